This design comes from an exercise in tuning for small area on the open sky130 flow, not from production work. Function was checked by simulation only, so behaviour that the tests miss may differ from the original. Order is by start time. A run may have started before the one above it ended, and the first run may already hold edits. The series may have gaps, and a smaller design here may also do less where the tests do not look. Power and IR drop assume default switching activity.

$ cat design/flow/config.mk
export PLATFORM = sky130hd
export DESIGN_NAME = top
export DESIGN_NICKNAME = top
export VERILOG_FILES = /design/flow/design.v
export SDC_FILE = /design/flow/constraint.sdc
export NUM_CORES = 4
export LEC_CHECK = 0
export CAP_MARGIN = 20
export CORE_MARGIN = 2
export CORE_UTILIZATION = 40
export SLEW_MARGIN = 20
$ cat design/flow/constraint.sdc
create_clock -name core_clock -period 10.0 [get_ports {clk}]
set_input_delay 2.0000 -clock core_clock [delete_from_list [all_inputs] [get_ports {clk}]]
set_output_delay 2.0000 -clock core_clock [all_outputs]
set_load 0.01 [all_outputs]
$ cat design/flow/design.v
module values (
    input logic       clk,
    input logic       rst_n,       
    input logic       newframe,   
    input logic [5:0] pixel,       
    input logic [63:0] seed,       
    output logic [7:0] read_data,
    output logic [63:0] debug_grid  
);
    logic [63:0] current_state;
    logic [63:0] next_state;
    logic [31:0] frame_counter;    
    logic update_frame;            
    always_ff @(posedge clk) begin
        if (!rst_n) begin
            current_state <= seed;   
        end else if (newframe) begin
            current_state <= next_state;
        end
    end
    assign debug_grid = current_state;
always_comb begin 
    integer x_offset, y_offset;
    logic [5:0] neighbor_count[64];
    next_state = 64'b0;
    if (newframe) begin
        int neighbor_counter;
        logic [2:0] row;
        logic [2:0] col;
        logic is_alive;
        logic becomes_alive;
        for (int i = 0; i < 64; i++) begin
            neighbor_counter = 0;
            row = i / 8;  
            col = i % 8;   
            for (x_offset = -1; x_offset <= 1; x_offset = x_offset + 1) begin
                for (y_offset = -1; y_offset <= 1; y_offset = y_offset + 1) begin
                    if (!(x_offset == 0 && y_offset == 0)) begin
                        logic [5:0] neighbor_index;
                        logic [2:0] new_row, new_col;
                        if ((row + x_offset >= 0) && (row + x_offset < 8) &&
                            (col + y_offset >= 0) && (col + y_offset < 8)) begin
                            new_row = row + x_offset;
                            new_col = col + y_offset;
                            neighbor_index = new_row * 8 + new_col;
                            if (current_state[neighbor_index]) begin
                                neighbor_counter = neighbor_counter + 1;
                            end
                        end
                        else begin
                            neighbor_index =0;
                            new_row = 0;
                            new_col = 0;
                        end
                    end
                end
            end
            is_alive = current_state[i];
            becomes_alive = (is_alive && (neighbor_counter == 2 || neighbor_counter == 3)) ||
                (!is_alive && (neighbor_counter == 3));
            next_state[i] = becomes_alive;
        end
    end
    else begin
        next_state = current_state;  
        x_offset = 0;
        y_offset = 0;
    end
end
always_comb begin
    if (current_state[pixel]) begin
        read_data = 8'hFF;  
    end else begin
        read_data = 8'h00;  
    end
end
endmodule
module ws2812b(
    input logic clk, 
    input logic rst_n,
    input logic serial_in, 
    input logic transmit, 
    output logic ws2812b_out, 
    output logic shift
);
    localparam IDLE = 1'b0;  
    localparam TRANSMITTING = 1'b1;
    localparam T0_CYCLE_COUNT = 4'd5;
    localparam T1_CYCLE_COUNT = 4'd10;
    localparam MAX_CYCLE_COUNT = 4'd15;
    logic state;
    logic [3:0] cycle_count;
    logic bit_being_sent;
    always_ff @(posedge clk) begin
        if (!rst_n) begin
            state <= IDLE;
            cycle_count <= 4'd0;
            bit_being_sent <= 1'b0;
        end else
        unique case (state)
            IDLE:
                if (transmit == 1'b1) begin
                    state <= TRANSMITTING;  
                    cycle_count <= 4'd0;  
                    bit_being_sent <= serial_in;
                end
            TRANSMITTING:  
                if (transmit == 1'b0) begin
                    state <= IDLE;  
                end
                else if (cycle_count == MAX_CYCLE_COUNT - 1) begin  
                    cycle_count <= 4'd0;
                    bit_being_sent <= serial_in;
                end
                else begin
                    cycle_count <= cycle_count + 1;
                end
        endcase
    end
    always_comb begin
        if (state == TRANSMITTING)
            if (bit_being_sent == 1'b0)  
                ws2812b_out = (cycle_count < T0_CYCLE_COUNT);  
            else
                ws2812b_out = (cycle_count < T1_CYCLE_COUNT);  
        else
            ws2812b_out = 1'b0;  
    end
    assign shift = (state == TRANSMITTING) && (cycle_count == 4'd0);  
endmodule
module controller (
    input logic clk, 
    input logic rst_n,
    output logic load_sreg, 
    output logic transmit_pixel, 
    output logic [5:0] pixel, 
    output logic newframe
);
    localparam TRANSMIT_FRAME       = 1'b0;
    localparam IDLE                 = 1'b1;
    localparam [2:0] READ_CH_VALS   = 3'b001;
    localparam [2:0] LOAD_SREG      = 3'b010;
    localparam [2:0] TRANSMIT_PIXEL = 3'b100;
    localparam [8:0] TRANSMIT_CYCLES    = 9'd360;        
    localparam [19:0] IDLE_CYCLES       = 20'd3600;      
    logic state;
    logic next_state;
    logic [2:0] transmit_phase;
    logic [2:0] next_transmit_phase;
    logic [5:0] pixel_counter;
    logic [5:0] frame_counter;  
    logic [8:0] transmit_counter;
    logic [19:0] idle_counter;
    logic transmit_pixel_done;
    logic idle_done;
    assign transmit_pixel_done = (transmit_counter == TRANSMIT_CYCLES - 1);
    assign idle_done = (idle_counter == IDLE_CYCLES - 1);
    always_ff @(posedge clk) begin
        if (!rst_n) begin
            state <= TRANSMIT_FRAME;
            transmit_phase <= READ_CH_VALS;
        end else begin
            state <= next_state;
            transmit_phase <= next_transmit_phase;
        end
    end
    always_comb begin
        next_state = 1'bx;
        unique case (state)
            TRANSMIT_FRAME:
                if ((pixel_counter == 6'd0) && (transmit_pixel_done))
                    next_state = IDLE;
                else
                    next_state = TRANSMIT_FRAME;
            IDLE:
                if (idle_done)
                    next_state = TRANSMIT_FRAME;
                else
                    next_state = IDLE;
        endcase
    end
    always_comb begin
        next_transmit_phase = READ_CH_VALS;
        if (state == TRANSMIT_FRAME) begin
            case (transmit_phase)
                READ_CH_VALS:
                    next_transmit_phase = LOAD_SREG;
                LOAD_SREG:
                    next_transmit_phase = TRANSMIT_PIXEL;
                TRANSMIT_PIXEL:
                    next_transmit_phase = transmit_pixel_done ? READ_CH_VALS : TRANSMIT_PIXEL;
            endcase
        end
    end
    always_ff @(posedge clk) begin
        if (!rst_n) begin
            pixel_counter <= 6'd63;
        end else if ((state == TRANSMIT_FRAME) && transmit_pixel_done) begin
            pixel_counter <= pixel_counter - 1;
        end
    end
    always_ff @(posedge clk) begin
        if (!rst_n) begin
            newframe <= 1'b0;
            frame_counter <= 6'd0;
        end else if (idle_done) begin
            if (frame_counter == 6'd1) begin
                newframe <= 1'b1;
                frame_counter <= 6'd0;
            end else begin
                newframe <= 1'b0;
                frame_counter <= frame_counter + 6'd1;
            end
        end else begin
            newframe <= 1'b0;
        end
    end
    always_ff @(posedge clk) begin
        if (!rst_n) begin
            transmit_counter <= 9'd0;
        end else if (transmit_phase == TRANSMIT_PIXEL) begin
            transmit_counter <= transmit_counter + 1;
        end
        else begin
            transmit_counter <= 9'd0;
        end
    end
    always_ff @(posedge clk) begin
        if (!rst_n) begin
            idle_counter <= 20'd0;
        end else if (state == IDLE) begin
            idle_counter <= idle_counter + 1;
        end
        else begin
            idle_counter <= 20'd0;
        end
    end
    assign pixel = pixel_counter;
    assign load_sreg = (transmit_phase == LOAD_SREG);
    assign transmit_pixel = (transmit_phase == TRANSMIT_PIXEL);
endmodule
module top(
    input logic     clk, 
    input logic     SW, 
    input logic     BOOT, 
    input logic [63:0] seed,
    output logic    _48b, 
    output logic    _45a
);
    logic [7:0] read_data;
    logic [5:0] pixel;
    logic newframe; 
    logic [23:0] shift_reg;  
    logic load_sreg;
    logic transmit_pixel;
    logic shift; 
    logic ws2812b_out;
    logic [63:0] pixel_control;
    logic [63:0] next_pixel_control;  
    logic [5:0] pixel_index;  
    logic [1:0] flipper;  
    values u1 (
        .clk         (clk), 
        .rst_n       (SW),  
        .newframe    (newframe), 
        .pixel        (pixel),
        .seed        (seed),
        .read_data     (read_data),
        .debug_grid  ()
    );
    ws2812b u4 (  
        .clk            (clk), 
        .rst_n          (SW),
        .serial_in      (shift_reg[23]),  
        .transmit       (transmit_pixel),  
        .ws2812b_out    (ws2812b_out), 
        .shift          (shift)
    );
    controller u5 (
        .clk            (clk), 
        .rst_n          (SW),
        .load_sreg      (load_sreg), 
        .transmit_pixel (transmit_pixel), 
        .pixel          (pixel),  
        .newframe          (newframe)  
    );
    always_ff @(posedge clk) begin
        if (!SW) begin
            flipper = 2'b00;
            shift_reg <= 24'd0;
        end else begin
        if(newframe) begin
            flipper = flipper + 1;
            if (flipper == 2'b11) begin
                flipper = 2'b00;
            end
        end
        if (load_sreg) begin  
            unique case (flipper)
                2'b00:
                    shift_reg <= { read_data, 16'd0 };
                2'b01:
                    shift_reg <= { 8'd0, read_data, 8'd0 };
                2'b10:
                    shift_reg <= { 16'd0, read_data };
                2'b11:  
                    shift_reg <= { 16'd0, read_data };
            endcase
        end
        else if (shift) begin
            shift_reg <= { shift_reg[22:0], 1'b0 }; 
        end
        end
    end
    assign _48b = ws2812b_out;  
    assign _45a = ~ws2812b_out;  
endmodule
$ cat design/flow/run.sh
#!/bin/bash
# synth_recipe.tcl (not shown) runs the flow's synth.tcl, then flattens the netlist and writes it again
# the make line also repeats each setting of config.mk as NAME=value (left out here)
make -C /OpenROAD-flow-scripts/flow DESIGN_CONFIG=/design/flow/config.mk WORK_HOME=/design/flow/orfs CLKGATE_MAP_FILE= SYNTH_SCRIPT=/design/flow/synth_recipe.tcl finish
==> results of run 1 <==
==> kinds of logic after synthesis <==
group / share of synthesized area [%]
adder cells (fa/ha/maj): 16.6
buffers and inverters: 6.06
AO/OA/AOI/OAI: 18.6
XOR/XNOR: 21.0
AND/OR/NAND/NOR: 20.0
multiplexers: 4.76
flip-flops: 13.0
==> per-stage QoR <==
step           area [sq um]  worst slack, ps  hold WS (ps)  util (%)
3_3_place_gp          28000             4380           445      42.5
4_1_cts               28600             4280           469      43.4
5_1_grt               28600             3820           488      43.4
6_report              28600             4240           465      43.4
3_5_place_dp          28000             4310           454      42.5
2_1_floorplan         26800             4610           428         -
==> cells in the final DEF, fill, tap and decap left out, drive strengths merged, types with 57 or more instances in the layout <==
master and n:
xnor2 285, xor2 180, nand2 384, a21oi 142, edfxtp 64, clkdlybuf4s50 66
ha 348, dfxtp 78, o21ai 155, a31oi 59, nand3 142, inv 200
nand2b 57, nor2 233
==> path summary, 6_finish.rpt <==
kind / from / to / slack, ps
hold reg to reg: u5.idle_counter[0] / u5.idle_counter[0] / 460
setup reg to reg: u1.current_state[45] / u1.current_state[54] / 4240
setup / recovery: u1.current_state[45] / u1.current_state[54] / 4240
hold / removal: u5.idle_counter[0] / u5.idle_counter[0] / 460
==> worst max-delay path, cell delays in order, from the launching register on <==
cell	delay [ps]
edfxtp_1	330
buf_4	340
inv_1	420
ha_1	490
xor2_1	170
ha_1	360
mux2_2	270
ha_1	260
nand2b_1	140
o31a_1	160
and2_1	170
ha_1	250
and2_1	150
a31oi_1	240
inv_1	100
ha_1	280
nand2_1	100
o21a_1	170
inv_1	50
ha_1	310
nand2_1	60
o41ai_1	370
nor3_1	80
o32ai_1	290
==> area by class of cell <==
| type | instances | area share [%] |
|---|---|---|
| multi-input cells | 2830 | 75.7 |
| flip-flops and latches | 142 | 12.2 |
| repair buffers | 113 | 3.54 |
| clock buffers | 17 | 1.49 |
| well taps | 864 | 3.78 |
| inverters | 208 | 2.73 |
| clock inverters | 15 | 0.581 |
==> per-layer routing <==
metal / GRT usage, % / share of wire [%] / vias up
li1: - / - / 12000
met1: 25.2 / 50 / 10900
met2: 31.6 / 45 / 330
met3: 1.83 / 2.6 / 71
met4: 5.50 / 1.9 / 0
met5: 0 / 0 / -
==> cells in the mapped netlist, drive strengths merged (18+ instances only) <==
cell type,n
and2,45
nor2b,48
nor2,233
or2,19
o311ai,24
o31ai,47
nand4,44
a211oi,22
o21ai,155
a31oi,59
inv,190
nand3,142
xor2,180
ha,348
mux2,41
mux4,19
nor3,50
and3,27
nand2b,57
dfxtp,78
xnor3,40
nand2,384
a21oi,142
buf,92
clkbuf,98
xor3,22
mux2i,38
o211ai,32
xnor2,285
clkinv,18
edfxtp,64
a211o,18
==> flow_metrics.env, run 1 <==
export IMPL_num_ports=69
export IMPL_die_y_um=263
export IMPL_netlist_instances=3370
export IMPL_largest_register_ff_count=64
export IMPL_max_frequency_mhz=174
export IMPL_core_area_sq_um=66000
export IMPL_nFillCells=6542
export IMPL_crit_path_category="reg -> reg"
export IMPL_critical_path_peak_fanout=31
export IMPL_first_iter_violations=1335
export IMPL_register_area_sq_um=3480
export IMPL_via_count=23300
export IMPL_maxSlewHeadroom_pct=41.4
export IMPL_timing_max_transition_violations_final=0
export IMPL_post_cts_hold_buffer_count=0
export IMPL_num_antenna_cells=0
export IMPL_layout_worst_path_cycle_share_pct=57.6
export IMPL_grtUsageTotal_pct=18.7
export IMPL_worstRegToRegCells=23
export IMPL_cts_resized=0
export IMPL_route_detailed_vias_per_inst=5.56
export IMPL_fin_setup_tns_ps=0
export IMPL_end_kind="register"
export IMPL_grt_start_max_net_pins=57
export IMPL_post_synthesis_net_count=3789
export IMPL_initial_utilization_pct=40.6
export IMPL_netlist_top_cells_area="ha_1 (16%), xnor2_1 (9.0%), edfxtp_1 (7.2%)"
export IMPL_result_of_the_run="complete, no violations"
export IMPL_post_layout_nonfiller_instances=4189
export IMPL_placementRows=94
export IMPL_cts_path_max_buffers=2
export IMPL_max_cap_violations=0
export IMPL_design_final_nets=3731
export IMPL_tritoncts_num_buffers=17
export IMPL_worstSkewPairLatency_ps=490
export IMPL_initial_antenna_violation_count=0
export IMPL_finalSetupViolations=0
export IMPL_drt_wirelength_per_cell_um=15.6
export IMPL_clockRootBuffer="clkbuf_16"
export IMPL_die_width_um=263
export IMPL_synthToLayoutAreaGrowth_pct=6.91
export IMPL_asyncSetResetFlopFracSynth_pct=0
export IMPL_critPathLaunchType="register"
export IMPL_dp_cells=4157
export IMPL_synth_seq_area_share_pct=13.0
export IMPL_finalWirelength_um=65300
export IMPL_grt_pass1_vias=21900
export IMPL_synthDistinctLibCells=94
export IMPL_postSynthRegisterBits=142
export IMPL_tritoncts_clock_tree="yes"
export IMPL_ys_warnings_count=4
export IMPL_die_area_sq_um=69000
export IMPL_final_layout_size_suffix_gt1_share_pct=6.02
export IMPL_synth_edf_count=64
export IMPL_multi_input_comb_area_sq_um=21700
export IMPL_drt_pass1_iterations=5
export IMPL_cts_setup_buffers=0
export IMPL_port_buffers=67
export IMPL_drcViolationCount=0
export IMPL_biggest_area_consumer_among_synthesized_cells="ha_1"
export IMPL_syn_area_per_cell_sq_um=7.95
export IMPL_cts_num_sinks=142
export IMPL_post_synth_top_area_fraction_pct=16.3
export IMPL_worst_ep_required_time_ps=10310
export IMPL_grt_pass1_wl_um=108000
export IMPL_worst_pin_slew_ps=878
export IMPL_holdPathStages=1
export IMPL_yosys_most_used_dff="dfxtp_1"
export IMPL_drt_antenna_violating_nets=0
export IMPL_path_clk_slew_ps=90
export IMPL_final_worst_clock_skew_ps=23.8
export IMPL_remaining_overflow_grt=0
export IMPL_crit_arrival_ps=6070
export IMPL_grt_setup_unrepaired="no"
export IMPL_clock_tree_htree_level_count=4
export IMPL_half_perimeter_wire_length_after_detailed_placement_um=46000
export IMPL_holdCritPathClass="reg -> reg"
export IMPL_layout_min_cycle_time_ps=5760
export IMPL_timing_final_hold_violations=0
export IMPL_area_of_the_mapped_netlist_sq_um=26800
export IMPL_gp_congestion=0.811
Power of run 1 is not shown: default switching activity piles up to over one toggle a cycle in this logic, so the estimate is an artifact.
==> run 2: changes to the inputs <==
==> design/flow/design.v (replaced) <==
module top(
    input  logic        clk,
    input  logic        SW,
    input  logic        BOOT,
    input  logic [63:0] seed,
    output logic        _48b,
    output logic        _45a
);
    logic [63:0] grid;
    logic [8:0]  hist;
    logic [5:0]  s;
    logic [3:0]  c;
    logic [4:0]  j;
    logic [6:0]  k;
    logic [1:0]  f;         
    logic        odd;       
    logic        pend;      
    logic        upd;       
    logic        nxt;       
    logic        cur;       
    logic rn, rs, cw, ce;   
    assign rn = (s[5:3] != 3'd0);    
    assign rs = (s[5:3] != 3'd7);    
    assign cw = (s[2:0] != 3'd0);    
    assign ce = (s[2:0] != 3'd7);    
    logic [7:0] nb;
    assign nb = {hist[0] & cw, hist[6] & rn & ce, hist[7] & rn, hist[8] & rn & cw,
                 grid[62] & ce, grid[56] & rs & cw, grid[55] & rs, grid[54] & rs & ce};
    logic [3:0] cnt;
    assign cnt = nb[0] + nb[1] + nb[2] + nb[3] + nb[4] + nb[5] + nb[6] + nb[7];
    logic next_cell;
    assign next_cell = (cnt == 4'd3) | (grid[63] & (cnt == 4'd2));
    always_ff @(posedge clk) begin
        if (!SW)
            grid <= seed;
        else
            grid <= {grid[62:0], upd ? next_cell : grid[63]};
    end
    always_ff @(posedge clk)
        hist <= {hist[7:0], grid[63]};
    logic kinc;
    assign kinc = (c == 4'd14) & ((j == 5'd24) | ((j == 5'd23) & k[6]));
    always_ff @(posedge clk) begin
        if (!SW) begin
            s    <= 6'd0;
            c    <= 4'd12;
            j    <= 5'd23;
            k    <= 7'd73;
            f    <= 2'd0;
            odd  <= 1'b0;
            pend <= 1'b0;
            upd  <= 1'b0;
        end else begin
            s <= s + 6'd1;
            if (c == 4'd14) begin
                if ((j == 5'd23) & !k[6]) begin
                    j <= 5'd24;
                    c <= 4'd13;
                end else begin
                    c <= 4'd0;
                    j <= kinc ? 5'd0 : j + 5'd1;
                end
            end else
                c <= c + 4'd1;
            if (kinc)
                k <= (k == 7'd73) ? 7'd0 : k + 7'd1;
            if (kinc & (k == 7'd63)) begin
                odd <= !odd;
                if (odd)
                    f <= (f == 2'd2) ? 2'd0 : f + 2'd1;
            end
            pend <= (kinc & (k == 7'd63) & odd) ? 1'b1 : ((s == 6'd63) ? 1'b0 : pend);
            if (s == 6'd63)
                upd <= pend;
        end
    end
    always_ff @(posedge clk) begin
        if (!SW)
            nxt <= seed[63];
        else if (s == (k[5:0] | {6{k[6]}}))
            nxt <= grid[62];
    end
    always_ff @(posedge clk)
        if (kinc)
            cur <= nxt;
    logic out;
    assign out = !k[6] & ((c < 4'd5) | ((c < 4'd10) & cur & (j[4:3] == f)));
    assign _48b = out;
    assign _45a = !out;
endmodule
==> flow_metrics.env, run 2 <==
export IMPL_result_of_the_run="complete, no violations"
export IMPL_finalHoldWorstSlack_ps=334
export IMPL_path_clk_slew_ps=90
export IMPL_area_of_the_mapped_netlist_sq_um=4150
export IMPL_placementRows=37
export IMPL_static_leakage_power_nw=2.02
export IMPL_critical_path_peak_fanout=7
export IMPL_dpl_worst_slack_ps=5760
export IMPL_initial_antenna_violation_count=0
export IMPL_die_area_sq_um=11200
export IMPL_grt_start_max_net_pins=63
export IMPL_grtUsageTotal_pct=14.0
export IMPL_drt_pass1_iterations=5
export IMPL_crit_arrival_ps=4560
export IMPL_port_buffers=67
export IMPL_grt_pass1_wl_um=12500
export IMPL_final_worst_clock_skew_ps=10.7
export IMPL_post_synth_top_cells="dfxtp_1 (100), mux2_2 (65), nand2_1 (30), inv_1 (14)"
export IMPL_ys_warnings_count=1
export IMPL_post_cts_hold_buffer_count=0
export IMPL_worst_pin_slew_ps=729
export IMPL_initial_utilization_pct=40.8
export IMPL_final_layout_size_suffix_gt1_share_pct=20.6
export IMPL_synthDistinctLibCells=51
export IMPL_synth_edf_count=2
export IMPL_drcViolationCount=0
export IMPL_finalSetupViolations=0
export IMPL_netlist_instances=372
export IMPL_fin_ws_ps=5750
export IMPL_top_register="grid"
export IMPL_asyncSetResetFlopFracSynth_pct=0
export IMPL_die_width_um=106
export IMPL_largest_register_ff_count=64
export IMPL_gp_congestion=0.732
export IMPL_num_ports=69
export IMPL_synth_seq_area_share_pct=49.6
export IMPL_fin_setup_tns_ps=0
export IMPL_core_area_sq_um=10200
export IMPL_holdCritPathClass="reg -> reg"
export IMPL_synthToLayoutAreaGrowth_pct=22.7
export IMPL_timing_final_hold_violations=0
export IMPL_max_frequency_mhz=235
export IMPL_ir_worst_vdd_v=0.0000827
export IMPL_layout_min_cycle_time_ps=4250
export IMPL_first_iter_violations=36
export IMPL_end_kind="register"
export IMPL_cts_num_sinks=102
export IMPL_remaining_overflow_grt=0
export IMPL_post_synth_top_count_cell="dfxtp_1"
export IMPL_worstSkewPairLatency_ps=360
export IMPL_m1WireLength_um=3280
export IMPL_tritoncts_num_buffers=9
export IMPL_crit_path_category="reg -> reg"
export IMPL_num_antenna_cells=0
export IMPL_post_route_util_pct=50.0
export IMPL_syn_area_per_cell_sq_um=11.2
export IMPL_cts_path_max_buffers=2
export IMPL_wl_met3_um=567
export IMPL_layout_worst_path_cycle_share_pct=42.5
export IMPL_clock_tree_htree_level_count=3
export IMPL_clockRootBuffer="clkbuf_8"
export IMPL_maxSlewHeadroom_pct=51.4
export IMPL_post_synth_top_area_fraction_pct=48.2
export IMPL_drt_antenna_violating_nets=0
export IMPL_grt_pass1_vias=2779
export IMPL_timing_max_transition_violations_final=0
export IMPL_highest_layer_used_for_signal_routing="met4"
export IMPL_cts_resized=0
export IMPL_finalWirelength_um=7270
export IMPL_max_cap_violations=0
export IMPL_design_final_nets=512
export IMPL_mostFrequentLayoutCells="dfxtp_1 (100), clkdlybuf4s50_1 (66), mux2_2 (65), nand2_1 (30), inv_1 (14)"
export IMPL_critPathLaunchType="register"
export IMPL_final_common_cell="dfxtp_1"
export IMPL_postSynthRegisterBits=102
export IMPL_tritoncts_clock_tree="yes"
export IMPL_post_synthesis_net_count=456
export IMPL_drt_wirelength_per_cell_um=12.8
export IMPL_power_density_nw_per_um2=196
export IMPL_route_detailed_vias_per_inst=4.83
export IMPL_grt_setup_unrepaired="no"
export IMPL_biggest_area_consumer_among_synthesized_cells="dfxtp_1"
export IMPL_worst_ep_required_time_ps=10310
export IMPL_via_count=2748
export IMPL_netlist_top_cells_area="dfxtp_1 (48%), mux2_2 (18%), ha_1 (3.9%)"
export IMPL_yosys_most_used_dff="dfxtp_1"
export IMPL_met2RoutedLength_um=3260
export IMPL_die_y_um=106
export IMPL_cts_setup_buffers=0
export IMPL_half_perimeter_wire_length_after_detailed_placement_um=5100
-- run 2: worst max-delay path: stages, from the launching register on --
cell and delay (ps):
dfxtp_1 380, ha_1 260, ha_1 210, nand3b_1 190
fa_1 540, inv_1 50, fa_1 500, fa_1 500
ha_1 240, fa_1 510, or3b_2 450, a31oi_1 200
mux2_2 170
-- run 2: power breakdown --
group          internal [mW]  total, mW  switching, mW
registers              0.462      0.511         0.0494
logic                  0.118      0.221          0.103
clock network          0.129      0.265          0.136
-- run 2: worst paths after layout --
path | startpoint | end | slack, ps | cells past startpoint
setup reg to reg | s[0] | grid[0] | 5750 | 12
hold / removal | hist[5] | hist[6] | 330 | 0
hold reg to reg | hist[5] | hist[6] | 330 | 0
setup / recovery | s[0] | grid[0] | 5750 | 12
-- run 2: area by class of cell --
type	count	area (sq um)
Clock buffer	11	151
Clock inverter	5	57.6
Fill cell	976	5090
Inverter	15	63.8
Multi-Input combinational cell	232	1910
Sequential cell	102	2060
Tap cell	136	170
Timing Repair Buffer	68	676
-- run 2: logic make-up (layout without fill, tap and decap cells) --
family	after synthesis	count (layout)	share of synthesized area [%]
fa+ha+maj	17	17	5.84
mux	69	69	18.6
simple gates	85	85	11.4
flops	102	102	49.6
compound gates	53	53	8.55
xor+xnor	8	8	1.69
buf+inv	38	99	4.28
-- run 2: metrics by stage --
| step | power [mW] | instances | instance area (sq um) |
|---|---|---|---|
| after global placement | 0.734 | 553 | 4890 |
| after detailed placement | 0.742 | 553 | 4890 |
| after CTS | 1.01 | 569 | 5090 |
| after floorplan | 0.684 | 372 | 4150 |
| final | 0.997 | 569 | 5090 |
| after global routing | 1.06 | 569 | 5090 |
-- run 2: metal layers --
layer  track usage, %  up-vias
li1                 -     1406
met1             17.0     1272
met2             21.7       59
met3             5.21       11
met4             7.05        0
met5                0        -
==> run 3: changes to the inputs <==
==> design/flow/design.v (replaced) <==
module top(
    input  logic        clk,
    input  logic        SW,
    input  logic        BOOT,
    input  logic [63:0] seed,
    output logic        _48b,
    output logic        _45a
);
    logic [63:0] grid;
    logic [8:0]  hist;
    logic [5:0]  s;
    logic [3:0]  c;
    logic [4:0]  j;
    logic [6:0]  k;
    logic [1:0]  f;         
    logic        odd;       
    logic        pend;      
    logic        upd;       
    logic        cur;       
    logic rs, cw, ce;       
    assign rs = (s[5:3] != 3'd7);    
    assign cw = (s[2:0] != 3'd0);    
    assign ce = (s[2:0] != 3'd7);    
    logic n0, n1, n2, n3, n4, n5, n6, n7;
    assign n0 = hist[0] & cw;
    assign n1 = hist[6] & ce;
    assign n2 = hist[7];
    assign n3 = hist[8] & cw;
    assign n4 = grid[62] & ce;
    assign n5 = grid[56] & rs & cw;
    assign n6 = grid[55] & rs;
    assign n7 = grid[54] & rs & ce;
    logic a1, a0, b1, b0, d1, d0, e1, e0, g1, g0;
    assign {a1, a0} = n0 + n1 + n2;
    assign {b1, b0} = n3 + n4 + n5;
    assign {d1, d0} = n6 + n7;
    assign {e1, e0} = a0 + b0 + d0;
    assign {g1, g0} = a1 + b1 + d1;
    logic next_cell;
    assign next_cell = !g1 & (g0 ^ e1) & (e0 | grid[63]);
    logic load;             
    rst_inv u_inv(.rst_n(SW), .load(load));
    logic [63:0] grid_next;
    assign grid_next = {grid[62:0], upd ? next_cell : grid[63]};
    always_ff @(posedge clk)
        grid <= (grid_next & {64{SW}}) | (seed & {64{load}});
    always_ff @(posedge clk)
        hist <= {hist[7:0], grid[63] & upd};
    logic c_last;           
    assign c_last = (c == 4'd8);
    logic kinc;
    assign kinc = c_last & ((j == 5'd24) | ((j == 5'd23) & k[6]));
    always_ff @(posedge clk) begin
        if (!SW) begin
            s    <= 6'd0;
            c    <= 4'd14;
            j    <= 5'd23;
            k    <= 7'd127;
            f    <= 2'd0;
            odd  <= 1'b0;
            pend <= 1'b0;
            upd  <= 1'b0;
        end else begin
            s <= s + 6'd1;
            if (c_last & (j == 5'd23) & !k[6]) begin
                j <= 5'd24;
                c <= 4'd12;
            end else begin
                c <= {c[2:0], c[3] ^ c[2]};
                if (c_last)
                    j <= kinc ? 5'd0 : j + 5'd1;
            end
            if (kinc)
                k <= (k == 7'd63) ? 7'd118 : k + 7'd1;
            if (kinc & (k == 7'd63)) begin
                odd <= !odd;
                if (odd)
                    f <= (f == 2'd2) ? 2'd0 : f + 2'd1;
            end
            pend <= (kinc & (k == 7'd63) & odd) ? 1'b1 : ((s == 6'd63) ? 1'b0 : pend);
            if (s == 6'd63)
                upd <= pend;
        end
    end
    always_ff @(posedge clk) begin
        if (!SW)
            cur <= seed[63];
        else if (s == k[5:0])
            cur <= (k[6] | ((f == 2'd0) & (j[4:3] != 2'd0))) ? grid[62] : grid[63];
    end
    logic c_lo, c_mid;
    always_comb begin
        case (c)
            4'd1, 4'd2, 4'd4, 4'd9, 4'd3:           begin c_lo = 1'b1; c_mid = 1'b1; end
            4'd6, 4'd13, 4'd10, 4'd5, 4'd11:        begin c_lo = 1'b0; c_mid = 1'b1; end
            default:                                begin c_lo = 1'b0; c_mid = 1'b0; end
        endcase
    end
    logic out;
    assign out = !k[6] & (c_lo | (c_mid & cur & (j[4:3] == f)));
    assign _48b = out;
    assign _45a = !out;
endmodule
module rst_inv(
    input  logic rst_n,
    output logic load
);
    assign load = !rst_n;
endmodule
==> design/flow/flow/run.sh (new file) <==
#!/bin/bash
# The standard layout, with the smallest buffer on every port instead of the
# resizer's default pick.
set -euo pipefail
export BUFFER_PORTS_ARGS="-buffer_cell sky130_fd_sc_hd__buf_1"
bash standard.sh > standard_flow.log 2>&1
==> design/flow/standard.sh (new file) <==
#!/bin/bash
# synth_recipe.tcl (not shown) runs the flow's synth.tcl, then flattens the netlist and writes it again
# the make line also repeats each setting of config.mk as NAME=value (left out here)
make -C /OpenROAD-flow-scripts/flow DESIGN_CONFIG=/design/flow/config.mk WORK_HOME=/design/flow/orfs CLKGATE_MAP_FILE= SYNTH_SCRIPT=/design/flow/synth_recipe.tcl "${@:-finish}"
--- a/design/flow/config.mk
+++ b/design/flow/config.mk
@@ -9,3 +9,5 @@
 export CORE_MARGIN = 2
 export CORE_UTILIZATION = 40
 export SLEW_MARGIN = 20
+export SYNTH_HIERARCHICAL = 1
+export SYNTH_MINIMUM_KEEP_SIZE = 0
removed: design/flow/run.sh
==> flow_metrics.env, run 3 <==
export IMPL_result_of_the_run="complete, no violations"
export IMPL_path_depth=5
export IMPL_via_count=2663
export IMPL_final_worst_clock_skew_ps=9.99
export IMPL_share_clk_of_total_power_pct=33.9
export IMPL_die_y_um=101
export IMPL_worst_ep_required_time_ps=8000
export IMPL_power_frac_seq_pct=56.7
export IMPL_clockRootBuffer="clkbuf_8"
export IMPL_route_detailed_vias_per_inst=5.18
export IMPL_gp_congestion=0.754
export IMPL_dp_cells=498
export IMPL_static_leakage_power_nw=1.79
export IMPL_worst_pin_slew_ps=982
export IMPL_area_of_the_mapped_netlist_sq_um=3760
export IMPL_post_synthesis_net_count=421
export IMPL_worst_r2r_setup_slack_ps=7530
export IMPL_maxSlewHeadroom_pct=34.4
export IMPL_finalHoldWorstSlack_ps=332
export IMPL_synth_seq_area_share_pct=54.1
export IMPL_finalWirelength_um=6860
export IMPL_first_iter_violations=106
export IMPL_ys_warnings_count=7
export IMPL_placementRows=35
export IMPL_crit_arrival_ps=1900
export IMPL_initial_antenna_violation_count=0
export IMPL_max_stage_delay_ps=520
export IMPL_switchingPower_mw=0.191
export IMPL_drt_wirelength_per_cell_um=13.3
export IMPL_grt_start_max_net_pins=91
export IMPL_finalSetupViolations=0
export IMPL_crit_chain="xor2_1 > o31ai_1 > a211oi_1 > or3b_1 > buf_1"
export IMPL_critical_path_reg2reg_endpoint="grid[0]"
export IMPL_initial_utilization_pct=40.8
export IMPL_max_cap_violations=0
export IMPL_num_antenna_cells=0
export IMPL_start_point_of_the_critical_path="j[3]"
export IMPL_die_area_sq_um=10200
export IMPL_r2r_start="s[0]"
export IMPL_cts_num_sinks=101
export IMPL_remaining_overflow_grt=0
export IMPL_setup_worst_path_end="_45a"
export IMPL_power_density_nw_per_um2=185
export IMPL_syn_area_per_cell_sq_um=11.0
export IMPL_timing_final_hold_violations=0
export IMPL_top_register="grid"
export IMPL_worstSkewPairLatency_ps=350
export IMPL_worstRegToRegCells=9
export IMPL_final_layout_size_suffix_gt1_share_pct=6.45
export IMPL_critPathLaunchType="register"
export IMPL_ir_worst_vdd_v=0.0000946
export IMPL_netlist_top_cells_area="dfxtp_1 (53%), a22o_1 (15%), ha_1 (2.7%)"
export IMPL_layout_worst_path_cycle_share_pct=39.0
export IMPL_post_layout_nonfiller_instances=514
export IMPL_fin_ws_ps=6100
export IMPL_cts_path_max_buffers=2
export IMPL_comb_power_share_pct=9.4
export IMPL_path_clk_slew_ps=100
export IMPL_top_family_by_delay_on_critical_path="flip-flops"
export IMPL_synth_edf_count=1
export IMPL_yosys_most_used_dff="dfxtp_1"
export IMPL_grtUsageTotal_pct=14.1
export IMPL_tritoncts_num_buffers=9
export IMPL_critical_path_buf_inv_count=1
export IMPL_postSynthRegisterBits=101
export IMPL_half_perimeter_wire_length_after_detailed_placement_um=4490
export IMPL_grt_setup_unrepaired="no"
export IMPL_cts_resized=0
export IMPL_core_area_sq_um=9200
export IMPL_cpMaxStageDelayCell="dfxtp_1"
export IMPL_final_common_cell="dfxtp_1"
export IMPL_largest_register_ff_count=64
export IMPL_cts_setup_buffers=0
export IMPL_num_ports=69
export IMPL_post_synth_top_count_cell="dfxtp_1"
export IMPL_grt_pass1_vias=2555
export IMPL_mostFrequentLayoutCells="dfxtp_1 (100), buf_1 (66), a22o_1 (64), nand2_1 (14), nor2_1 (11)"
export IMPL_post_synth_top_cells="dfxtp_1 (100), a22o_1 (64), clkbuf_1 (14), nand2_1 (14), nor2_1 (11)"
export IMPL_max_frequency_mhz=256
export IMPL_port_buffers=67
export IMPL_crit_path_category="reg -> out"
export IMPL_fin_setup_tns_ps=0
export IMPL_netlist_instances=342
export IMPL_grt_pass1_wl_um=11600
export IMPL_swShare_pct=24.2
export IMPL_biggest_area_consumer_among_synthesized_cells="dfxtp_1"
export IMPL_dpl_worst_slack_ps=6010
export IMPL_asyncSetResetFlopFracSynth_pct=0
export IMPL_timing_max_transition_violations_final=0
export IMPL_p_int_mw=0.597
export IMPL_post_cts_hold_buffer_count=0
export IMPL_drcViolationCount=0
export IMPL_end_kind="output port"
export IMPL_tritoncts_clock_tree="yes"
export IMPL_synthToLayoutAreaGrowth_pct=13.6
export IMPL_drt_antenna_violating_nets=0
export IMPL_layout_min_cycle_time_ps=3900
export IMPL_design_final_nets=477
export IMPL_critical_path_peak_fanout=10
export IMPL_drt_pass1_iterations=4
export IMPL_holdCritPathClass="reg -> reg"
export IMPL_die_width_um=101
export IMPL_post_synth_top_area_fraction_pct=53.3
export IMPL_synthDistinctLibCells=50
export IMPL_clock_tree_htree_level_count=3
[run 3: cell types whose count changed in the layout (fill, tap and decap cells not counted), moves of 4 or more]
cell             previous run  this run
a21boi_0                    6         0
a22o_1                      0        64
buf_1                       0        66
clkdlybuf4s50_1            66         0
ha_1                       13         8
inv_1                      14         8
mux2_2                     65         2
nand2_1                    30        14
nand3b_1                    6         0
nor2_1                      6        11
o21ai_1                     0         5
or3_1                       6         2
[run 3: how the worst min path moves through the flow]
| stage | start | cells after the start | slack (ps) | end |
|---|---|---|---|---|
| 6_report | hist[1] | 0 | 330 | hist[2] |
| 5_1_grt | hist[1] | 0 | 340 | hist[2] |
| 4_1_cts | hist[1] | 0 | 340 | hist[2] |
| 3_5_place_dp | hist[5] | 0 | 310 | hist[6] |
| 3_3_place_gp | hist[2] | 0 | 310 | hist[3] |
| 2_1_floorplan | hist[1] | 0 | 310 | hist[2] |
[run 3: cells by family (layout without fill, tap and decap cells)]
logic type | Yosys count | count (layout) | share of synthesized area [%]
adders and majority gates | 12 | 12 | 4.80
muxes | 8 | 8 | 2.20
and+or+nand+nor | 75 | 75 | 11.4
AOI/OAI and AO/OA | 102 | 102 | 21.4
buffers and inverters | 33 | 94 | 3.53
DFF | 101 | 101 | 54.1
xor gates and xnor gates | 11 | 11 | 2.56
[run 3: worst register-to-register path, cell delays in order (launching register included)]
cell and delay [ps]:
dfxtp_1 360, ha_1 240, ha_1 220, nand2b_1 170
fa_1 490, inv_1 50, fa_1 370, xnor2_1 160
o21ai_0 90, a22o_1 210
[run 3: Yosys stat by module, one instance, submodules excluded]
module / cells inside / flops+latches / area (sq um)
rst_inv: 1 / 0 / 3.75
top: 341 / 101 / 3750
[run 3: power groups by stage]
stage               registers [mW]  clock network (mW)  logic (mW)
floorplan                    0.450                   0      0.0583
global placement             0.455                   0      0.0733
detailed placement           0.455                   0      0.0748
CTS                          0.446               0.276      0.0752
global route                 0.450               0.292      0.0855
finish                       0.446               0.267      0.0743
[run 3: final cells by class]
| class | count | area, sq um |
|---|---|---|
| fill | 872 | 4930 |
| timing repair buffer | 68 | 260 |
| clock inverter | 5 | 66.3 |
| clock buffer | 11 | 141 |
| inverter | 10 | 37.5 |
| multi-input combinational | 208 | 1590 |
| tap | 111 | 139 |
| sequential | 101 | 2030 |
[run 3: per-layer routing]
| metal | wire, um | up-vias | track usage, % |
|---|---|---|---|
| met3 | 427 | 11 | 5.48 |
| met1 | 3320 | 1232 | 18.6 |
| met4 | 108 | 0 | 4.68 |
| met5 | 0 | - | 0 |
| met2 | 3000 | 60 | 21.3 |
| li1 | - | 1360 | - |
[run 3: stage by stage]
step	total power [mW]	util (%)	cell area [sq um]
floorplan	0.508	-	3760
global route	0.827	46.4	4270
CTS	0.797	46.4	4270
global placement	0.528	44.1	4060
detailed placement	0.530	44.1	4060
finish	0.788	46.4	4270
==> run 4: changes to the inputs <==
--- a/design/flow/design.v
+++ b/design/flow/design.v
@@ -8,7 +8,7 @@
 );
     logic [63:0] grid;
     logic [8:0]  hist;
-    logic [5:0]  s;
+    logic [5:0]  d;         
     logic [3:0]  c;
     logic [4:0]  j;
     logic [6:0]  k;
@@ -18,9 +18,9 @@
     logic        upd;       
     logic        cur;       
     logic rs, cw, ce;       
-    assign rs = (s[5:3] != 3'd7);    
-    assign cw = (s[2:0] != 3'd0);    
-    assign ce = (s[2:0] != 3'd7);    
+    assign rs = (d[5:3] != 3'd7);    
+    assign cw = (d[2:0] != 3'd0);    
+    assign ce = (d[2:0] != 3'd7);    
     logic n0, n1, n2, n3, n4, n5, n6, n7;
     assign n0 = hist[0] & cw;
     assign n1 = hist[6] & ce;
@@ -50,9 +50,17 @@
     assign c_last = (c == 4'd8);
     logic kinc;
     assign kinc = c_last & ((j == 5'd24) | ((j == 5'd23) & k[6]));
+    logic k_end;            
+    assign k_end = (k[5:0] == 6'd63);
+    logic frame_end;
+    assign frame_end = kinc & !k[6] & k_end;
+    logic d_hold;
+    assign d_hold = kinc & (k[6] == k_end);
+    logic d_top;            
+    assign d_top = (d == 6'd63);
     always_ff @(posedge clk) begin
         if (!SW) begin
-            s    <= 6'd0;
+            d    <= 6'd0;
             c    <= 4'd14;
             j    <= 5'd23;
             k    <= 7'd127;
@@ -61,7 +69,7 @@
             pend <= 1'b0;
             upd  <= 1'b0;
         end else begin
-            s <= s + 6'd1;
+            d <= d + {5'd0, !d_hold};
             if (c_last & (j == 5'd23) & !k[6]) begin
                 j <= 5'd24;
                 c <= 4'd12;
@@ -72,20 +80,20 @@
             end
             if (kinc)
                 k <= (k == 7'd63) ? 7'd118 : k + 7'd1;
-            if (kinc & (k == 7'd63)) begin
+            if (frame_end) begin
                 odd <= !odd;
                 if (odd)
                     f <= (f == 2'd2) ? 2'd0 : f + 2'd1;
             end
-            pend <= (kinc & (k == 7'd63) & odd) ? 1'b1 : ((s == 6'd63) ? 1'b0 : pend);
-            if (s == 6'd63)
+            pend <= (frame_end & odd) ? 1'b1 : ((d_top & k[6]) ? 1'b0 : pend);
+            if (d_top & k[6])
                 upd <= pend;
         end
     end
     always_ff @(posedge clk) begin
         if (!SW)
             cur <= seed[63];
-        else if (s == k[5:0])
+        else if (d_top)
             cur <= (k[6] | ((f == 2'd0) & (j[4:3] != 2'd0))) ? grid[62] : grid[63];
     end
     logic c_lo, c_mid;
==> design/flow/flow/run.sh (replaced) <==
#!/bin/bash
# The standard layout, with two changes that only affect cell choice:
#  - synthesis maps with an area-oriented ABC script (abc_area.script here)
#    instead of ORFS's speed script; everything else in synthesis is the
#    standard one (synth_recipe.tcl through standard.sh), so registers keep
#    their names and cell types;
#  - the port buffers are the smallest buffer instead of the resizer's pick.
# Each step's full output goes to a log file in this folder.
set -euo pipefail
here="$(pwd)"
cp -r "$FLOW_HOME/scripts" "$here/scripts_area"
cp "$here/flow/abc_area.script" "$here/scripts_area/abc_speed.script"
export BUFFER_PORTS_ARGS="-buffer_cell sky130_fd_sc_hd__buf_1"
SCRIPTS_DIR="$here/scripts_area" bash standard.sh synth > "$here/synth.log" 2>&1
bash standard.sh > "$here/layout.log" 2>&1
==> design/flow/flow/abc_area.script (new file) <==
strash
dch
map -a
strash
dch
map -a
strash
&get -n
&dch
&nf -a
&put
topo
stime -c
==> flow_metrics.env, run 4 <==
export IMPL_crit_path_frequent_cell="buf_4"
export IMPL_grt_pass1_wl_um=11400
export IMPL_post_synth_top_area_fraction_pct=57.2
export IMPL_grt_setup_unrepaired="no"
export IMPL_initial_utilization_pct=40.7
export IMPL_drcViolationCount=0
export IMPL_grtUsageTotal_pct=14.5
export IMPL_post_synth_top_cells="dfxtp_1 (100), a22o_1 (64), nand2_1 (20), clkinv_1 (17), o21ai_0 (15)"
export IMPL_dpl_instance_area_sq_um=3910
export IMPL_post_route_util_pct=47.9
export IMPL_yosys_most_used_dff="dfxtp_1"
export IMPL_worstSkewPairLatency_ps=350
export IMPL_result_of_the_run="complete, no violations"
export IMPL_drt_pass1_iterations=4
export IMPL_synth_compound_gate_area_share_pct=23.6
export IMPL_clockRootBuffer="clkbuf_8"
export IMPL_dpl_worst_slack_ps=6070
export IMPL_critical_path_reg2reg_endpoint="d[4]"
export IMPL_tritoncts_num_buffers=9
export IMPL_cts_path_max_buffers=2
export IMPL_via_count=2618
export IMPL_timing_max_transition_violations_final=0
export IMPL_m1WireLength_um=3050
export IMPL_fin_ws_ps=6460
export IMPL_cts_setup_buffers=0
export IMPL_die_area_sq_um=9510
export IMPL_met2RoutedLength_um=2800
export IMPL_grt_pass1_vias=2553
export IMPL_clock_tree_htree_level_count=3
export IMPL_max_frequency_mhz=282
export IMPL_fin_setup_tns_ps=0
export IMPL_r2r_start="j[0]"
export IMPL_cpMaxStageDelayCell="buf_4"
export IMPL_synth_edf_count=1
export IMPL_worst_pin_slew_ps=816
export IMPL_dp_cells=494
export IMPL_power_density_nw_per_um2=189
export IMPL_post_cts_hold_buffer_count=0
export IMPL_remaining_overflow_grt=0
export IMPL_static_leakage_power_nw=1.64
export IMPL_wl_met3_um=508
export IMPL_worstRegToRegCells=10
export IMPL_grt_start_max_net_pins=85
export IMPL_route_detailed_vias_per_inst=5.13
export IMPL_half_perimeter_wire_length_after_detailed_placement_um=4370
export IMPL_maxSlewHeadroom_pct=45.6
export IMPL_layout_worst_path_cycle_share_pct=35.4
export IMPL_die_y_um=97.5
export IMPL_start_point_of_the_critical_path="SW"
export IMPL_worst_r2r_setup_slack_ps=7360
export IMPL_layout_min_cycle_time_ps=3540
export IMPL_worst_ep_required_time_ps=10250
export IMPL_asyncSetResetFlopFracSynth_pct=0
export IMPL_crit_chain="clkbuf_2 > buf_4 > clkinv_1 > buf_4 > a22o_1"
export IMPL_highest_layer_used_for_signal_routing="met4"
export IMPL_first_iter_violations=104
export IMPL_crit_arrival_ps=3790
export IMPL_synth_simple_area_share_pct=11.2
export IMPL_post_synth_top_count_cell="dfxtp_1"
export IMPL_max_cap_violations=0
export IMPL_final_worst_clock_skew_ps=8.91
export IMPL_postSynthRegisterBits=101
export IMPL_placementRows=34
export IMPL_holdCritPathClass="reg -> reg"
export IMPL_drt_antenna_violating_nets=0
export IMPL_post_synthesis_net_count=394
export IMPL_critPathLaunchType="input port"
export IMPL_netlist_top_cells_area="dfxtp_1 (57%), a22o_1 (16%), ha_1 (2.5%)"
export IMPL_netlist_instances=316
export IMPL_biggest_area_consumer_among_synthesized_cells="dfxtp_1"
export IMPL_final_layout_size_suffix_gt1_share_pct=4.73
export IMPL_port_buffers=67
export IMPL_synth_xor_area_share_pct=0.501
export IMPL_setup_worst_path_end="grid[21]"
export IMPL_max_stage_delay_ps=620
export IMPL_num_antenna_cells=0
export IMPL_mostFrequentLayoutCells="dfxtp_1 (100), buf_1 (66), a22o_1 (64), nand2_1 (20), clkinv_1 (17)"
export IMPL_cts_num_sinks=101
export IMPL_critical_path_peak_fanout=84
export IMPL_synthMuxAreaShare_pct=0
export IMPL_design_final_nets=475
export IMPL_final_common_cell="dfxtp_1"
export IMPL_finalWirelength_um=6440
export IMPL_finalSetupViolations=0
export IMPL_ys_warnings_count=7
export IMPL_initial_antenna_violation_count=0
export IMPL_timing_final_hold_violations=0
export IMPL_tritoncts_clock_tree="yes"
export IMPL_gp_congestion=0.791
export IMPL_crit_path_category="in -> reg"
export IMPL_drt_wirelength_per_cell_um=12.6
export IMPL_synthToLayoutAreaGrowth_pct=17.7
export IMPL_design_area_sq_um=4120
export IMPL_cts_resized=0
export IMPL_main_combinational_cell_family_by_area_after_synthesis="compound AO/OA/AOI/OAI gates"
export IMPL_syn_area_per_cell_sq_um=11.1
export IMPL_path_clk_slew_ps=100
export IMPL_largest_register_ff_count=64
export IMPL_post_layout_nonfiller_instances=510
export IMPL_top_register="grid"
export IMPL_end_kind="register"
export IMPL_synthDistinctLibCells=32
export IMPL_synth_seq_area_share_pct=58.1
export IMPL_area_of_the_mapped_netlist_sq_um=3500
export IMPL_yosys_area_share_adder_pct=4.79
export IMPL_core_area_sq_um=8590
export IMPL_num_ports=69
export IMPL_die_width_um=97.5
export IMPL_ir_worst_vdd_v=0.0000966
[run 4: where the power goes]
group	leakage, nW	total [mW]	switching, mW	internal, mW
Sequential	0.842	0.446	0.0139	0.432
Combinational	0.702	0.0739	0.0359	0.0380
Clock	0.100	0.260	0.139	0.120
Total	1.64	0.780	0.189	0.591
[run 4: layout make-up]
type,instances,area (sq um)
fill,834,4480
sequential,101,2030
multi-input combinational,198,1400
timing repair buffer,70,275
tap,108,135
clock buffer,10,128
clock inverter,6,80.1
inverter,17,63.8
[run 4: how the worst min path moves through the flow]
stage | start | slack, ps | cells past startpoint | to
global route | hist[2] | 350 | 0 | hist[3]
global placement | hist[1] | 310 | 0 | hist[2]
CTS | hist[4] | 340 | 0 | hist[5]
finish | hist[4] | 340 | 0 | hist[5]
floorplan | hist[1] | 310 | 0 | hist[2]
detailed placement | hist[5] | 310 | 0 | hist[6]
[run 4: logic make-up (layout without fill, tap and decap cells)]
group                      Yosys count  after routing
xor gates and xnor gates             2              2
and+or+nand+nor                     76             76
buffers and inverters               17            103
adders and majority gates           11             11
AOI/OAI and AO/OA                  109            109
DFF                                101            101
[run 4: through the flow]
stage | hold WS [ps] | total power, mW
6_report | 336 | 0.780
5_1_grt | 349 | 0.822
4_1_cts | 339 | 0.793
3_5_place_dp | 312 | 0.530
3_3_place_gp | 313 | 0.528
2_1_floorplan | 310 | 0.502
[run 4: Yosys stat by module (local to each module, per instance)]
module	cells inside	flops+latches
top	315	101
rst_inv	1	0
[run 4: critical path, delay by kind of cell]
kind | cells | cell delay (ps)
buffers and inverters | 4 | 1460
AO/OA/AOI/OAI | 1 | 280
[run 4: metal layers]
metal | track usage [%] | up-vias
li1 | - | 1347
met3 | 6.19 | 9
met1 | 18.9 | 1198
met4 | 5.77 | 0
met5 | 0 | -
met2 | 21.1 | 64
==> run 5: changes to the inputs <==
==> design/flow/flow/run.sh (replaced) <==
#!/bin/bash
# The standard layout, with two changes that only affect cell choice:
#  - synthesis maps with an area-oriented ABC script (abc_area.script here)
#    instead of ORFS's speed script; everything else in synthesis is the
#    standard one (synth_recipe.tcl through standard.sh), so registers keep
#    their names and cell types;
#  - the port buffers are the smallest buffer instead of the resizer's pick;
#  - clock tree synthesis adds no dummy loads (the standard arguments plus
#    -dont_use_dummy_load).
# Each step's full output goes to a log file in this folder.
set -euo pipefail
here="$(pwd)"
cp -r "$FLOW_HOME/scripts" "$here/scripts_area"
cp "$here/flow/abc_area.script" "$here/scripts_area/abc_speed.script"
export BUFFER_PORTS_ARGS="-buffer_cell sky130_fd_sc_hd__buf_1"
export CTS_ARGS="-sink_clustering_enable -repair_clock_nets -dont_use_dummy_load"
SCRIPTS_DIR="$here/scripts_area" bash standard.sh synth > "$here/synth.log" 2>&1
bash standard.sh > "$here/layout.log" 2>&1
==> flow_metrics.env, run 5 <==
export IMPL_result_of_the_run="complete, no violations"
export IMPL_static_leakage_power_nw=1.61
export IMPL_max_frequency_mhz=281
export IMPL_num_antenna_cells=0
export IMPL_die_area_sq_um=9510
export IMPL_post_synthesis_net_count=394
export IMPL_grt_util_met1_pct=18.9
export IMPL_cts_num_sinks=101
export IMPL_drt_pass1_iterations=4
export IMPL_area_of_the_mapped_netlist_sq_um=3500
export IMPL_crit_arrival_ps=3780
export IMPL_die_y_um=97.5
export IMPL_clockRootBuffer="clkbuf_8"
export IMPL_cts_setup_buffers=0
export IMPL_drcViolationCount=0
export IMPL_design_area_sq_um=4030
export IMPL_route_detailed_vias_per_inst=5.19
export IMPL_ys_warnings_count=7
export IMPL_netlist_instances=316
export IMPL_drt_wirelength_per_cell_um=12.8
export IMPL_die_width_um=97.5
export IMPL_layout_min_cycle_time_ps=3560
export IMPL_dpl_instance_area_sq_um=3910
export IMPL_ir_worst_vdd_v=0.0000958
export IMPL_totalPowerFinal_mw=0.715
export IMPL_netlist_top_cells_area="dfxtp_1 (57%), a22o_1 (16%), ha_1 (2.5%)"
export IMPL_dp_cells=494
export IMPL_max_cap_violations=0
export IMPL_grtUsageMet2_pct=21.0
export IMPL_synth_seq_area_share_pct=58.1
export IMPL_tritoncts_num_buffers=9
export IMPL_gp_congestion=0.791
export IMPL_path_clk_slew_ps=80
export IMPL_cts_resized=0
export IMPL_fin_setup_tns_ps=0
export IMPL_power_density_nw_per_um2=177
export IMPL_num_ports=69
export IMPL_critical_path_peak_fanout=84
export IMPL_yosys_most_used_dff="dfxtp_1"
export IMPL_port_buffers=67
export IMPL_half_perimeter_wire_length_after_detailed_placement_um=4370
export IMPL_asyncSetResetFlopFracSynth_pct=0
export IMPL_clock_tree_htree_level_count=3
export IMPL_grt_setup_unrepaired="no"
export IMPL_biggest_area_consumer_among_synthesized_cells="dfxtp_1"
export IMPL_synth_edf_count=1
export IMPL_tritoncts_clock_tree="yes"
export IMPL_timing_final_hold_violations=0
export IMPL_initial_antenna_violation_count=0
export IMPL_synthDistinctLibCells=32
export IMPL_grtUsageTotal_pct=14.4
export IMPL_finalWirelength_um=6450
export IMPL_postSynthRegisterBits=101
export IMPL_syn_area_per_cell_sq_um=11.1
export IMPL_largest_register_ff_count=64
export IMPL_dpl_worst_slack_ps=6070
export IMPL_layout_worst_path_cycle_share_pct=35.6
export IMPL_drt_antenna_violating_nets=0
export IMPL_final_worst_clock_skew_ps=22.0
export IMPL_post_route_util_pct=46.9
export IMPL_global_route_usage_met3_pct=5.54
export IMPL_top_register="grid"
export IMPL_crit_path_category="in -> reg"
export IMPL_post_cts_hold_buffer_count=0
export IMPL_remaining_overflow_grt=0
export IMPL_first_iter_violations=125
export IMPL_final_common_cell="dfxtp_1"
export IMPL_timing_max_transition_violations_final=0
export IMPL_final_layout_size_suffix_gt1_share_pct=3.29
export IMPL_post_synth_top_cells="dfxtp_1 (100), a22o_1 (64), nand2_1 (20), clkinv_1 (17), o21ai_0 (15)"
export IMPL_placementRows=34
export IMPL_initial_utilization_pct=40.7
export IMPL_post_synth_top_count_cell="dfxtp_1"
export IMPL_core_area_sq_um=8590
export IMPL_synthToLayoutAreaGrowth_pct=15.3
export IMPL_maxSlewHeadroom_pct=45.6
export IMPL_grt_start_max_net_pins=85
export IMPL_finalHoldWorstSlack_ps=332
export IMPL_worst_ep_required_time_ps=10220
export IMPL_mostFrequentLayoutCells="dfxtp_1 (100), buf_1 (66), a22o_1 (64), nand2_1 (20), clkinv_1 (17)"
export IMPL_worstSkewPairLatency_ps=350
export IMPL_post_layout_nonfiller_instances=503
export IMPL_critPathLaunchType="input port"
export IMPL_finalSetupViolations=0
export IMPL_post_synth_top_area_fraction_pct=57.2
export IMPL_fin_ws_ps=6440
export IMPL_end_kind="register"
export IMPL_grt_pass1_vias=2555
export IMPL_cts_path_max_buffers=2
export IMPL_via_count=2613
export IMPL_worst_pin_slew_ps=816
export IMPL_grt_pass1_wl_um=11300
export IMPL_grt_busiest_layer="met2"
export IMPL_holdCritPathClass="reg -> reg"
export IMPL_design_final_nets=475
## run 5: cell counts after synthesis
Identical to the previous run, type by type.
## run 5: path summary, 6_finish.rpt
check	start	end	slack, ps	cells past startpoint
min	hist[4]	hist[5]	330	0
max reg2reg	j[1]	d[5]	7370	10
min reg2reg	hist[4]	hist[5]	330	0
max	SW	grid[19]	6440	5
## run 5: cell families after synthesis
logic type               share of synthesized area (%)
AO/OA/AOI/OAI                                     23.6
flip-flops                                        58.1
AND/OR/NAND/NOR                                   11.2
buffers and inverters                             1.82
adder cells (fa/ha/maj)                           4.79
XOR/XNOR                                         0.501
## run 5: per-module statistics from Yosys, one instance, submodules excluded
module / times used / area, sq um / flip-flops and latches / cells
rst_inv: 1 / 3.75 / 0 / 1
top: 1 / 3500 / 101 / 315
## run 5: worst max-delay path, cell delays in order
cell and delay [ps]:
clkbuf_2 70, buf_4 620, clkinv_1 360, buf_4 400, a22o_1 260
## run 5: report_power, final
part           leakage (nW)  switching, mW  total [mW]  internal [mW]
sequential            0.842         0.0139       0.446          0.433
clock                0.0647          0.114       0.195         0.0810
combinational         0.702         0.0359      0.0738         0.0380
total                  1.61          0.163       0.715          0.551
## run 5: cell type report
type                       instances  area [sq um]
clock buffer                       9           124
fill                             842          4560
inverter                          17          63.8
multi-input combinational        198          1400
sequential                       101          2030
tap                              108           135
timing repair buffer              70           275
## run 5: layer usage
metal  vias up  wire [um]
met1      1199       3060
li1       1338          -
met4         0         80
met5         -          0
met2        69       2790
met3         7        521
==> run 6: changes to the inputs <==
==> design/flow/design.v (replaced) <==
module top(
    input  logic        clk,
    input  logic        SW,
    input  logic        BOOT,
    input  logic [63:0] seed,
    output logic        _48b,
    output logic        _45a
);
    logic [63:0] grid;
    logic [8:0]  hist;
    logic [5:0]  d;         
    logic [3:0]  c;
    logic [4:0]  j;
    logic [6:0]  k;
    logic [1:0]  f;         
    logic        odd;       
    logic        pend;      
    logic        upd;       
    logic        cur;       
    logic rs, cw, ce;       
    assign rs = (d[5:3] != 3'd7);    
    assign cw = (d[2:0] != 3'd0);    
    assign ce = (d[2:0] != 3'd7);    
    logic p1, p0, q1, q0, m1, m0;
    assign {p1, p0} = hist[0] + hist[8] + (grid[56] & rs);
    assign {q1, q0} = hist[6] + grid[62] + (grid[54] & rs);
    assign {m1, m0} = hist[7] + (grid[55] & rs);
    logic e1, e0, g1, g0;
    assign {e1, e0} = (p0 & cw) + (q0 & ce) + m0;
    assign {g1, g0} = (p1 & cw) + (q1 & ce) + m1;
    logic next_cell;
    assign next_cell = !g1 & (g0 ^ e1) & (e0 | grid[63]);
    logic load;
    rst_inv u_inv(.rst_n(SW), .load(load));
    logic [63:0] gs;
    assign grid = gs ^ {32{2'b10}};
    always_ff @(posedge clk) begin
        gs[0] <= ((upd ? next_cell : grid[63]) & SW) | (seed[0] & load);
        for (int i = 1; i < 64; i++)
            if (i % 2 == 1)
                gs[i] <= !((load | gs[i-1]) & (SW | seed[i]));
            else
                gs[i] <= (!load & !gs[i-1]) | (load & seed[i]);
    end
    always_ff @(posedge clk)
        hist <= {hist[7:0], grid[63] & upd};
    logic c_last;           
    assign c_last = (c == 4'd12);
    logic kinc;             
    assign kinc = c_last & (j == 5'd23);
    logic k_end;            
    assign k_end = (k[5:0] == 6'd63);
    logic to_pixel;         
    assign to_pixel = (k[6] == k_end);
    logic frame_end;
    assign frame_end = kinc & !k[6] & k_end;
    logic d_hold;
    assign d_hold = kinc & to_pixel;
    logic d_top;            
    assign d_top = (d == 6'd63);
    always_ff @(posedge clk) begin
        if (!SW) begin
            d    <= 6'd0;
            c    <= 4'd12;
            j    <= 5'd23;
            k    <= 7'd127;
            f    <= 2'd0;
            odd  <= 1'b0;
            pend <= 1'b0;
            upd  <= 1'b0;
        end else begin
            d <= d + {5'd0, !d_hold};
            c <= d_hold ? 4'd14 : {c[2:0], c[3] ^ c[2]};
            if (c_last)
                j <= kinc ? {5{to_pixel}} : j + 5'd1;
            if (kinc)
                k <= (k == 7'd63) ? 7'd118 : k + 7'd1;
            if (frame_end) begin
                odd <= !odd;
                if (odd)
                    f <= (f == 2'd2) ? 2'd0 : f + 2'd1;
            end
            pend <= (frame_end & odd) ? 1'b1 : ((d_top & k[6]) ? 1'b0 : pend);
            if (d_top & k[6])
                upd <= pend;
        end
    end
    always_ff @(posedge clk) begin
        if (!SW)
            cur <= seed[63];
        else if (d_top)
            cur <= (k[6] | ((f == 2'd0) & (j[4] ^ j[3]))) ? grid[62] : grid[63];
    end
    logic c_lo, c_mid;
    always_comb begin
        case (c)
            4'd8, 4'd1, 4'd2, 4'd4, 4'd9:           begin c_lo = 1'b1; c_mid = 1'b1; end
            4'd3, 4'd6, 4'd13, 4'd10, 4'd5:         begin c_lo = 1'b0; c_mid = 1'b1; end
            default:                                begin c_lo = 1'b0; c_mid = 1'b0; end
        endcase
    end
    logic out;
    assign out = !k[6] & (c_lo | (c_mid & cur & (j[4:3] == f)));
    assign _48b = out;
    assign _45a = !out;
endmodule
module rst_inv(
    input  logic rst_n,
    output logic load
);
    assign load = !rst_n;
endmodule
==> design/flow/flow/run.sh (replaced) <==
#!/bin/bash
# The standard layout, with changes that only affect cell choice:
#  - synthesis maps with an area-oriented ABC script (abc_area.script here)
#    instead of ORFS's speed script, and leaves adders to ABC instead of
#    mapping them to full/half-adder cells first; everything else in
#    synthesis is the standard one (synth_recipe.tcl through standard.sh), so
#    registers keep their names and cell types;
#  - the port buffers are the smallest buffer instead of the resizer's pick;
#  - clock tree synthesis adds no dummy loads (the standard arguments plus
#    -dont_use_dummy_load).
# Each step's full output goes to a log file in this folder.
set -euo pipefail
here="$(pwd)"
cp -r "$FLOW_HOME/scripts" "$here/scripts_area"
cp "$here/flow/abc_area.script" "$here/scripts_area/abc_speed.script"
python3 - "$here/scripts_area/synth.tcl" <<'PY'
import sys
p = sys.argv[1]
s = open(p).read()
key = "# Technology mapping of adders\nif {"
assert s.count(key) == 1
open(p, "w").write(s.replace(key, "# Technology mapping of adders (skipped)\nif { 0 &&"))
PY
export BUFFER_PORTS_ARGS="-buffer_cell sky130_fd_sc_hd__buf_1"
export CTS_ARGS="-sink_clustering_enable -repair_clock_nets -dont_use_dummy_load"
SCRIPTS_DIR="$here/scripts_area" bash standard.sh synth > "$here/synth.log" 2>&1
bash standard.sh > "$here/layout.log" 2>&1
==> design/flow/flow/abc_area.script (replaced) <==
&get -n
&st
&dch
&nf -a
&st
&syn2
&if -g -K 6
&synch2
&nf -a
&st
&syn2
&if -g -K 6
&synch2
&nf -a
&st
&dch
&nf -a
&put
topo
stime -c
==> flow_metrics.env, run 6 <==
export IMPL_met2RoutedLength_um=2720
export IMPL_finalWirelength_um=6500
export IMPL_result_of_the_run="complete, no violations"
export IMPL_synthToLayoutAreaGrowth_pct=15.7
export IMPL_tritoncts_clock_tree="yes"
export IMPL_final_worst_clock_skew_ps=41.9
export IMPL_top_register="gs"
export IMPL_netlist_instances=343
export IMPL_synth_seq_area_share_pct=61.0
export IMPL_holdCritPathClass="reg -> reg"
export IMPL_drt_antenna_violating_nets=0
export IMPL_first_iter_violations=131
export IMPL_power_density_nw_per_um2=236
export IMPL_syn_area_per_cell_sq_um=9.71
export IMPL_post_synth_top_count_cell="dfxtp_1"
export IMPL_post_layout_nonfiller_instances=526
export IMPL_grt_pass1_vias=2395
export IMPL_placementRows=33
export IMPL_netlist_top_cells_area="dfxtp_1 (60%), o21ai_0 (7.2%), nand2_1 (6.1%)"
export IMPL_finalSetupViolations=0
export IMPL_static_leakage_power_nw=1.46
export IMPL_critical_path_buf_inv_count=2
export IMPL_clockRootBuffer="clkbuf_8"
export IMPL_timing_final_hold_violations=0
export IMPL_max_stage_delay_ps=450
export IMPL_synth_edf_count=1
export IMPL_cts_num_sinks=101
export IMPL_remaining_overflow_grt=0
export IMPL_fin_setup_tns_ps=0
export IMPL_gp_congestion=0.865
export IMPL_largest_register_ff_count=64
export IMPL_tritoncts_num_buffers=9
export IMPL_final_common_cell="dfxtp_1"
export IMPL_die_area_sq_um=9080
export IMPL_initial_utilization_pct=41.0
export IMPL_layout_worst_path_cycle_share_pct=35.9
export IMPL_drcViolationCount=0
export IMPL_cts_resized=0
export IMPL_dp_cells=517
export IMPL_drt_wirelength_per_cell_um=12.4
export IMPL_num_antenna_cells=0
export IMPL_die_y_um=95.3
export IMPL_ir_worst_vdd_v=0.000105
export IMPL_max_frequency_mhz=278
export IMPL_top_family_by_delay_on_critical_path="compound AO/OA/AOI/OAI gates"
export IMPL_worst_pin_slew_ps=924
export IMPL_grt_pass1_wl_um=11000
export IMPL_asyncSetResetFlopFracSynth_pct=0
export IMPL_crit_path_category="reg -> out"
export IMPL_post_synth_top_cells="dfxtp_1 (100), nand2_1 (54), o21ai_0 (48), o22ai_1 (32), a21oi_1 (18)"
export IMPL_mostFrequentLayoutCells="dfxtp_1 (100), buf_1 (66), nand2_1 (54), o21ai_0 (48), o22ai_1 (32)"
export IMPL_worst_ep_required_time_ps=8000
export IMPL_port_buffers=67
export IMPL_design_final_nets=490
export IMPL_layout_min_cycle_time_ps=3590
export IMPL_die_width_um=95.3
export IMPL_wl_met3_um=484
export IMPL_crit_chain="o21ai_0 > a221oi_1 > a22o_1 > nand4b_1 > clkinv_1 > buf_1"
export IMPL_critical_path_peak_fanout=7
export IMPL_core_area_sq_um=8130
export IMPL_fin_ws_ps=6410
export IMPL_grtUsageTotal_pct=15.7
export IMPL_postSynthRegisterBits=101
export IMPL_cts_path_max_buffers=2
export IMPL_m1WireLength_um=3210
export IMPL_post_synth_top_area_fraction_pct=60.1
export IMPL_area_of_the_mapped_netlist_sq_um=3330
export IMPL_route_detailed_vias_per_inst=5.02
export IMPL_post_synthesis_net_count=410
export IMPL_cts_setup_buffers=0
export IMPL_end_kind="output port"
export IMPL_synthDistinctLibCells=36
export IMPL_highest_layer_used_for_signal_routing="met4"
export IMPL_maxSlewHeadroom_pct=38.3
export IMPL_timing_max_transition_violations_final=0
export IMPL_max_cap_violations=0
export IMPL_drt_pass1_iterations=4
export IMPL_path_clk_slew_ps=80
export IMPL_clock_tree_htree_level_count=3
export IMPL_num_ports=69
export IMPL_via_count=2638
export IMPL_grt_setup_unrepaired="no"
export IMPL_worstSkewPairLatency_ps=370
export IMPL_ys_warnings_count=7
export IMPL_grt_start_max_net_pins=72
export IMPL_dpl_worst_slack_ps=6270
export IMPL_finalHoldWorstSlack_ps=332
export IMPL_post_cts_hold_buffer_count=0
export IMPL_biggest_area_consumer_among_synthesized_cells="dfxtp_1"
export IMPL_critPathLaunchType="register"
export IMPL_crit_arrival_ps=1590
export IMPL_half_perimeter_wire_length_after_detailed_placement_um=4390
export IMPL_initial_antenna_violation_count=0
export IMPL_yosys_most_used_dff="dfxtp_1"
export IMPL_nFillCells=789
export IMPL_cpMaxStageDelayCell="dfxtp_1"
export IMPL_final_layout_size_suffix_gt1_share_pct=3.09
==> run 6: layout make-up <==
class | count | area, sq um | area share, %
Clock buffer | 9 | 124 | 3.21
Inverter | 8 | 30.0 | 0.779
Multi-Input combinational cell | 234 | 1270 | 32.9
Sequential cell | 101 | 2030 | 52.7
Tap cell | 105 | 131 | 3.41
Timing Repair Buffer | 69 | 268 | 6.95
==> run 6: cells by family after synthesis <==
group / synth area share (%)
xor+xnor: 3.94
fa+ha+maj: 0.300
flops: 61.0
simple gates: 13.7
compound gates: 20.2
buf+inv: 0.901
==> run 6: final timing paths <==
kind / startpoint / endpoint / slack (ps) / cells past startpoint
max: j[4] / _48b / 6410 / 6
min reg2reg: hist[1] / hist[2] / 330 / 0
max reg2reg: c[2] / d[5] / 6620 / 7
min: hist[1] / hist[2] / 330 / 0
==> run 6: per-stage QoR <==
stage                     cell area (sq um)  utilization, %  total power [mW]
after floorplan                        3330               -             0.665
after global placement                 3730            45.9             0.713
after detailed placement               3730            45.9             0.719
after CTS                              3850            47.4             0.919
after global routing                   3850            47.4             0.975
final                                  3850            47.4             0.909
==> run 6: metal layers <==
| metal | GRT usage [%] | vias up |
|---|---|---|
| li1 | - | 1387 |
| met5 | 0 | - |
| met2 | 22.5 | 64 |
| met1 | 20.9 | 1179 |
| met3 | 6.72 | 8 |
| met4 | 6.16 | 0 |
==> run 6: Yosys stat by module (local to each module, per instance) <==
module   copies in the design  flops+latches  cells inside  cell area [sq um]
top                         1            101           342               3330
rst_inv                     1              0             1               3.75
==> run 6: power by group <==
group          switching [mW]  internal [mW]  leakage (nW)
Sequential             0.0489          0.462         0.843
Clock                   0.119         0.0810        0.0647
Combinational           0.108         0.0899         0.548
Total                   0.276          0.633          1.46
==> run 7: changes to the inputs <==
==> design/flow/flow/abc_area.script (replaced) <==
&get -n
&st
&dch
&nf -a -R 1000
&st
&syn2
&if -g -K 6
&synch2
&nf -a -R 1000
&st
&syn2
&if -g -K 6
&synch2
&nf -a -R 1000
&st
&dch
&nf -a -R 1000
&put
topo
stime -c
==> flow_metrics.env, run 7 <==
export IMPL_timing_final_hold_violations=0
export IMPL_critical_path_peak_fanout=6
export IMPL_maxSlewHeadroom_pct=46.7
export IMPL_initial_utilization_pct=40.9
export IMPL_remaining_overflow_grt=0
export IMPL_half_perimeter_wire_length_after_detailed_placement_um=4110
export IMPL_die_y_um=95.2
export IMPL_ir_worst_vdd_v=0.0000983
export IMPL_syn_area_per_cell_sq_um=9.75
export IMPL_power_density_nw_per_um2=228
export IMPL_worst_ep_required_time_ps=8000
export IMPL_largest_register_ff_count=64
export IMPL_clockRootBuffer="clkbuf_8"
export IMPL_design_final_nets=488
export IMPL_layout_min_cycle_time_ps=3560
export IMPL_core_area_sq_um=8130
export IMPL_ys_warnings_count=7
export IMPL_drt_pass1_iterations=4
export IMPL_finalWirelength_um=6310
export IMPL_synth_seq_area_share_pct=61.1
export IMPL_tritoncts_clock_tree="yes"
export IMPL_final_layout_size_suffix_gt1_share_pct=3.10
export IMPL_global_route_usage_met3_pct=4.66
export IMPL_grt_setup_unrepaired="no"
export IMPL_num_ports=69
export IMPL_postSynthRegisterBits=101
export IMPL_worst_pin_slew_ps=798
export IMPL_mostFrequentLayoutCells="dfxtp_1 (100), buf_1 (66), nand2_1 (55), o21ai_0 (49), o22ai_1 (32)"
export IMPL_final_worst_clock_skew_ps=32.4
export IMPL_cts_resized=0
export IMPL_grt_util_met1_pct=19.3
export IMPL_first_iter_violations=93
export IMPL_end_kind="output port"
export IMPL_fin_ws_ps=6440
export IMPL_final_common_cell="dfxtp_1"
export IMPL_dpl_worst_slack_ps=6400
export IMPL_totalPowerFinal_mw=0.879
export IMPL_register_area_sq_um=2030
export IMPL_path_clk_slew_ps=70
export IMPL_finalSetupViolations=0
export IMPL_asyncSetResetFlopFracSynth_pct=0
export IMPL_post_cts_hold_buffer_count=0
export IMPL_post_synth_top_cells="dfxtp_1 (100), nand2_1 (55), o21ai_0 (49), o22ai_1 (32), a21oi_1 (20)"
export IMPL_top_register="gs"
export IMPL_area_of_the_mapped_netlist_sq_um=3320
export IMPL_static_leakage_power_nw=1.45
export IMPL_placementRows=33
export IMPL_result_of_the_run="complete, no violations"
export IMPL_cts_setup_buffers=0
export IMPL_max_cap_violations=0
export IMPL_post_synthesis_net_count=408
export IMPL_cts_path_max_buffers=2
export IMPL_fin_setup_tns_ps=0
export IMPL_synthDistinctLibCells=30
export IMPL_die_width_um=95.2
export IMPL_drcViolationCount=0
export IMPL_route_detailed_vias_per_inst=4.97
export IMPL_gp_congestion=0.848
export IMPL_critPathLaunchType="register"
export IMPL_drt_antenna_violating_nets=0
export IMPL_grtUsageMet2_pct=21.9
export IMPL_via_count=2603
export IMPL_multi_input_comb_area_sq_um=1270
export IMPL_nFillCells=798
export IMPL_clock_tree_htree_level_count=3
export IMPL_grt_pass1_wl_um=10400
export IMPL_timing_max_transition_violations_final=0
export IMPL_max_frequency_mhz=281
export IMPL_netlist_top_cells_area="dfxtp_1 (60%), o21ai_0 (7.4%), nand2_1 (6.2%)"
export IMPL_port_buffers=67
export IMPL_layout_worst_path_cycle_share_pct=35.6
export IMPL_post_synth_top_count_cell="dfxtp_1"
export IMPL_tritoncts_num_buffers=9
export IMPL_grt_pass1_vias=2378
export IMPL_crit_path_category="reg -> out"
export IMPL_netlist_instances=341
export IMPL_post_synth_top_area_fraction_pct=60.2
export IMPL_drt_wirelength_per_cell_um=12.0
export IMPL_grt_busiest_layer="met2"
export IMPL_synth_edf_count=1
export IMPL_synthToLayoutAreaGrowth_pct=15.7
export IMPL_holdCritPathClass="reg -> reg"
export IMPL_grtUsageTotal_pct=14.6
export IMPL_worstSkewPairLatency_ps=360
export IMPL_yosys_most_used_dff="dfxtp_1"
export IMPL_num_antenna_cells=0
export IMPL_grt_start_max_net_pins=94
export IMPL_cts_num_sinks=101
export IMPL_biggest_area_consumer_among_synthesized_cells="dfxtp_1"
export IMPL_die_area_sq_um=9060
export IMPL_initial_antenna_violation_count=0
export IMPL_crit_arrival_ps=1560
run 7: kinds of logic (layout without fill, tap and decap cells):
kind of cell           count (synthesis)  count (layout)  synth area share [%]
XOR/XNOR                              18              18                  4.74
AO/OA/AOI/OAI                        116             116                  19.8
flip-flops                           101             101                  61.1
buffers and inverters                  5              83                 0.565
AND/OR/NAND/NOR                      101             101                  13.7
run 7: layer usage:
metal | share of wire (%) | vias up
met1 | 50 | 1173
met3 | 6.2 | 8
met5 | 0 | -
li1 | - | 1371
met2 | 42 | 51
met4 | 1.4 | 0
run 7: metrics by stage:
| step | hold slack [ps] | utilization, % | instance area (sq um) | instances |
|---|---|---|---|---|
| 2_1_floorplan | 310 | - | 3320 | 341 |
| 3_3_place_gp | 311 | 45.8 | 3720 | 515 |
| 3_5_place_dp | 315 | 45.8 | 3720 | 515 |
| 4_1_cts | 333 | 47.3 | 3850 | 524 |
| 5_1_grt | 335 | 47.3 | 3850 | 524 |
| 6_report | 330 | 47.3 | 3850 | 524 |
run 7: modules after synthesis, one instance, submodules excluded:
| module | cell area, sq um | flip-flops and latches | times used |
|---|---|---|---|
| top | 3320 | 101 | 1 |
| rst_inv | 3.75 | 0 | 1 |
run 7: path summary, 6_finish.rpt:
check	end	start	cells after the start	slack, ps
setup / recovery	_48b	j[4]	7	6440
hold / removal	hist[4]	hist[3]	0	330
setup reg to reg	f[0]	c[2]	9	6760
hold reg to reg	hist[4]	hist[3]	0	330
run 7: area by class of cell:
type | instances | area share [%]
Sequential cell | 101 | 52.8
Multi-Input combinational cell | 235 | 33.1
Timing Repair Buffer | 69 | 6.96
Tap cell | 105 | 3.41
Clock buffer | 9 | 3.22
Inverter | 5 | 0.488
run 7: power by group:
part | switching, mW | leakage, nW | total (mW) | internal, mW
registers | 0.0405 | 0.843 | 0.499 | 0.458
logic | 0.100 | 0.538 | 0.182 | 0.0817
clock network | 0.118 | 0.0647 | 0.199 | 0.0810
total | 0.258 | 1.45 | 0.879 | 0.621
run 7: worst max-delay path, cell delays in order, from the launching register on:
cell,delay [ps]
dfxtp_1,430
clkinv_1,120
a21oi_1,150
o211ai_1,100
o211ai_1,90
nand4b_1,130
clkinv_1,60
buf_1,140
==> run 8: changes to the inputs <==
==> design/flow/flow/run.sh (replaced) <==
#!/bin/bash
# The standard layout, with changes that only affect cell choice:
#  - synthesis maps with area-oriented ABC scripts (flow/abc_*.script)
#    instead of ORFS's speed script, and leaves adders to ABC instead of
#    mapping them to full/half-adder cells first.  Synthesis runs once per
#    script and the run with the smallest cell area is kept; everything else
#    in synthesis is the standard one (synth_recipe.tcl through standard.sh),
#    so registers keep their names and cell types;
#  - the port buffers are the smallest buffer instead of the resizer's pick;
#  - clock tree synthesis adds no dummy loads (the standard arguments plus
#    -dont_use_dummy_load).
# Each step's full output goes to a log file in this folder.
set -euo pipefail
here="$(pwd)"
export BUFFER_PORTS_ARGS="-buffer_cell sky130_fd_sc_hd__buf_1"
export CTS_ARGS="-sink_clustering_enable -repair_clock_nets -dont_use_dummy_load"
cp -r "$FLOW_HOME/scripts" "$here/scripts_area"
python3 - "$here/scripts_area/synth.tcl" <<'PY'
import sys
p = sys.argv[1]
s = open(p).read()
key = "# Technology mapping of adders\nif {"
assert s.count(key) == 1
open(p, "w").write(s.replace(key, "# Technology mapping of adders (skipped)\nif { 0 &&"))
PY
stat_file="orfs/reports/$FLOW_PLATFORM/top/base/synth_stat.txt"
best=""
best_area=""
for sc in "$here"/flow/abc_*.script; do
  name="$(basename "$sc" .script)"
  cp "$sc" "$here/scripts_area/abc_speed.script"
  rm -rf "$here/orfs"
  if SCRIPTS_DIR="$here/scripts_area" bash standard.sh synth > "$here/synth_$name.log" 2>&1; then
    area="$(grep "Chip area for top module" "$here/$stat_file" | awk '{print $NF}')"
    echo "$name $area" >> "$here/synth_areas.txt"
    if [[ -z "$best" ]] || python3 -c "import sys; sys.exit(0 if float('$area') < float('$best_area') else 1)"; then
      rm -rf "$here/orfs_best"
      mv "$here/orfs" "$here/orfs_best"
      best="$name"
      best_area="$area"
    fi
  else
    echo "$name failed" >> "$here/synth_areas.txt"
  fi
done
[[ -n "$best" ]]
rm -rf "$here/orfs"
mv "$here/orfs_best" "$here/orfs"
echo "kept $best $best_area" >> "$here/synth_areas.txt"
bash standard.sh > "$here/layout.log" 2>&1
==> design/flow/flow/abc_1.script (new file) <==
&get -n
&st
&dch
&nf -a
&st
&syn2
&if -g -K 6
&synch2
&nf -a
&st
&syn2
&if -g -K 6
&synch2
&nf -a
&st
&dch
&nf -a
&put
topo
stime -c
==> design/flow/flow/abc_2.script (new file) <==
&get -n
&st
&dch
&nf -a -R 1000
&st
&syn2
&if -g -K 6
&synch2
&nf -a -R 1000
&st
&syn2
&if -g -K 6
&synch2
&nf -a -R 1000
&st
&dch
&nf -a -R 1000
&put
topo
stime -c
==> design/flow/flow/abc_3.script (new file) <==
strash
dch
map -a
strash
dch
map -a
strash
&get -n
&dch
&nf -a
&put
topo
stime -c
==> design/flow/flow/abc_4.script (new file) <==
&get -n
&st
&dch -f
&nf -a
&st
&syn2
&if -g -K 6
&synch2
&nf -a
&st
&syn2
&if -g -K 6
&synch2
&nf -a
&st
&dch -f
&nf -a
&put
topo
stime -c
==> design/flow/flow/abc_5.script (new file) <==
&get -n
&st
&dch
&nf -a
&st
&dch
&nf -a
&st
&dch
&nf -a
&put
topo
stime -c
==> design/flow/flow/abc_6.script (new file) <==
&get -n
&st
&dch
&nf -a
&st
&syn2
&if -g -K 6
&synch2
&nf -a
&st
&syn2
&if -g -K 6
&synch2
&nf -a
&st
&dch
&nf -a
&st
&syn2
&if -g -K 6
&synch2
&nf -a
&st
&dch
&nf -a
&put
topo
stime -c
removed: design/flow/flow/abc_area.script
==> flow_metrics.env, run 8 <==
export IMPL_result_of_the_run="complete, no violations"
export IMPL_max_frequency_mhz=290
export IMPL_crit_path_frequent_cell="o211ai_1"
export IMPL_synth_compound_gate_area_share_pct=20.0
export IMPL_mostFrequentLayoutCells="dfxtp_1 (100), buf_1 (66), nand2_1 (54), o21ai_0 (48), o22ai_1 (32)"
export IMPL_synth_xor_area_share_pct=1.85
export IMPL_initial_antenna_violation_count=0
export IMPL_holdPathStages=0
export IMPL_worst_ep_required_time_ps=8000
export IMPL_dp_cells=515
export IMPL_max_stage_delay_ps=350
export IMPL_drt_pass1_iterations=4
export IMPL_synthToLayoutAreaGrowth_pct=16.0
export IMPL_layout_worst_path_cycle_share_pct=34.5
export IMPL_main_combinational_cell_family_by_area_after_synthesis="compound AO/OA/AOI/OAI gates"
export IMPL_timing_final_hold_violations=0
export IMPL_static_leakage_power_nw=1.46
export IMPL_grt_pass1_vias=2408
export IMPL_placementRows=33
export IMPL_netlist_top_cells_area="dfxtp_1 (60%), o21ai_0 (7.3%), nand2_1 (6.1%)"
export IMPL_worstSkewPairLatency_ps=350
export IMPL_clock_tree_htree_level_count=3
export IMPL_num_ports=69
export IMPL_post_synth_top_area_fraction_pct=60.5
export IMPL_first_iter_violations=112
export IMPL_finalSetupViolations=0
export IMPL_power_density_nw_per_um2=228
export IMPL_netlist_instances=340
export IMPL_worst_pin_slew_ps=859
export IMPL_syn_area_per_cell_sq_um=9.73
export IMPL_tritoncts_clock_tree="yes"
export IMPL_drt_wirelength_per_cell_um=11.8
export IMPL_clockRootBuffer="clkbuf_8"
export IMPL_via_count=2603
export IMPL_post_cts_hold_buffer_count=0
export IMPL_biggest_area_consumer_among_synthesized_cells="dfxtp_1"
export IMPL_num_antenna_cells=0
export IMPL_grt_setup_unrepaired="no"
export IMPL_area_of_the_mapped_netlist_sq_um=3310
export IMPL_ir_worst_vdd_v=0.0000911
export IMPL_layout_min_cycle_time_ps=3450
export IMPL_post_synthesis_net_count=407
export IMPL_grt_pass1_wl_um=10600
export IMPL_post_synth_top_count_cell="dfxtp_1"
export IMPL_final_common_cell="dfxtp_1"
export IMPL_port_buffers=67
export IMPL_post_layout_nonfiller_instances=524
export IMPL_yosys_area_share_adder_pct=0.302
export IMPL_final_layout_size_suffix_gt1_share_pct=3.34
export IMPL_gp_congestion=0.739
export IMPL_ys_warnings_count=7
export IMPL_synthMuxAreaShare_pct=0
export IMPL_crit_arrival_ps=1450
export IMPL_largest_register_ff_count=64
export IMPL_critPathLaunchType="register"
export IMPL_cts_path_max_buffers=2
export IMPL_synth_simple_area_share_pct=15.5
export IMPL_r2r_start="c[2]"
export IMPL_route_detailed_vias_per_inst=4.97
export IMPL_drt_antenna_violating_nets=0
export IMPL_grtUsageTotal_pct=14.9
export IMPL_die_y_um=95.0
export IMPL_core_area_sq_um=8130
export IMPL_grt_start_max_net_pins=77
export IMPL_holdCritPathClass="reg -> reg"
export IMPL_maxSlewHeadroom_pct=42.0
export IMPL_top_register="gs"
export IMPL_worstRegToRegCells=9
export IMPL_asyncSetResetFlopFracSynth_pct=0
export IMPL_design_final_nets=488
export IMPL_finalWirelength_um=6180
export IMPL_timing_max_transition_violations_final=0
export IMPL_cts_setup_buffers=0
export IMPL_half_perimeter_wire_length_after_detailed_placement_um=4250
export IMPL_final_worst_clock_skew_ps=32.1
export IMPL_max_cap_violations=0
export IMPL_fin_setup_tns_ps=0
export IMPL_worstHoldStart="hist[5]"
export IMPL_initial_utilization_pct=40.7
export IMPL_yosys_most_used_dff="dfxtp_1"
export IMPL_cpMaxStageDelayCell="dfxtp_1"
export IMPL_critical_path_peak_fanout=5
export IMPL_synth_seq_area_share_pct=61.4
export IMPL_remaining_overflow_grt=0
export IMPL_cts_num_sinks=101
export IMPL_path_clk_slew_ps=80
export IMPL_synthDistinctLibCells=34
export IMPL_critical_path_reg2reg_endpoint="d[5]"
export IMPL_tritoncts_num_buffers=9
export IMPL_worst_r2r_setup_slack_ps=6620
export IMPL_cts_resized=0
export IMPL_synth_edf_count=1
export IMPL_post_synth_top_cells="dfxtp_1 (100), nand2_1 (54), o21ai_0 (48), o22ai_1 (32), nor2_1 (18)"
export IMPL_end_kind="output port"
export IMPL_postSynthRegisterBits=101
export IMPL_crit_path_category="reg -> out"
export IMPL_drcViolationCount=0
export IMPL_die_area_sq_um=9020
export IMPL_die_width_um=95.0
export IMPL_crit_chain="xor2_1 > a21oi_1 > o211ai_1 > o211ai_1 > nand2_1 > clkinv_1 > buf_1"
export IMPL_min_delay_worst_endpoint="hist[6]"
-- run 8: worst max-delay path, delay by kind of cell (launching register included) --
| family | cells | cell delay (ps) |
|---|---|---|
| DFF | 1 | 350 |
| xor gates and xnor gates | 1 | 150 |
| buffers and inverters | 2 | 180 |
| AOI/OAI and AO/OA | 3 | 330 |
| and+or+nand+nor | 1 | 100 |
-- run 8: worst max path at each step --
stage,start,end,depth (start not counted)
floorplan,SW,gs[0],2
global placement,SW,gs[38],5
detailed placement,SW,gs[38],5
CTS,j[3],_48b,7
global route,c[2],d[5],9
finish,j[3],_48b,7
-- run 8: where the power goes --
| group | leakage [nW] | internal (mW) | switching [mW] |
|---|---|---|---|
| clock network | 0.0647 | 0.0810 | 0.113 |
| logic | 0.553 | 0.0819 | 0.104 |
| registers | 0.843 | 0.458 | 0.0383 |
| total | 1.46 | 0.621 | 0.255 |
-- run 8: layout make-up --
class,count,area [sq um]
Inverter,8,30.0
Tap cell,105,131
Sequential cell,101,2030
Multi-Input combinational cell,231,1250
Clock buffer,9,124
Fill cell,789,4290
Timing Repair Buffer,70,275
-- run 8: through the flow --
stage	hold slack, ps	utilization [%]	total power, mW	worst slack, ps	area, sq um
after floorplan	310	-	0.634	6090	3310
after global placement	313	45.7	0.686	6330	3720
after detailed placement	317	45.7	0.692	6310	3720
after CTS	332	47.2	0.889	6510	3840
after global routing	339	47.2	0.942	6300	3840
final	329	47.2	0.876	6550	3840
-- run 8: cell families after synthesis --
| kind of cell | count (synthesis) |
|---|---|
| adder cells (fa/ha/maj) | 1 |
| flip-flops | 101 |
| buffers and inverters | 8 |
| AND/OR/NAND/NOR | 111 |
| AO/OA/AOI/OAI | 112 |
| XOR/XNOR | 7 |
-- run 8: per-layer routing --
metal | global-route usage (%) | wire length, um
met5 | 0 | 0
met2 | 21.7 | 2650
met3 | 5.75 | 456
met1 | 19.5 | 3020
met4 | 6.52 | 46
-- run 8: modules after synthesis, one instance, submodules excluded --
module	flops+latches	times used	area (sq um)
top	101	1	3310
rst_inv	0	1	3.75

## separate check: timing with driven ports
In the flow no input, the clock included, has a driving cell. The finished layouts below were timed again as built, in two steps. Step 1, drivers: a clkbuf_16 drives clk and a buf_2 each remaining input, both assumed. Step 2, shift: input delay + t, output delay - t, t = (earliest + latest rising clock arrival at the registers) / 2. This alone moves slack from input paths to output paths. Slacks: ideal / step 1 / step 2; pairs: ideal / step 1.
run	shift t [ns]	setup slack, ns	clock arrival spread, ns	worst slew at a driven data input, ns	cell pins on the clock port's net
run 1	0.541	4.244 / 4.244 / 4.244	0.024 / 0.024	0.04	1
run 2	0.385	5.746 / 5.746 / 5.746	0.011 / 0.012	0.05	1
run 3	0.377	6.101 / 6.070 / 6.013	0.010 / 0.010	0.05	1
run 4	0.381	6.459 / 6.468 / 6.089	0.011 / 0.011	0.05	1
run 5	0.370	6.440 / 6.450 / 6.080	0.036 / 0.036	0.05	1
run 6	0.382	6.406 / 6.376 / 6.306	0.042 / 0.042	0.05	1
run 7	0.373	6.445 / 6.415 / 6.430	0.034 / 0.035	0.04	1
run 8	0.362	6.551 / 6.521 / 6.309	0.035 / 0.035	0.05	1
After both steps setup and hold are still met in every run listed. For run 4, which loses most, drivers alone change the setup slack by +0.009 ns; drivers and shift together by -0.370 ns.
